This is an optimization exercise on Yosys and OpenROAD, whose aim is small area, not a production implementation.
The RTL was checked by simulation tests, not by an equivalence proof against the original design.
The runs stand in the order in which they began. Some may have run side by side, so a run need not build on the results above it, and the first need not be the original design.
The series may have gaps, and a smaller design here may also do less where the tests do not look.
Power figures rest on the tool's default switching activity, not on a simulated workload.

**run.sh**
```bash
#!/bin/bash
# synth_recipe.tcl (not shown) runs the flow's synth.tcl, then flattens the netlist and writes it again
# the make line also repeats each setting of config.mk as NAME=value (left out here)
make -C /OpenROAD-flow-scripts/flow DESIGN_CONFIG=/design/flow/config.mk WORK_HOME=/design/flow/orfs CLKGATE_MAP_FILE= SYNTH_SCRIPT=/design/flow/synth_recipe.tcl finish
```
**config.mk**
```make
export PLATFORM = sky130hd
export DESIGN_NAME = Snake404
export DESIGN_NICKNAME = Snake404
export VERILOG_FILES = /design/flow/design.v
export SDC_FILE = /design/flow/constraint.sdc
export NUM_CORES = 8
export LEC_CHECK = 0
export CAP_MARGIN = 40
export CORE_MARGIN = 2
export CORE_UTILIZATION = 25
export SLEW_MARGIN = 40
```
**constraint.sdc**
```tcl
create_clock -name core_clock -period 100.0 [get_ports {clockInp}]
set_input_delay 20.0000 -clock core_clock [delete_from_list [all_inputs] [get_ports {clockInp}]]
set_output_delay 20.0000 -clock core_clock [all_outputs]
set_load 0.01 [all_outputs]
```
**design.v**
```verilog
module Snake404
(
input [1:0] KEY ,  
input clockInp,  
input reset,  
output [47:0] HEX,  
output [9:0] LED  
);
function [2:0] jinc; input [2:0] j; jinc = {j[1], j[0], ~j[2]}; endfunction
function [2:0] jdec; input [2:0] j; jdec = {~j[0], j[2], j[1]}; endfunction
function [5:0] step_pos;
    input [5:0] p;
    input [2:0] c;
    reg [2:0] s;
    reg [1:0] dd;  
    begin
        s = 3'd0; dd = 2'd0;
        case ({p[2:0], c})
            6'o00: begin s = 0; dd = 1; end
            6'o01: begin s = 0; dd = 1; end
            6'o02: begin s = 0; dd = 2; end
            6'o03: begin s = 0; dd = 2; end
            6'o04: s = 4;
            6'o05: s = 5;
            6'o06: s = 1;
            6'o07: s = 2;
            6'o10: s = 3;
            6'o11: s = 0;
            6'o12: begin s = 3; dd = 2; end
            6'o13: begin s = 0; dd = 2; end
            6'o14, 6'o15, 6'o16, 6'o17: s = 2;
            6'o20: s = 6;
            6'o21: s = 3;
            6'o22: begin s = 6; dd = 2; end
            6'o23: begin s = 3; dd = 2; end
            6'o24, 6'o25, 6'o26, 6'o27: s = 1;
            6'o30: begin s = 3; dd = 1; end
            6'o31: begin s = 3; dd = 1; end
            6'o32: begin s = 3; dd = 2; end
            6'o33: begin s = 3; dd = 2; end
            6'o34: s = 5;
            6'o35: s = 4;
            6'o36: s = 2;
            6'o37: s = 1;
            6'o40: begin s = 3; dd = 1; end
            6'o41: begin s = 0; dd = 1; end
            6'o42: s = 3;
            6'o43: s = 0;
            6'o44, 6'o45, 6'o46, 6'o47: s = 5;
            6'o50: begin s = 6; dd = 1; end
            6'o51: begin s = 3; dd = 1; end
            6'o52: s = 6;
            6'o53: s = 3;
            6'o54, 6'o55, 6'o56, 6'o57: s = 4;
            6'o60: begin s = 6; dd = 1; end
            6'o61: begin s = 6; dd = 1; end
            6'o62: begin s = 6; dd = 2; end
            6'o63: begin s = 6; dd = 2; end
            6'o64: s = 4;
            6'o65: s = 5;
            6'o66: s = 1;
            6'o67: s = 2;
            default: ;
        endcase
        step_pos[2:0] = s;
        step_pos[5:3] = (dd == 2'd1) ? jinc(p[5:3]) : (dd == 2'd2) ? jdec(p[5:3]) : p[5:3];
    end
endfunction
function [2:0] cand_code;
    input [2:0] cp;
    input [2:0] k;
    begin
        if (cp == 3'd0 || cp == 3'd3 || cp == 3'd6)
            cand_code = k[2] ? {1'b0, k[0], 1'b0} : {1'b1, k[1:0]};
        else
            cand_code = (k == 3'd0) ? 3'b100 : {1'b0, 2'(k - 3'd1)};
    end
endfunction
localparam [47:0] MSG_COOL = 48'b111111111000111010001000100010001000111111111111;
localparam [47:0] MSG_LOSE = 48'b100010011111111110001111100010001010001010000110;
reg [47:0] hq;       
reg [4:0] cnt;       
reg mclk;            
reg [3:0] lvl;       
reg ledu;            
reg [4:0] c5;        
reg eg;              
reg pressed, applied;
reg [2:0] dhv;       
reg [5:0] apple;
reg [5:0] headpos;
reg [5:0] tail;
reg [4:0] H;         
reg [4:0] T;         
reg [4:0] ph;        
reg [2:0] pend;      
reg [2:0] ring [0:29];
reg adv;             
reg [1:0] wst;       
reg [5:0] wpos;
reg [5:0] tf;        
reg [3:0] sf;        
integer i;
genvar g;
generate for (g = 0; g < 48; g = g + 1) begin : gh
    if (g % 8 == 7) begin : dot
        assign HEX[g] = 1'b1;
    end
    else begin : seg
        assign HEX[g] = hq[g];
    end
end endgenerate
wire [3:0] nled = lvl + {3'b0, ledu};
generate for (g = 0; g < 10; g = g + 1) begin : gl
    assign LED[g] = (nled > g);
end endgenerate
wire ph_h = (ph == H);
wire ph_t = (ph == T);
wire [2:0] code = ph_h ? pend : ring[29];
wire idle = (wst == 2'd0);
wire w_start = (wst == 2'd1) && ph_t;
wire [5:0] sx = idle ? headpos : (w_start ? tail : wpos);
wire [2:0] sc = idle ? dhv : code;
wire [5:0] sy = step_pos(sx, sc);
wire [5:0] np = sy;
wire [5:0] cin = w_start ? 6'd0 : sy;
wire wrapT = (T > H) && (T <= 5'd28);
reg [5:0] match;
always @* begin
    for (i = 0; i < 6; i = i + 1)
        match[i] = (cin == step_pos(headpos, cand_code(headpos[2:0], i[2:0])));
end
wire wrap = cnt[4] & cnt[1] & cnt[0];    
wire stp = wrap && mclk;
wire mv = !eg && c5[2];                   
wire egend = c5[4] & c5[2];               
wire typeA = (headpos[2:0] == 3'd0) || (headpos[2:0] == 3'd3) || (headpos[2:0] == 3'd6);
reg [2:0] nslot;
reg [1:0] rslot, lslot;
always @* begin
    if (typeA) begin
        nslot = dhv[2] ? {1'b0, dhv[1:0]} : {2'b10, dhv[1]};
        if (!dhv[2]) begin
            rslot = {dhv[1], 1'b0};
            lslot = {dhv[1], 1'b1};
        end
        else begin
            rslot = {1'b0, dhv[0]};
            lslot = {1'b1, dhv[0]};
        end
    end
    else begin
        nslot = dhv[2] ? 3'd0 : {1'b0, dhv[1:0]} + 3'd1;
        rslot = 2'd0;
        lslot = 2'd0;
    end
end
wire crash = tf[nslot] || (sf[rslot] && sf[lslot]);
wire eat = (apple == np);
wire [4:0] T4 = (T >= 5'd26) ? T - 5'd26 : T + 5'd4;
wire win = eat && (H == T4) && !(lvl[3] && lvl[1]);
wire [4:0] Hn = (H == 5'd29) ? 5'd0 : H + 5'd1;
wire [4:0] Tn = (T == 5'd29) ? 5'd0 : T + 5'd1;
wire [5:0] apple_n = (apple[2:0] == 3'd0) ? {~apple[5:3], 3'd6}
                                         : {~jinc(apple[5:3]), apple[2:0] - 3'd1};
wire [3:0] lvl_n = (stp && mv) ? (crash ? 4'd0 : (win ? lvl + 4'd1 : lvl)) : lvl;
function [5:0] dig1h; input [2:0] j;
    dig1h = {j[2] & ~j[1], j[1] & ~j[0], j[2] & j[0], j[1] & ~j[2], ~j[1] & j[0], ~j[2] & ~j[0]};
endfunction
wire [5:0] dA = dig1h(apple[5:3]), dT = dig1h(tail[5:3]), dN = dig1h(np[5:3]);
wire [7:0] sA = 8'd1 << apple[2:0], sT = 8'd1 << tail[2:0], sN = 8'd1 << np[2:0];
reg [47:0] hx;
always @* begin
    for (i = 0; i < 48; i = i + 1) begin
        hx[i] = hq[i];
        if (mv) begin
            if (dT[i/8] && sT[i%8]) hx[i] = 1'b1;
            if (crash) hx[i] = MSG_LOSE[i];
            else begin
                if (dN[i/8] && sN[i%8]) hx[i] = 1'b0;
                if (win) hx[i] = MSG_COOL[i];
            end
        end
        if (dA[i/8] && sA[i%8]) hx[i] = ~hq[i];
    end
end
always @(posedge clockInp) begin
    for (i = 1; i < 30; i = i + 1) ring[i] <= ring[i-1];
    ring[0] <= code;
    ph <= (ph == 5'd29) ? 5'd0 : ph + 5'd1;
    if (reset) begin
        hq <= 48'hFFFFFFFFFFFF;
        cnt <= 0;
        mclk <= 0;
        lvl <= 0;
        ledu <= 0;
        c5 <= 0;
        eg <= 0;
        pressed <= 0;
        applied <= 0;
        dhv <= 0;
        apple <= 0;
        headpos <= 0;
        tail <= 0;
        H <= 0;
        T <= 0;
        adv <= 0;
        wst <= 2'd1;
    end
    else begin
        begin : btn
            reg a1, p1;
            a1 = wrap ? 1'b0 : applied;
            p1 = (KEY == 2'b11) ? 1'b0 : pressed;
            if (!KEY[0] && !p1 && !a1) begin
                p1 = 1; a1 = 1;
                if (!dhv[2]) dhv <= {1'b1, dhv[1], ~dhv[1]};
                else dhv <= {1'b0, dhv[0], dhv[0]};
            end
            else if (!KEY[1] && !p1 && !a1) begin
                p1 = 1; a1 = 1;
                if (!dhv[2]) dhv <= {1'b1, dhv[1], dhv[1]};
                else dhv <= {1'b0, ~dhv[0], dhv[0]};
            end
            pressed <= p1;
            applied <= a1;
        end
        case (wst)
            2'd1: if (ph_t) begin
                tf <= match & {6{wrapT}};
                sf <= 4'd0;
                if (adv) begin
                    tail <= sy;
                    wpos <= sy;
                end
                else wpos <= tail;
                adv <= 0;
                wst <= ph_h ? 2'd0 : 2'd2;
            end
            2'd2: begin
                wpos <= sy;
                tf <= tf | match;
                wst <= ph_h ? 2'd0 : 2'd3;
            end
            2'd3: begin
                wpos <= sy;
                tf <= tf | match;
                sf <= sf | match[3:0];
                wst <= ph_h ? 2'd0 : 2'd3;
            end
            default: ;
        endcase
        cnt <= wrap ? {1'b0, lvl_n} : cnt + 5'd1;
        if (wrap) mclk <= ~mclk;
        if (stp) begin
            c5 <= (mv || egend) ? 5'd0 : c5 + 5'd1;
            if (eg) begin
                if (egend) begin
                    hq <= 48'hFFFFFFFFFFFF;
                    eg <= 0;
                end
            end
            else begin
                ledu <= 1;
                hq <= hx;
                if (mv) begin
                    wst <= 2'd1;
                    if (crash) begin
                        eg <= 1;
                        apple <= 0;
                        lvl <= 0;
                        ledu <= 0;
                        headpos <= 0;
                        tail <= 0;
                        T <= H;
                        adv <= 0;
                    end
                    else begin
                        H <= Hn;
                        headpos <= np;
                        pend <= dhv;
                        if (eat) apple <= apple_n;
                        if (win) begin
                            lvl <= lvl + 4'd1;
                            ledu <= 0;
                            eg <= 1;
                            T <= Hn;
                            tail <= np;
                            adv <= 0;
                        end
                        else if (eat) adv <= 0;
                        else begin
                            T <= Tn;
                            adv <= 1;
                        end
                    end
                end
            end
        end
    end
end
endmodule
```
==> summary.txt, run 1 <==
The flow ran to the end and the layout has no timing, DRC or antenna violations. The initial utilization of the core area, before any placement, comes to 25.1%. For the sequential cell area fraction in the yosys report, the log shows 36.3%. The core region is 0.0486 sq mm. The first routing iteration left 1202 violations.

The tools report the category of the worst setup path capture point as a primary output. The top cell type by area accounts for 31.6% of the synthesized area. Across the VDD grid, the largest voltage drop is 0.00994 mV. Derived from the worst setup path, the maximum achievable clock frequency is 44.2 MHz. Total routing usage reported by global routing: 14.4%.

The first-pass GRT wire length is 58900 um. The die covers 0.0507 sq mm. The final sum of negative setup slack came out at 0 ns.

The slowest stage of the critical path belongs to the cell sky130_fd_sc_hd__clkdlybuf4s50_1. For this design the ratio of total power to cell area is 13.5 mW/mm^2. The tree is rooted in a sky130_fd_sc_hd__clkbuf_16. Number of diodes added for antenna fixing: 0. For the maximum number of pins on one net before global-route repair, the log shows 52.

Fill cells in the final layout number 5202. The tool flagged a number of max-cap violations equal to 0. For the sequential cell area, the log shows 0.00444 sq mm. Yosys attributes the largest share of cell area to sky130_fd_sc_hd__dfxtp_1, sky130_fd_sc_hd__a21oi_1, sky130_fd_sc_hd__mux2i_1, sky130_fd_sc_hd__edfxtp_1, sky130_fd_sc_hd__nor2_1. For this run, the detailed router's first-pass iteration total came to 8. Buffers added to address setup during post-CTS repair amount to 0. Cells fill 28.8% of the core in the end. The tools report the net switching power figure as 0.0503 mW. Setup repair after global routing left no endpoint under its margin. In this run, distinct cell masters in the synthesized netlist total 85.

The clock insertion delay at the later pin of the skew report came out at 0.54 ns. The run gives 0 as the sum of overflow across all layers after global routing. The clock network is responsible for 43.6% of the overall power. The headroom to the max-slew limit is 42.9%, and the final cycle utilization of the critical path is 22.6%. In this run the worst hold path is classified as flip-flop to flip-flop. The die extent in y is 225 um, and the number of endpoints with negative hold slack in the final report is 0. Peak fanout along the critical path: 5. Across the routed clock network, the largest skew measured is 0.0314 ns. After synthesis, the mean cell area works out to 8.27 sq um. The number of max-slew violations in the final report came out at 0. The post-synthesis cell area is 0.0122 sq mm. Counting flops with an async set or reset pin after synthesis yields a share of 0%. The actual transition at the worst max-transition pin came out at 0.850 ns. By count the netlist is led by sky130_fd_sc_hd__dfxtp_1, sky130_fd_sc_hd__nor2_1, sky130_fd_sc_hd__nand2_1.

Summing over every cut layer, the via total after detailed routing is 11.3k. The run gives 45.9% as the relative contribution of sequential cells to total power. In the post-synthesis netlist, the cell with the most instances is sky130_fd_sc_hd__dfxtp_1. The most used flip-flop cell after synthesis is sky130_fd_sc_hd__dfxtp_1. The critical path goes through ha_1 > nand3_1 > xor2_1 > inv_1 > or2_2 > a21o_1 > clkdlybuf4s50_1.

For the number of buffers inserted for hold repair after clock tree synthesis, the log shows 0. The number of global-route vias before repair is 10.6k. Buffers placed on the I/O ports in this run total 55. The multi-input combinational cells in the finished layout cover a total of 0.00725 sq mm. The synthesized design spends more area on one cell type than any other, namely sky130_fd_sc_hd__dfxtp_1. After detailed routing, the number of remaining DRC violations is 0. Combinational cells account for 10.6% of the total power. Data on the critical path arrives at its endpoint at 2.60 ns. Power after layout: 0.189 mW. In the final layout, the share of cells above drive strength 1 is 8.80%. The internal cell power is 0.139 mW, and the wire length reported by the detailed router is 37300 um. At the end of routability-driven placement, the weighted congestion stood at 0.931. Measured along the x axis, the die boundary spans 225 um. For this run, the post-layout net count is 1517. The number of placement rows is 81, and the total of cells resized after clock tree synthesis is 0.

For this run, the number of Yosys warnings is 2. In this run the static leakage power is 4.90 nW. TritonCTS built the clock tree. In this design, the stage delay of the slowest critical-path cell is 0.47 ns. Startpoint-to-endpoint class of the critical path: flip-flop to primary output. The total clock sinks is 212, and the number of top-level pins is 62. Subtracting the final worst setup slack from the clock period gives 22.60 ns. The count of antenna-violating nets left after detailed routing was 0; the worst slack after detailed placement was 77.95 ns.

The flip-flop and latch count after synthesis was 212; the number of CTS-inserted buffers was 23. Clock-pin slew on the worst setup and hold paths: 0.06 ns. The number of buffers between clock root and the deepest sink was 3; the detailed-route vias per instance was 5.34. The number of enable-type register cells in the synthesized netlist was 19; the relative area change from synthesis to final layout was 14.5%. For the initial antenna violation count, the log shows 0.

STA puts the critical path data required time at 80.00 ns. Once routing completed, OpenROAD measured the worst setup slack at 77.40 ns. The net switching fraction of the power works out to 26.6%. For the number of failing setup endpoints in the final timing report, the log shows 0. The H-tree depth is 1, and the routed wire length per instance is 17.7 um. The detailed placement HPWL was 25900 um.

The worst setup path is launched from a flip-flop. Synthesis produced a netlist whose cell count is 1478.
per-stage QoR:
step | instance area (sq um) | instances | hold slack [ns]
after global routing | 14000 | 2111 | 0.330
after global placement | 13200 | 2070 | 0.313
after CTS | 14000 | 2111 | 0.322
after detailed placement | 13300 | 2070 | 0.312
after floorplan | 12200 | 1483 | 0.310
final | 14000 | 2111 | 0.320
power groups by stage:
stage	registers, mW	clock network, mW	logic, mW
after floorplan	0.0886	0	0.0144
after global placement	0.0887	0	0.0190
after detailed placement	0.0887	0	0.0195
after CTS	0.0868	0.0845	0.0196
after global routing	0.0869	0.0877	0.0215
final	0.0868	0.0824	0.0200
worst paths after layout:
path	start	end	slack (ns)	depth (start not counted)
min reg2reg	ring[10][0]$_DFF_P_	ring[11][0]$_DFF_P_	0.32	0
max reg2reg	headpos[0]$_SDFFE_PP0P_	flip-flop	95.00	15
max	lvl[0]$_SDFFE_PP0P_	LED[2]	77.40	7
min	ring[10][0]$_DFF_P_	ring[11][0]$_DFF_P_	0.32	0
per-layer routing:
layer  global-route usage, %  wire, um
met5                       0         0
met4                    5.92      1530
met3                    2.10      2380
met2                    23.4     16900
met1                    19.3     16500
critical path, delay by kind of cell, from the launching register on:
family | cells | cell delay (ns)
AND/OR/NAND/NOR | 2 | 0.44
flip-flops | 1 | 0.39
XOR/XNOR | 1 | 0.27
AO/OA/AOI/OAI | 1 | 0.16
adder cells (fa/ha/maj) | 1 | 0.20
buffers and inverters | 2 | 0.61
flip-flops by register name (all words and copies together) (netlist names), 6 cells and up, named ones only:
name	count
apple	6
tail	6
headpos	6
tf	6
wpos	6
hq	42
ring	90
cell families (layout without fill, tap and decap cells):
kind of cell	after synthesis	count (layout)	share of synthesized area [%]
and+or+nand+nor	514	514	20.2
AOI/OAI and AO/OA	439	439	24.4
DFF	212	212	36.3
buffers and inverters	145	151	5.18
muxes	66	66	5.51
xor gates and xnor gates	61	61	4.37
adders and majority gates	40	40	4.09
other	1	6	0.0307
cells in the final DEF (no fill, tap or decap), types with 7 or more instances in the layout:
cell type,n
sky130_fd_sc_hd__a211oi_1,16
sky130_fd_sc_hd__a21boi_0,9
sky130_fd_sc_hd__a21o_1,10
sky130_fd_sc_hd__a21oi_1,121
sky130_fd_sc_hd__a221oi_1,14
sky130_fd_sc_hd__a221oi_2,24
sky130_fd_sc_hd__a22oi_1,11
sky130_fd_sc_hd__a31oi_1,41
sky130_fd_sc_hd__and2_1,12
sky130_fd_sc_hd__and3_1,18
sky130_fd_sc_hd__buf_4,17
sky130_fd_sc_hd__clkbuf_16,24
sky130_fd_sc_hd__clkdlybuf4s50_1,54
sky130_fd_sc_hd__dfxtp_1,192
sky130_fd_sc_hd__edfxtp_1,19
sky130_fd_sc_hd__ha_1,40
sky130_fd_sc_hd__inv_1,39
sky130_fd_sc_hd__mux2i_1,59
sky130_fd_sc_hd__nand2_1,139
sky130_fd_sc_hd__nand3_1,65
sky130_fd_sc_hd__nand4_1,15
sky130_fd_sc_hd__nor2_1,146
sky130_fd_sc_hd__nor2b_1,17
sky130_fd_sc_hd__nor3_1,26
sky130_fd_sc_hd__nor4_1,7
sky130_fd_sc_hd__o211ai_1,10
sky130_fd_sc_hd__o21a_1,10
sky130_fd_sc_hd__o21ai_0,101
sky130_fd_sc_hd__or2_2,13
sky130_fd_sc_hd__or3_1,8
sky130_fd_sc_hd__xnor2_1,43
sky130_fd_sc_hd__xor2_1,18
cell type report:
type                       instances  area share (%)
clock buffer                      33            4.75
clock inverter                     8           0.429
inverter                          39            1.05
multi-input combinational       1126            51.8
sequential                       212            31.7
tap                              622            5.56
timing repair buffer              71            4.77
==> run 2: changes to the inputs <==
--- a/design.v
+++ b/design.v
@@ -12,57 +12,30 @@
     input [5:0] p;
     input [2:0] c;
-    reg [2:0] s;
-    reg [1:0] dd;  
+    reg [2:0] cp, s;
+    reg up, dn;  
     begin
-        s = 3'd0; dd = 2'd0;
-        case ({p[2:0], c})
-            6'o00: begin s = 0; dd = 1; end
-            6'o01: begin s = 0; dd = 1; end
-            6'o02: begin s = 0; dd = 2; end
-            6'o03: begin s = 0; dd = 2; end
-            6'o04: s = 4;
-            6'o05: s = 5;
-            6'o06: s = 1;
-            6'o07: s = 2;
-            6'o10: s = 3;
-            6'o11: s = 0;
-            6'o12: begin s = 3; dd = 2; end
-            6'o13: begin s = 0; dd = 2; end
-            6'o14, 6'o15, 6'o16, 6'o17: s = 2;
-            6'o20: s = 6;
-            6'o21: s = 3;
-            6'o22: begin s = 6; dd = 2; end
-            6'o23: begin s = 3; dd = 2; end
-            6'o24, 6'o25, 6'o26, 6'o27: s = 1;
-            6'o30: begin s = 3; dd = 1; end
-            6'o31: begin s = 3; dd = 1; end
-            6'o32: begin s = 3; dd = 2; end
-            6'o33: begin s = 3; dd = 2; end
-            6'o34: s = 5;
-            6'o35: s = 4;
-            6'o36: s = 2;
-            6'o37: s = 1;
-            6'o40: begin s = 3; dd = 1; end
-            6'o41: begin s = 0; dd = 1; end
-            6'o42: s = 3;
-            6'o43: s = 0;
-            6'o44, 6'o45, 6'o46, 6'o47: s = 5;
-            6'o50: begin s = 6; dd = 1; end
-            6'o51: begin s = 3; dd = 1; end
-            6'o52: s = 6;
-            6'o53: s = 3;
-            6'o54, 6'o55, 6'o56, 6'o57: s = 4;
-            6'o60: begin s = 6; dd = 1; end
-            6'o61: begin s = 6; dd = 1; end
-            6'o62: begin s = 6; dd = 2; end
-            6'o63: begin s = 6; dd = 2; end
-            6'o64: s = 4;
-            6'o65: s = 5;
-            6'o66: s = 1;
-            6'o67: s = 2;
-            default: ;
-        endcase
+        cp = p[2:0];
+        s = cp; up = 1'b0; dn = 1'b0;
+        if (c[2]) begin  
+            if (cp == 3'd1) s = 3'd2;
+            else if (cp == 3'd2) s = 3'd1;
+            else if (cp == 3'd4) s = 3'd5;
+            else if (cp == 3'd5) s = 3'd4;
+            else if (cp == 3'd3) s = c[1] ? (c[0] ? 3'd1 : 3'd2) : (c[0] ? 3'd4 : 3'd5);
+            else s = c[1] ? (c[0] ? 3'd2 : 3'd1) : (c[0] ? 3'd5 : 3'd4);  
+        end
+        else if (cp == 3'd0 || cp == 3'd3 || cp == 3'd6) begin
+            up = !c[1]; dn = c[1];
+        end
+        else if (cp == 3'd1 || cp == 3'd2) begin
+            s = c[0] ? (cp == 3'd1 ? 3'd0 : 3'd3) : (cp == 3'd1 ? 3'd3 : 3'd6);
+            dn = c[1];
+        end
+        else begin  
+            s = c[0] ? (cp == 3'd4 ? 3'd0 : 3'd3) : (cp == 3'd4 ? 3'd3 : 3'd6);
+            up = !c[1];
+        end
         step_pos[2:0] = s;
-        step_pos[5:3] = (dd == 2'd1) ? jinc(p[5:3]) : (dd == 2'd2) ? jdec(p[5:3]) : p[5:3];
+        step_pos[5:3] = up ? jinc(p[5:3]) : dn ? jdec(p[5:3]) : p[5:3];
     end
 endfunction
@@ -83,5 +56,4 @@
 reg mclk;            
 reg [3:0] lvl;       
-reg ledu;            
 reg [4:0] c5;        
 reg eg;              
@@ -111,5 +83,5 @@
     end
 end endgenerate
-wire [3:0] nled = lvl + {3'b0, ledu};
+wire [3:0] nled = lvl + {3'b0, c5[3] & !eg};
 generate for (g = 0; g < 10; g = g + 1) begin : gl
     assign LED[g] = (nled > g);
@@ -126,9 +98,11 @@
 wire [5:0] cin = w_start ? 6'd0 : sy;
 wire wrapT = (T > H) && (T <= 5'd28);
-reg [5:0] match;
-always @* begin
-    for (i = 0; i < 6; i = i + 1)
-        match[i] = (cin == step_pos(headpos, cand_code(headpos[2:0], i[2:0])));
-end
+wire [2:0] hj = headpos[5:3], cj = cin[5:3], hs = headpos[2:0], cs = cin[2:0];
+wire e0 = (cj == hj), ep = (cj == jinc(hj)), em = (cj == jdec(hj));
+wire [5:0] match;
+generate for (g = 0; g < 6; g = g + 1) begin : mt
+    wire [5:0] t = step_pos({3'b000, hs}, cand_code(hs, g));    
+    assign match[g] = (cs == t[2:0]) && ((t[5:3] == 3'b000) ? e0 : (t[5:3] == 3'b001) ? ep : em);
+end endgenerate
 wire wrap = cnt[4] & cnt[1] & cnt[0];    
 wire stp = wrap && mclk;
@@ -170,29 +144,35 @@
 wire [5:0] dA = dig1h(apple[5:3]), dT = dig1h(tail[5:3]), dN = dig1h(np[5:3]);
 wire [7:0] sA = 8'd1 << apple[2:0], sT = 8'd1 << tail[2:0], sN = 8'd1 << np[2:0];
-reg [47:0] hx;
-always @* begin
-    for (i = 0; i < 48; i = i + 1) begin
-        hx[i] = hq[i];
-        if (mv) begin
-            if (dT[i/8] && sT[i%8]) hx[i] = 1'b1;
-            if (crash) hx[i] = MSG_LOSE[i];
-            else begin
-                if (dN[i/8] && sN[i%8]) hx[i] = 1'b0;
-                if (win) hx[i] = MSG_COOL[i];
-            end
-        end
-        if (dA[i/8] && sA[i%8]) hx[i] = ~hq[i];
-    end
-end
+localparam [47:0] APPLES = (48'd1 << 0) | (48'd1 << 3) | (48'd1 << 6) | (48'd1 << 10) | (48'd1 << 13) |
+                           (48'd1 << 17) | (48'd1 << 20) | (48'd1 << 24) | (48'd1 << 27) | (48'd1 << 30) |
+                           (48'd1 << 34) | (48'd1 << 37) | (48'd1 << 41) | (48'd1 << 44);
+wire rst1 = reset || (stp && eg && egend);           
+wire tk = stp && !eg && !reset;                       
+wire mvt = tk && mv;                                   
+wire lsx = mvt && crash;                               
+wire wnx = mvt && !crash && win;                       
+wire nmx = mvt && !crash && !win;                      
+wire [3:0] f1 = {rst1 | lsx | wnx, rst1 | lsx, rst1 | wnx, rst1};    
+wire [3:0] f0 = {1'b0, wnx, lsx, lsx | wnx};
+wire [5:0] dAt = dA & {6{tk}}, dTn = dT & {6{nmx}}, dNn = dN & {6{nmx}};
+wire [47:0] hn;
+generate for (g = 0; g < 48; g = g + 1) begin : hb
+    wire a = APPLES[g] & dAt[g/8] & sA[g%8];
+    wire t = dTn[g/8] & sT[g%8];
+    wire h = dNn[g/8] & sN[g%8];
+    wire s1 = f1[{MSG_LOSE[g], MSG_COOL[g]}] | (t & ~h);
+    wire s0 = f0[{MSG_LOSE[g], MSG_COOL[g]}] | h;
+    wire u = s1 | (hq[g] & ~s0);
+    assign hn[g] = (a & ~hq[g]) | (~a & u);
+end endgenerate
 always @(posedge clockInp) begin
+    hq <= hn;
     for (i = 1; i < 30; i = i + 1) ring[i] <= ring[i-1];
     ring[0] <= code;
     ph <= (ph == 5'd29) ? 5'd0 : ph + 5'd1;
     if (reset) begin
-        hq <= 48'hFFFFFFFFFFFF;
         cnt <= 0;
         mclk <= 0;
         lvl <= 0;
-        ledu <= 0;
         c5 <= 0;
         eg <= 0;
@@ -254,14 +234,10 @@
         if (wrap) mclk <= ~mclk;
         if (stp) begin
-            c5 <= (mv || egend) ? 5'd0 : c5 + 5'd1;
             if (eg) begin
-                if (egend) begin
-                    hq <= 48'hFFFFFFFFFFFF;
-                    eg <= 0;
-                end
+                c5 <= egend ? 5'd0 : c5 + 5'd1;
+                if (egend) eg <= 0;
             end
             else begin
-                ledu <= 1;
-                hq <= hx;
+                c5 <= {2'b01, mv ? 3'd0 : c5[2:0] + 3'd1};
                 if (mv) begin
                     wst <= 2'd1;
@@ -270,5 +246,5 @@
                         apple <= 0;
                         lvl <= 0;
-                        ledu <= 0;
+                        c5 <= 0;
                         headpos <= 0;
                         tail <= 0;
@@ -283,5 +259,5 @@
                         if (win) begin
                             lvl <= lvl + 4'd1;
-                            ledu <= 0;
+                            c5 <= 0;
                             eg <= 1;
                             T <= Hn;
==> flow/run.sh (new file) <==
#!/bin/bash
# Own layout flow: the standard flow (standard.sh) with two changes.
#  1. Synthesis is the standard flow's own synthesis script, except that ABC maps the logic with the
#     area-oriented script flow/area.abc and Yosys does not extract half/full adders first.
#     (&deepsyn, a time-limited search, then area-oriented mapping.)
#     Registers are inferred and mapped exactly as in the standard synthesis (ABC only sees
#     the logic between them), so they keep their names and cell types.
#  2. Ports are buffered with the smallest buffer cell.
#  3. Clock tree synthesis uses clkbuf_8 buffers, clusters of at most 20 flip-flops and no dummy
#     loads (the standard settings build the tree from clkbuf_16 cells).
# Each tool's output goes to a log file in this folder (synth.log, layout.log) and ORFS's own
# logs under orfs/logs.
set -euo pipefail
W=$(pwd)
RES="$W/orfs/results/$FLOW_PLATFORM/Snake404/base"
ABC="$W/flow/area.abc"

# synth_recipe.tcl, with Yosys's abc command redirected to our script
{
  cat <<EOF
proc abc {args} {
  set out {}
  set skip 0
  foreach a \$args {
    if {\$skip} { set skip 0; continue }
    if {\$a eq "-script"} { set skip 1; continue }
    lappend out \$a
  }
  yosys abc -script $ABC {*}\$out
}
EOF
  cat "$W/synth_recipe.tcl"
} > "$W/own_synth.tcl"

make -C "$FLOW_HOME" DESIGN_CONFIG="$W/config.mk" WORK_HOME="$W/orfs" CLKGATE_MAP_FILE= \
  SYNTH_SCRIPT="$W/own_synth.tcl" ADDER_MAP_FILE= "$RES/1_2_yosys.v" > "$W/synth.log" 2>&1

CTS="-sink_clustering_enable -sink_clustering_size 20 -sink_clustering_max_diameter 60"
CTS="$CTS -buf_list sky130_fd_sc_hd__clkbuf_8 -root_buf sky130_fd_sc_hd__clkbuf_8 -dont_use_dummy_load -repair_clock_nets"
bash "$W/standard.sh" "BUFFER_PORTS_ARGS=-buffer_cell sky130_fd_sc_hd__buf_1" "CTS_ARGS=$CTS" finish \
  > "$W/layout.log" 2>&1
==> flow/area.abc (new file) <==
strash; &get -n; &deepsyn -T 300; &put; &get -n; &dch -f; &nf -a -R 1000; &put; topo; dnsize -c
==> standard.sh (new file) <==
#!/bin/bash
# synth_recipe.tcl (not shown) runs the flow's synth.tcl, then flattens the netlist and writes it again
# the make line also repeats each setting of config.mk as NAME=value (left out here)
make -C /OpenROAD-flow-scripts/flow DESIGN_CONFIG=/design/flow/config.mk WORK_HOME=/design/flow/orfs CLKGATE_MAP_FILE= SYNTH_SCRIPT=/design/flow/synth_recipe.tcl "${@:-finish}"
--- a/config.mk
+++ b/config.mk
@@ -8,4 +8,4 @@
 export CAP_MARGIN = 40
 export CORE_MARGIN = 2
-export CORE_UTILIZATION = 25
+export CORE_UTILIZATION = 60
 export SLEW_MARGIN = 40
removed: run.sh
==> run 2 against run 1 <==
Against the previous run:
- non-clock buffer count fell by 8
- first-iteration DRC count fell by 54%
- combinational power is 14% lower
- largest cell class is now flip-flops and latches
- critical path depth up 2
- cell count decreased by 48%
- worst setup slack worse by 0.055 ns
- design area down 39%
- fmax fell by 0.24%
- synthesized cell count down 43%
- global-route usage up 13 points
==> summary.txt, run 2 <==
For this design the ratio of total power to cell area is 16.7 mW/mm^2. The number of buffers between clock root and the deepest sink is 3, and the total of cells resized after clock tree synthesis is 0. Across all layers, the routed design uses 6735 vias. Yosys printed 2 warnings. By count the netlist is led by sky130_fd_sc_hd__dfxtp_1, sky130_fd_sc_hd__a21oi_1, sky130_fd_sc_hd__nor2_1.

At the worst endpoint, the required time is 100.36 ns. The number of standard cells in the final layout excluding fillers was 1090. After layout, the design draws a total of 0.143 mW. Ranked by flip-flop count, first place goes to ring. The tools report the H-tree depth as 1. Summing all placed instances gives a cell area of 0.00838 sq mm.

Max-cap violations in this run came to 0. For the number of CTS-inserted buffers, the log shows 15. The count of nets after finishing is 924, and the number of enable-type register cells in the synthesized netlist is 19.

The peak fanout along the critical path is 22, and the die boundary width is 119 um. The post-layout instance area is 0.00859 sq mm, and the die footprint is 0.0141 sq mm. Summing all multi-input logic gate instances after layout gives 0.00347 sq mm.

The detailed placement HPWL is 14000 um. Yosys instantiated no cell more often than sky130_fd_sc_hd__dfxtp_1. Measured along the y axis, the die boundary spans 119 um. After detailed routing, the number of vias per cell comes to 6.18. The final critical-path setup slack came out at 77.35 ns. The largest registers in the layout are ring: 90 flops, hq: 42 flops.

Average footprint of a synthesized cell: 9.39 sq um. The critical path data arrival time was 23.01 ns. The worst-case hold slack was 0.313 ns; the number of global-route vias before repair was 6351. For the number of diodes added for antenna fixing, the log shows 0.

The number of max-slew violations in the final report came out at 0. The flip-flop cell with the highest count after synthesis was sky130_fd_sc_hd__dfxtp_1. The first-pass iteration count of the detailed router was 5. The biggest area contributor in the post-synthesis netlist is sky130_fd_sc_hd__dfxtp_1. Entering global routing, the biggest net connects 23 pins. The number of hold buffers added after CTS was 0. After detailed routing, the average wire length per cell comes to 18.1 um. The worst setup path is captured at a flip-flop. In the global route stage, overall resource usage came out at 27.6%. The run finished with no timing, DRC or antenna violations. In the layout the commonest cells are sky130_fd_sc_hd__dfxtp_1, sky130_fd_sc_hd__a21oi_1, sky130_fd_sc_hd__nor2_1, sky130_fd_sc_hd__nand2_1, sky130_fd_sc_hd__buf_1. Setup total negative slack on the finished layout was measured at 0 ns. The number of placed instances with taps included came out at 1075. For the worst-skew pair, the clock arrives at the later sink with an insertion delay of 0.49 ns. The core region is 0.0127 sq mm.

Setup violations remaining at the end of the flow were counted as 0. Counting every instance in the synthesized netlist gives 841. For the final database, setup skew stands at 0.0505 ns. Clock-pin slew was measured on the worst setup and hold paths at 0.11 ns. The min-delay analysis places its worst path in the category flip-flop to flip-flop. For this block, the initial DRC count from the detailed router was 557.

At the end of routability-driven placement, the weighted congestion stood at 0.936. Startpoint kind of the worst setup timing path: an input port. The run gives 3.18 nW as the total leakage power. After detailed routing, the total wire length is 19800 um. The sum of overflow across all layers after global routing is 0, and the effective utilization at floorplan is 62.0%. Count of port buffers added during placement: 55.

After detailed routing, the number of remaining DRC violations is 0. Compared with the post-synthesis result, the final layout area differs by 8.88%. The final cycle utilization of the critical path came out at 22.7%.

Synthesis inferred 208 register bits. The maximum frequency from static timing analysis was 44.1 MHz. The buffers inserted during post-CTS setup optimization was 0; the post-synthesis cell area was 0.00789 sq mm. The post-route netlist has 3.38% of its cells at a drive strength greater than 1.

For the finished layout, the period the worst path requires is 22.65 ns. Most common cell after layout, fill and taps aside: sky130_fd_sc_hd__dfxtp_1. Clock tree synthesis found a total of 208 sinks. The critical path is of the input port to flip-flop type. CTS placed an instance of sky130_fd_sc_hd__clkbuf_8 at the clock tree root. IR analysis of the VDD net gives a maximum drop of 0.0123 mV. Measured against its own limit, the worst slew margin works out to 40.7%. Setup repair after global routing left no endpoint under its margin. TritonCTS built the clock tree.

The initial antenna violation count was 0; the fraction of synthesized cell area taken by the top area cell type was 47.9%. The register with the most flip-flops in the layout has 90 of them. In this run the core area contains 41 standard-cell rows. For the number of distinct library cell variants in the gate-level netlist after synthesis, the log shows 53.

Fill cells in the final layout number 1046. 62 I/O pins were placed. Timing analysis after detailed placement gives a worst setup slack of 76.92 ns. In the final layout, flip-flops and latches occupy 0.00435 sq mm. For this run, asynchronously set or reset flops after synthesis account for 0%.

Ranked by total cell area, the synthesized netlist is headed by sky130_fd_sc_hd__dfxtp_1, sky130_fd_sc_hd__edfxtp_1, sky130_fd_sc_hd__a21oi_1, sky130_fd_sc_hd__nor2_1, sky130_fd_sc_hd__nand2_1. In this run the remaining antenna-violating nets after routing total 0. The number of endpoints with negative hold slack in the final report is 0, and the actual transition at the worst max-transition pin is 0.888 ns. The first global-routing pass estimated 31800 um of wire. The sequential cell area fraction in the yosys report was 55.2%.

For this run, the share of the core covered by cells in the final layout is 67.6%.
run 2: critical path: stages:
cell and delay, ns:
sky130_fd_sc_hd__buf_1 0.08, sky130_fd_sc_hd__buf_4 0.21, sky130_fd_sc_hd__nor2_1 0.47, sky130_fd_sc_hd__nor2_1 0.26, sky130_fd_sc_hd__a21oi_1 0.45, sky130_fd_sc_hd__or2_0 0.45
sky130_fd_sc_hd__a21boi_0 0.67, sky130_fd_sc_hd__or2_0 0.31, sky130_fd_sc_hd__o21ai_0 0.11
run 2: metal layers:
layer  global-route usage (%)  vias up  share of wire (%)  wire (um)
met5                        0        -                  0          0
met4                     11.1        0                4.0        798
met3                     4.05       58                6.7       1320
met2                     44.9      273                 46       9080
met1                     37.1     3207                 43       8570
li1                         -     3197                  -          -
run 2: kinds of logic after synthesis:
logic type | after synthesis | share of synthesized area [%]
buffers and inverters | 28 | 1.62
xor gates and xnor gates | 36 | 3.99
AOI/OAI and AO/OA | 236 | 18.9
muxes | 7 | 0.903
and+or+nand+nor | 325 | 19.3
DFF | 208 | 55.2
other | 1 | 0.0475
run 2: layout make-up:
type                    count  area share, %
flip-flops and latches    208           50.7
well taps                 172           2.50
clock buffers              15           2.40
multi-input cells         610           40.4
inverters                  22          0.961
repair buffers             63           3.10
run 2: worst paths after layout:
path / slack, ns / depth (start not counted) / to / start
setup / recovery: 77.35 / 9 / tail[2]$_SDFF_PP0_ / reset
hold / removal: 0.31 / 0 / ring[10][2]$_DFF_P_ / ring[9][2]$_DFF_P_
setup reg to reg: 93.48 / 22 / tail[2]$_SDFF_PP0_ / ph[0]$_SDFF_PN0_
hold reg to reg: 0.31 / 0 / ring[10][2]$_DFF_P_ / ring[9][2]$_DFF_P_
run 2: where the power goes:
group	internal, mW	total [mW]	switching [mW]
logic	0.00572	0.0172	0.0115
registers	0.0858	0.0886	0.00278
clock network	0.0136	0.0376	0.0240
total	0.105	0.143	0.0383
==> run 3: changes to the inputs <==
--- a/design.v
+++ b/design.v
@@ -61,4 +61,5 @@
 reg [2:0] dhv;       
 reg [5:0] apple;
+reg [2:0] lc;        
 reg [5:0] headpos;
 reg [5:0] tail;
@@ -96,5 +97,5 @@
 wire [5:0] sy = step_pos(sx, sc);
 wire [5:0] np = sy;
-wire [5:0] cin = w_start ? 6'd0 : sy;
+wire [5:0] cin = sy;
 wire wrapT = (T > H) && (T <= 5'd28);
 wire [2:0] hj = headpos[5:3], cj = cin[5:3], hs = headpos[2:0], cs = cin[2:0];
@@ -130,8 +131,7 @@
     end
 end
-wire crash = tf[nslot] || (sf[rslot] && sf[lslot]);
+wire crash = tf[nslot] || (wrapT && np == 6'd0) || (sf[rslot] && sf[lslot]);
 wire eat = (apple == np);
-wire [4:0] T4 = (T >= 5'd26) ? T - 5'd26 : T + 5'd4;
-wire win = eat && (H == T4) && !(lvl[3] && lvl[1]);
+wire win = eat && (lc == 3'd4) && !(lvl[3] && lvl[1]);   
 wire [4:0] Hn = (H == 5'd29) ? 5'd0 : H + 5'd1;
 wire [4:0] Tn = (T == 5'd29) ? 5'd0 : T + 5'd1;
@@ -167,4 +167,9 @@
 end endgenerate
 always @(posedge clockInp) begin
+    wpos <= (w_start && !adv) ? tail : sy;
+    tf <= w_start ? 6'd0 : (tf | (match & {6{wst[1]}}));
+    sf <= w_start ? 4'd0 : (sf | (match[3:0] & {4{wst == 2'd3}}));
+end
+always @(posedge clockInp) begin
     hq <= hn;
     for (i = 1; i < 30; i = i + 1) ring[i] <= ring[i-1];
@@ -181,4 +186,5 @@
         dhv <= 0;
         apple <= 0;
+        lc <= 0;
         headpos <= 0;
         tail <= 0;
@@ -208,25 +214,10 @@
         case (wst)
             2'd1: if (ph_t) begin
-                tf <= match & {6{wrapT}};
-                sf <= 4'd0;
-                if (adv) begin
-                    tail <= sy;
-                    wpos <= sy;
-                end
-                else wpos <= tail;
+                if (adv) tail <= sy;
                 adv <= 0;
                 wst <= ph_h ? 2'd0 : 2'd2;
             end
-            2'd2: begin
-                wpos <= sy;
-                tf <= tf | match;
-                wst <= ph_h ? 2'd0 : 2'd3;
-            end
-            2'd3: begin
-                wpos <= sy;
-                tf <= tf | match;
-                sf <= sf | match[3:0];
-                wst <= ph_h ? 2'd0 : 2'd3;
-            end
+            2'd2: wst <= ph_h ? 2'd0 : 2'd3;
+            2'd3: wst <= ph_h ? 2'd0 : 2'd3;
             default: ;
         endcase
@@ -245,4 +236,5 @@
                         eg <= 1;
                         apple <= 0;
+                        lc <= 0;
                         lvl <= 0;
                         c5 <= 0;
@@ -256,7 +248,11 @@
                         headpos <= np;
                         pend <= dhv;
-                        if (eat) apple <= apple_n;
+                        if (eat) begin
+                            apple <= apple_n;
+                            lc <= lc + 3'd1;
+                        end
                         if (win) begin
                             lvl <= lvl + 4'd1;
+                            lc <= 0;
                             c5 <= 0;
                             eg <= 1;
--- a/flow/run.sh
+++ b/flow/run.sh
@@ -1,4 +1,4 @@
 #!/bin/bash
-# Own layout flow: the standard flow (standard.sh) with two changes.
+# Own layout flow: the standard flow (standard.sh) with three changes.
 #  1. Synthesis is the standard flow's own synthesis script, except that ABC maps the logic with the
 #     area-oriented script flow/area.abc and Yosys does not extract half/full adders first.
==> run 3 against run 2 <==
Against the previous run:
- still clean on timing, DRC and antenna
- core utilization is 0.54 points lower
- non-clock buffer count is 1 higher
- clock power is 4% higher
- register-to-register slack worse by 0.85 ns
- highest routed layer unchanged
==> summary.txt, run 3 <==
Post-synthesis cell area: 0.00767 sq mm. Subtracting the final worst setup slack from the clock period gives 22.37 ns. In this run the most critical hold path is launched from ring[1][0]$_DFF_P_. The tools report the iteration-0 DRC count of the detailed router as 442. Dividing the detail-routed via count by the number of cells gives 6.13. Registers are responsible for 54.6% of the overall power. The clock passes through at most 3 buffers. Buffer type at the clock tree root: sky130_fd_sc_hd__clkbuf_8. The number of instances on the worst hold path was 0. In this run the critical register-to-register path is launched from ph[0]$_SDFF_PN0_. In this run the tool buffered the top-level ports with 55 buffer cells. Global routing used 27.9% of the available tracks. Setup slack on the worst reg-to-reg path comes out at 92.63 ns. The die footprint was 0.0137 sq mm; the effective utilization at floorplan was 61.1%. The number of buffers inserted for hold repair after clock tree synthesis is 0, and the first-pass iteration count of the detailed router is 5.

The final clock skew was 0.0489 ns; the number of CTS-inserted buffers was 16. After synthesis, the netlist uses 49 different library cells. Of the cells placed in the final design, the portion with a size suffix greater than 1 is 3.98%.

The number of endpoints with negative hold slack in the final report is 0. In this run, synthesis inferred 3 flip-flops with an integrated enable. The total of warnings raised by yosys was 2; the relative area change from synthesis to final layout was 9.75%.

The buffers inserted during post-CTS setup optimization is 0, and the total leakage power is 3.03 nW. The flip-flop and latch count after synthesis came out at 211. By count the netlist is led by sky130_fd_sc_hd__dfxtp_1, sky130_fd_sc_hd__a21oi_1, sky130_fd_sc_hd__nor2_1. Clock-pin slew was measured on the worst setup and hold paths at 0.10 ns.

The number of diodes added for antenna fixing is 0. In this run the mean area of a mapped cell was 9.59 sq um. The wire length reported by the detailed router was 18800 um. Setup repair after global routing left no endpoint under its margin. Cell accounting for the most synthesized area: sky130_fd_sc_hd__dfxtp_1.

The tools report the weighted congestion reported at the end of routability-driven placement as 0.920. The library cell used most frequently in the layout, excluding fill and tap cells, is sky130_fd_sc_hd__dfxtp_1. The tools report the initial antenna violation count as 0. The logs give 62 for the number of top-level pins and 100.34 ns for the required time of the critical path. For the worst flop-to-flop path, the logic depth is 22. Dividing total power by cell area gives a power density of 19.6 mW/mm^2. The flip-flop cell with the highest count after synthesis is sky130_fd_sc_hd__dfxtp_1. Counting flops with an async set or reset pin after synthesis yields a share of 0%. Counting flops per register, the top entry is ring. The floorplan step set the die width to 117 um. The floorplan step defined a core boundary enclosing 0.0126 sq mm. In the post-synthesis netlist, the biggest area contributors are sky130_fd_sc_hd__dfxtp_1, sky130_fd_sc_hd__a21oi_1, sky130_fd_sc_hd__nor2_1, sky130_fd_sc_hd__a221oi_1, sky130_fd_sc_hd__nor3_1. Summed over all nets, the half-perimeter wirelength after detailed placement is 13100 um. The internal cell power is 0.114 mW, and the total clock sinks is 211.

Leaving out fill and tap cells, the most frequent cells in the layout are sky130_fd_sc_hd__dfxtp_1, sky130_fd_sc_hd__a21oi_1, sky130_fd_sc_hd__nor2_1, sky130_fd_sc_hd__nand2_1, sky130_fd_sc_hd__buf_1. Static timing analysis puts the maximum clock frequency at 44.7 MHz. The worst setup path is launched from an input port.

The largest registers in the layout are ring: 90 flops, hq: 42 flops. In this run the remaining antenna-violating nets after routing total 0. Final sum of negative setup slack: 0 ns. In this run the tightest slew margin relative to its limit is 45.2%. The worst register-to-register path ends at tail[2]$_SDFF_PP0_. The startpoint-to-endpoint class of the critical path was input port to flip-flop. The number of global-route vias before repair is 6102, and the critical path data arrival time is 22.71 ns. Die extent in y: 117 um. For hold timing, the worst endpoint is ring[2][0]$_DFF_P_. The fraction of synthesized cell area taken by the top area cell type works out to 54.3%. IR analysis of the VDD net gives a maximum drop of 0.0101 mV. Across the run, the number of max-cap violations was 0. Summing over every cut layer, the via total after detailed routing is 6438. The first global-routing pass estimated 30300 um of wire. Of the synthesized area, sequential elements account for 55.4%. The tools report the sum of overflow across all layers after global routing as 0. In the routed design, unresolved DRC markers number 0. Actual transition at the worst max-transition pin: 0.810 ns. The flow ran to the end and the layout has no timing, DRC or antenna violations. The H-tree depth came out at 1. TritonCTS built the clock tree. Clock latency on the worst-skew pair, taken at its later pin, is 0.50 ns.

The number of failing setup endpoints in the final timing report was 0; the final cycle utilization of the critical path was 22.4%. The peak fanout along the critical path was 18; the net switching fraction of the power was 31.1%. The clock power share was 23.7%. The worst setup path is captured at a flip-flop. For this run, the post-layout net count is 885. The count of filler cells inserted in the layout came out at 1041. The number of max-slew violations in the final report came out at 0. Among all cell types in the netlist, the one instantiated most often is sky130_fd_sc_hd__dfxtp_1.

In the synthesized netlist, the number of instances is 800. The min-delay analysis places its worst path in the category flip-flop to flip-flop. In this run, post-CTS repair resized a total of 0 instances. The number of placement rows came out at 41.

The tightest hold path in the finished design has a slack of 0.320 ns. The launch point of the worst path was reset. The register with the most flip-flops in the layout has 90 of them. Entering global routing, the biggest net connects 21 pins.

For this design the total switching power over the nets is 0.0514 mW. In this run, the combinational gates consume 21.7% of the power. Dividing the detail-routed wire length by the instance count gives 17.9 um.
## run 3: metrics by stage
| step | setup slack [ns] | cells | area, sq um | total power, mW | util (%) |
|---|---|---|---|---|---|
| after global placement | 77.39 | 1035 | 8150 | 0.124 | 64.8 |
| after CTS | 77.72 | 1051 | 8410 | 0.165 | 66.9 |
| final | 77.63 | 1051 | 8420 | 0.165 | 67.0 |
| after floorplan | 78.02 | 805 | 7690 | 0.115 | - |
| after global routing | 77.42 | 1051 | 8420 | 0.173 | 67.0 |
| after detailed placement | 77.21 | 1035 | 8190 | 0.127 | 65.1 |
## run 3: cell families (layout without fill, tap and decap cells)
group	count (synthesis)	in the layout	share of synthesized area (%)
xor+xnor	23	23	2.62
simple gates	278	278	17.7
mux	13	13	1.76
buf+inv	36	110	2.05
compound gates	238	238	20.4
other cells	1	6	0.0489
flops	211	211	55.4
## run 3: how the worst max path moves through the flow
stage / slack (ns) / endpoint / cells after the start
after floorplan: 78.02 / hq[20]$_DFF_P_ / 9
after global placement: 77.39 / hq[17]$_DFF_P_ / 11
after detailed placement: 77.21 / hq[20]$_DFF_P_ / 11
after CTS: 77.72 / hq[3]$_DFF_P_ / 11
after global routing: 77.42 / hq[3]$_DFF_P_ / 11
final: 77.63 / hq[3]$_DFF_P_ / 11
## run 3: metal layers
metal	share of wire, %	vias to the layer above	global-route usage, %
met5	0	-	0
met4	2.2	0	8.94
met3	7.3	41	5.20
met2	47	285	46.4
met1	44	3030	37.0
li1	-	3082	-
## run 3: critical path, cell delays in order
cell and delay, ns:
sky130_fd_sc_hd__buf_1 0.07, sky130_fd_sc_hd__buf_4 0.23, sky130_fd_sc_hd__or3_1 0.35, sky130_fd_sc_hd__clkinv_1 0.32, sky130_fd_sc_hd__nand2_1 0.13, sky130_fd_sc_hd__or2_0 0.48, sky130_fd_sc_hd__nand2_1 0.49, sky130_fd_sc_hd__a221oi_1 0.35
sky130_fd_sc_hd__a21oi_1 0.08, sky130_fd_sc_hd__a21oi_1 0.15, sky130_fd_sc_hd__a31oi_1 0.05
## run 3: cell type report
| class | instances | area [sq um] | share of cell area, % |
|---|---|---|---|
| Tap cell | 172 | 215 | 2.55 |
| Multi-Input combinational cell | 558 | 3350 | 39.7 |
| Timing Repair Buffer | 64 | 274 | 3.25 |
| Sequential cell | 211 | 4250 | 50.5 |
| Clock buffer | 16 | 220 | 2.61 |
| Inverter | 30 | 113 | 1.34 |
## run 3: power groups by stage
stage | combinational (mW) | clock [mW] | sequential, mW
global placement | 0.0330 | 0 | 0.0914
detailed placement | 0.0348 | 0 | 0.0919
floorplan | 0.0242 | 0 | 0.0907
finish | 0.0358 | 0.0391 | 0.0901
global route | 0.0392 | 0.0432 | 0.0905
CTS | 0.0349 | 0.0402 | 0.0900
==> run 4: changes to the inputs <==
--- a/design.v
+++ b/design.v
@@ -64,7 +64,8 @@
 reg [5:0] headpos;
 reg [5:0] tail;
-reg [4:0] H;         
-reg [4:0] T;         
 reg [4:0] ph;        
+reg [4:0] kH;        
+reg [4:0] kT;        
+reg pT;              
 reg [2:0] pend;      
 reg [2:0] ring [0:29];
@@ -88,6 +89,6 @@
     assign LED[g] = (nled > g);
 end endgenerate
-wire ph_h = (ph == H);
-wire ph_t = (ph == T);
+wire ph_h = (kH == 5'd0);
+wire ph_t = (kT == 5'd0);
 wire [2:0] code = ph_h ? pend : ring[29];
 wire idle = (wst == 2'd0);
@@ -98,5 +99,4 @@
 wire [5:0] np = sy;
 wire [5:0] cin = sy;
-wire wrapT = (T > H) && (T <= 5'd28);
 wire [2:0] hj = headpos[5:3], cj = cin[5:3], hs = headpos[2:0], cs = cin[2:0];
 wire e0 = (cj == hj), ep = (cj == jinc(hj)), em = (cj == jdec(hj));
@@ -131,9 +131,9 @@
     end
 end
-wire crash = tf[nslot] || (wrapT && np == 6'd0) || (sf[rslot] && sf[lslot]);
+wire crash = tf[nslot] || (pT && np == 6'd0) || (sf[rslot] && sf[lslot]);
 wire eat = (apple == np);
 wire win = eat && (lc == 3'd4) && !(lvl[3] && lvl[1]);   
-wire [4:0] Hn = (H == 5'd29) ? 5'd0 : H + 5'd1;
-wire [4:0] Tn = (T == 5'd29) ? 5'd0 : T + 5'd1;
+function [4:0] inc30; input [4:0] x; inc30 = (x == 5'd29) ? 5'd0 : x + 5'd1; endfunction
+wire moved = stp && mv && !crash;             
 wire [5:0] apple_n = (apple[2:0] == 3'd0) ? {~apple[5:3], 3'd6}
                                          : {~jinc(apple[5:3]), apple[2:0] - 3'd1};
@@ -169,4 +169,5 @@
     wpos <= (w_start && !adv) ? tail : sy;
     tf <= w_start ? 6'd0 : (tf | (match & {6{wst[1]}}));
+    pT <= w_start ? 1'b0 : (pT | (wst == 2'd3 && ph == 5'd0));
     sf <= w_start ? 4'd0 : (sf | (match[3:0] & {4{wst == 2'd3}}));
 end
@@ -175,6 +176,8 @@
     for (i = 1; i < 30; i = i + 1) ring[i] <= ring[i-1];
     ring[0] <= code;
-    ph <= (ph == 5'd29) ? 5'd0 : ph + 5'd1;
     if (reset) begin
+        ph <= 0;
+        kH <= 0;
+        kT <= 0;
         cnt <= 0;
         mclk <= 0;
@@ -189,10 +192,12 @@
         headpos <= 0;
         tail <= 0;
-        H <= 0;
-        T <= 0;
         adv <= 0;
         wst <= 2'd1;
     end
     else begin
+        ph <= inc30(ph);
+        kH <= moved ? kH : inc30(kH);
+        if (stp && mv && (crash || win)) kT <= moved ? kH : inc30(kH);    
+        else if (!(moved && !eat)) kT <= inc30(kT);                       
         begin : btn
             reg a1, p1;
@@ -241,9 +246,7 @@
                         headpos <= 0;
                         tail <= 0;
-                        T <= H;
                         adv <= 0;
                     end
                     else begin
-                        H <= Hn;
                         headpos <= np;
                         pend <= dhv;
@@ -257,5 +260,4 @@
                             c5 <= 0;
                             eg <= 1;
-                            T <= Hn;
                             tail <= np;
                             adv <= 0;
@@ -263,5 +265,4 @@
                         else if (eat) adv <= 0;
                         else begin
-                            T <= Tn;
                             adv <= 1;
                         end
--- a/flow/run.sh
+++ b/flow/run.sh
@@ -7,5 +7,5 @@
 #     the logic between them), so they keep their names and cell types.
 #  2. Ports are buffered with the smallest buffer cell.
-#  3. Clock tree synthesis uses clkbuf_8 buffers, clusters of at most 20 flip-flops and no dummy
+#  3. Clock tree synthesis uses clkbuf_8 buffers, clusters of at most 16 flip-flops and no dummy
 #     loads (the standard settings build the tree from clkbuf_16 cells).
 # Each tool's output goes to a log file in this folder (synth.log, layout.log) and ORFS's own
@@ -36,5 +36,5 @@
   SYNTH_SCRIPT="$W/own_synth.tcl" ADDER_MAP_FILE= "$RES/1_2_yosys.v" > "$W/synth.log" 2>&1
 
-CTS="-sink_clustering_enable -sink_clustering_size 20 -sink_clustering_max_diameter 60"
+CTS="-sink_clustering_enable -sink_clustering_size 16 -sink_clustering_max_diameter 60"
 CTS="$CTS -buf_list sky130_fd_sc_hd__clkbuf_8 -root_buf sky130_fd_sc_hd__clkbuf_8 -dont_use_dummy_load -repair_clock_nets"
 bash "$W/standard.sh" "BUFFER_PORTS_ARGS=-buffer_cell sky130_fd_sc_hd__buf_1" "CTS_ARGS=$CTS" finish \
--- a/config.mk
+++ b/config.mk
@@ -6,6 +6,6 @@
 export NUM_CORES = 8
 export LEC_CHECK = 0
-export CAP_MARGIN = 40
+export CAP_MARGIN = 20
 export CORE_MARGIN = 2
-export CORE_UTILIZATION = 60
-export SLEW_MARGIN = 40
+export CORE_UTILIZATION = 70
+export SLEW_MARGIN = 20
==> run 4 against run 3 <==
Against the previous run:
- sequential share of layout area rose by 1.7 points
- still clean
- first-iteration DRC count rose by 63%
- via count rose by 2.1%
- wire length rose by 5.1%
==> summary.txt, run 4 <==
The run finished with no timing, DRC or antenna violations. The tools report the die footprint as 0.0116 sq mm. The final critical path takes up 22.3% of the cycle. The logs give 0 for the number of violations of the max-capacitance limit and 0.917 for the weighted congestion reported at the end of routability-driven placement.

The run gives 24.1% as the headroom to the max-slew limit. The cell class contributing the biggest share of worst-path delay is simple AND/OR/NAND/NOR gates. Most common cell after layout, fill and taps aside: sky130_fd_sc_hd__dfxtp_1.

The worst-case hold slack is 0.322 ns, and the stage delay of the slowest cell on the critical path is 0.59 ns. From synthesis to final layout, the design area changed by 8.56%. For the number of endpoints with negative hold slack in the final report, the log shows 0.

After synthesis, the cell types taking the most area are sky130_fd_sc_hd__dfxtp_1, sky130_fd_sc_hd__a21oi_1, sky130_fd_sc_hd__nor2_1, sky130_fd_sc_hd__nand2_1, sky130_fd_sc_hd__a221oi_1. The number of distinct library cell variants in the gate-level netlist after synthesis was 50; the clock insertion delay at the later pin of the skew report was 0.51 ns. More flip-flops sit in one register than any other, and that register is ring. Counting flops with an async set or reset pin after synthesis yields a share of 0%.

TritonCTS built the clock tree. The number of enable-type register cells in the synthesized netlist came out at 3. The actual transition at the worst max-transition pin is 1.14 ns, and the number of placed instances with taps included is 975. Summed over all layers, the global routing overflow is 0. Clock tree synthesis inserted a total of 17 buffers.

Summing internal, switching and leakage power gives 0.189 mW. The floorplan step set the die height to 108 um. In this run, post-CTS hold repair placed 0 buffers. Once detailed placement completed, the half-perimeter wirelength came to 13700 um.

The tools report the number of top-level pins as 62. For this design, the slowest cell found on the critical path is sky130_fd_sc_hd__nor3_2. The logs give 0 for the total DRC errors in the routed layout and 0 for the number of max-slew violations in the final report. The worst setup path is captured at a flip-flop.

The worst setup path is launched from an input port. The core region is 0.0104 sq mm. The total routing usage reported by global routing is 33.7%, and the maximum frequency from static timing analysis is 44.8 MHz. The flip-flop and latch count after synthesis works out to 212.

The H-tree depth is 1, and the count of port buffers added during placement is 55. The total leakage power was 3.06 nW; the sequential cell area fraction in the yosys report was 56.7%. Count of nets after finishing: 863.

The largest registers in the layout are ring: 90 flops, hq: 42 flops. Counting the fill cells in the layout gives 699. After synthesis, the mean cell area works out to 9.68 sq um. The number of placement rows came out at 37. The tree is rooted in a sky130_fd_sc_hd__clkbuf_8.

The largest total area in the synthesized netlist belongs to sky130_fd_sc_hd__dfxtp_1. The min-delay analysis places its worst path in the category flip-flop to flip-flop. The number of instances in the synthesized netlist was 779; the first-pass GRT wire length was 31100 um. The first-pass iteration count of the detailed router was 8.

Among all flip-flop cells after synthesis, the most frequent one is sky130_fd_sc_hd__dfxtp_1. Dividing the detail-routed via count by the number of cells gives 6.62. Counting instances in the post-synthesis netlist gives the leading cell types as sky130_fd_sc_hd__dfxtp_1, sky130_fd_sc_hd__nor2_1, sky130_fd_sc_hd__a21oi_1.

The minimum clock period came out at 22.31 ns. The iteration-0 DRC count of the detailed router was 719. The die boundary width works out to 108 um. Summing all flip-flop and latch instances after layout gives 0.00427 sq mm. For the post-layout instance area, the log shows 0.00819 sq mm. The startpoint-to-endpoint class of the critical path is input port to flip-flop. The power density of the placed cells is 23.0 mW/mm^2. The run gives 6575 as the vias after detailed routing. The buffering stage count on the worst path with inverters included was 3; the required time of the critical path was 100.41 ns.

The routed wire length per instance is 19.9 um, and the area of the multi-input gates is 0.00319 sq mm. Counting along the longest clock path gives a buffer depth of 3. For the placed instance area, the log shows 0.00795 sq mm. Setup repair after global routing left no endpoint under its margin.

The wire length reported by the detailed router is 19700 um, and the fraction of final layout cells sized beyond drive strength 1 is 3.03%. After clock tree synthesis, the clock-pin slew on the worst setup and hold paths is 0.10 ns. The number of flip-flops in the largest register came out at 90. The logs give 0 for the buffers inserted during post-CTS setup optimization and 0.0195 mV for the largest vdd supply drop. Among all cell types in the netlist, the one instantiated most often is sky130_fd_sc_hd__dfxtp_1. The total of warnings raised by yosys was 2. Once detail routing completed, the nets flagged for antenna violations numbered 0. The tools report the final clock skew as 0.0668 ns.

The total of cells resized after clock tree synthesis is 0, and the peak fanout along the critical path is 27. Final sum of negative setup slack: 0 ns. The tools report the number of global-route vias before repair as 6287. Walking the worst path, the cells encountered are buf_1 > buf_4 > nor3_2 > clkinv_1 > nor2_1 > nand2_1 > nor2_1 > a22oi_1 > a21oi_1 > nor3_1 > a21oi_1.

The number of standard cells in the final layout excluding fillers was 993. The effective utilization at floorplan is 72.4%, and the maximum number of pins on one net before global-route repair is 28. The synthesized design devotes to its leading area cell type 55.5% of total area.

Data on the critical path arrives at its endpoint at 22.72 ns. For the initial antenna violation count, the log shows 0. The number of antenna diodes in the final layout is 0. Post-synthesis cell area: 0.00754 sq mm. The library cells used most frequently in the layout, excluding fill and tap cells, are sky130_fd_sc_hd__dfxtp_1, sky130_fd_sc_hd__nor2_1, sky130_fd_sc_hd__a21oi_1, sky130_fd_sc_hd__nand2_1, sky130_fd_sc_hd__buf_1. Counting every sink on the clock net gives 212. The number of failing setup endpoints in the final timing report was 0.
==> run 4: worst paths after layout <==
| path | from | depth (start not counted) | endpoint | slack [ns] |
|---|---|---|---|---|
| worst max-delay path | reset | 11 | hq[37]$_DFF_P_ | 77.69 |
| worst min-delay path | ring[1][2]$_DFF_P_ | 0 | ring[2][2]$_DFF_P_ | 0.32 |
| worst max register to register | wst[1]$_SDFF_PP0_ | 19 | hq[3]$_DFF_P_ | 93.26 |
| worst min register to register | ring[1][2]$_DFF_P_ | 0 | ring[2][2]$_DFF_P_ | 0.32 |
==> run 4: report_power, final <==
part | total (mW) | leakage, nW | switching [mW] | internal, mW
clock network | 0.0408 | 0.122 | 0.0255 | 0.0154
logic | 0.0506 | 1.19 | 0.0354 | 0.0152
registers | 0.0972 | 1.75 | 0.00532 | 0.0918
total | 0.189 | 3.06 | 0.0662 | 0.122
==> run 4: through the flow <==
step | worst slack, ns | util (%)
finish | 77.69 | 78.6
global route | 77.41 | 78.6
CTS | 77.30 | 78.5
detailed placement | 76.84 | 76.3
global placement | 76.83 | 76.2
floorplan | 77.74 | -
==> run 4: layout make-up <==
type / count / area share, %
flip-flops and latches: 212 / 52.2
multi-input cells: 549 / 39.0
repair buffers: 62 / 3.13
clock buffers: 17 / 2.86
well taps: 136 / 2.08
inverters: 17 / 0.779
==> run 4: logic make-up (layout without fill, tap and decap cells) <==
| logic type | after synthesis | count (layout) | share of synthesized area [%] |
|---|---|---|---|
| AOI/OAI and AO/OA | 231 | 231 | 20.3 |
| xor gates and xnor gates | 24 | 24 | 2.79 |
| buffers and inverters | 23 | 96 | 1.44 |
| DFF | 212 | 212 | 56.7 |
| muxes | 12 | 12 | 1.69 |
| other | 1 | 6 | 0.0497 |
| and+or+nand+nor | 276 | 276 | 17.1 |
==> run 4: metal layers <==
metal	track usage (%)	vias up	part of all wire (%)
met5	0	-	0
li1	-	3012	-
met2	55.4	405	46
met3	5.45	106	9.5
met1	44.2	3052	40
met4	14.5	0	4.6
==> run 4: worst reg2reg max path, stage by stage (launching register included) <==
cell and delay, ns:
sky130_fd_sc_hd__dfxtp_1 0.57, sky130_fd_sc_hd__nor4b_1 0.11, sky130_fd_sc_hd__nand2_1 0.54, sky130_fd_sc_hd__nand2_1 0.27
sky130_fd_sc_hd__o21bai_1 0.44, sky130_fd_sc_hd__xor2_1 0.16, sky130_fd_sc_hd__o32a_1 0.38, sky130_fd_sc_hd__nor2b_1 0.16
sky130_fd_sc_hd__o221ai_1 0.35, sky130_fd_sc_hd__o21ai_0 0.31, sky130_fd_sc_hd__o21ai_0 0.59, sky130_fd_sc_hd__xnor2_1 0.20
sky130_fd_sc_hd__nand4_1 0.24, sky130_fd_sc_hd__nor4_1 0.91, sky130_fd_sc_hd__nand2_1 0.50, sky130_fd_sc_hd__nand2_1 0.51
sky130_fd_sc_hd__a221oi_1 0.10, sky130_fd_sc_hd__a21oi_1 0.17, sky130_fd_sc_hd__nor2_1 0.05, sky130_fd_sc_hd__a21oi_1 0.11
==> run 5: changes to the inputs <==
--- a/design.v
+++ b/design.v
@@ -55,5 +55,5 @@
 reg [4:0] cnt;       
 reg mclk;            
-reg [3:0] lvl;       
+reg [3:0] nl;        
 reg [4:0] c5;        
 reg eg;              
@@ -85,7 +85,7 @@
     end
 end endgenerate
-wire [3:0] nled = lvl + {3'b0, c5[3] & !eg};
+wire ledu = c5[3] & !eg;                  
 generate for (g = 0; g < 10; g = g + 1) begin : gl
-    assign LED[g] = (nled > g);
+    assign LED[g] = (nl > g);
 end endgenerate
 wire ph_h = (kH == 5'd0);
@@ -106,5 +106,5 @@
     assign match[g] = (cs == t[2:0]) && ((t[5:3] == 3'b000) ? e0 : (t[5:3] == 3'b001) ? ep : em);
 end endgenerate
-wire wrap = cnt[4] & cnt[1] & cnt[0];    
+wire wrap = ledu ? (cnt[4] & cnt[2]) : (cnt[4] & cnt[1] & cnt[0]);    
 wire stp = wrap && mclk;
 wire mv = !eg && c5[2];                   
@@ -133,10 +133,10 @@
 wire crash = tf[nslot] || (pT && np == 6'd0) || (sf[rslot] && sf[lslot]);
 wire eat = (apple == np);
-wire win = eat && (lc == 3'd4) && !(lvl[3] && lvl[1]);   
+wire win = eat && (lc == 3'd4) && !(nl[3] && nl[1] && nl[0]);   
 function [4:0] inc30; input [4:0] x; inc30 = (x == 5'd29) ? 5'd0 : x + 5'd1; endfunction
 wire moved = stp && mv && !crash;             
 wire [5:0] apple_n = (apple[2:0] == 3'd0) ? {~apple[5:3], 3'd6}
                                          : {~jinc(apple[5:3]), apple[2:0] - 3'd1};
-wire [3:0] lvl_n = (stp && mv) ? (crash ? 4'd0 : (win ? lvl + 4'd1 : lvl)) : lvl;
+wire [3:0] nl_n = (stp && !eg) ? ((mv && crash) ? 4'd0 : (ledu ? nl : nl + 4'd1)) : nl;
 function [5:0] dig1h; input [2:0] j;
     dig1h = {j[2] & ~j[1], j[1] & ~j[0], j[2] & j[0], j[1] & ~j[2], ~j[1] & j[0], ~j[2] & ~j[0]};
@@ -182,5 +182,5 @@
         cnt <= 0;
         mclk <= 0;
-        lvl <= 0;
+        nl <= 0;
         c5 <= 0;
         eg <= 0;
@@ -227,5 +227,6 @@
             default: ;
         endcase
-        cnt <= wrap ? {1'b0, lvl_n} : cnt + 5'd1;
+        cnt <= wrap ? {1'b0, nl_n} : cnt + 5'd1;
+        nl <= nl_n;
         if (wrap) mclk <= ~mclk;
         if (stp) begin
@@ -242,5 +243,4 @@
                         apple <= 0;
                         lc <= 0;
-                        lvl <= 0;
                         c5 <= 0;
                         headpos <= 0;
@@ -256,5 +256,4 @@
                         end
                         if (win) begin
-                            lvl <= lvl + 4'd1;
                             lc <= 0;
                             c5 <= 0;
==> run 5 against run 4 <==
Against the previous run:
- still clean on timing, DRC and antenna
- non-clock buffer count down 3
- global-route usage down 0.36 points
- fmax down 0.67%
- synthesized area up 0.46%
- hold slack worse by 0.0047 ns
- core utilization up 0.060 points
- combinational power down 16%
- clock power about the same
- largest power group unchanged
==> summary.txt, run 5 <==
The largest registers in the layout are ring: 90 flops, hq: 42 flops. sky130_fd_sc_hd__dfxtp_1 takes more of the synthesized area than any other cell. The most common cell after layout, fill and taps aside is sky130_fd_sc_hd__dfxtp_1. The HPWL after detailed placement is 13800 um.

Setup repair after global routing left no endpoint under its margin. The tools report the startpoint of the lowest-slack hold path as ring[7][1]$_DFF_P_. The tools report the wire length reported by the detailed router as 19400 um.

The most common cell in the synthesized netlist is sky130_fd_sc_hd__dfxtp_1. After floorplanning, the core was sized to cover 0.0104 sq mm. The tool flagged a number of max-cap violations equal to 0.

The worst register-to-register path has a setup slack of 93.30 ns. Subtracting the final worst setup slack from the clock period gives 22.46 ns. The floorplan step set the die height to 108 um. The run gives 6290 as the number of global-route vias before repair. For the critical path data arrival time, the log shows 22.90 ns. For this run, the leading register cell type out of synthesis is sky130_fd_sc_hd__dfxtp_1.

The logs give 0 for the initial antenna violation count and 8 for the first-pass iteration count of the detailed router. For this design, the sink count on the clock tree is 212. Setup slack on the critical path of the routed design comes to 77.54 ns.

Counting instances in the post-synthesis netlist gives the leading cell types as sky130_fd_sc_hd__dfxtp_1, sky130_fd_sc_hd__a21oi_1, sky130_fd_sc_hd__nor2_1. The number of instances in the synthesized netlist was 782. The largest vdd supply drop came out at 0.0167 mV.

The total of cells resized after clock tree synthesis is 0, and the relative area change from synthesis to final layout is 8.14%. Total DRC errors in the routed layout: 0. Number of distinct library cell variants in the gate-level netlist after synthesis: 50. Clock-pin slew was measured on the worst setup and hold paths at 0.10 ns. The worst setup path is launched from an input port.

Counting stages on the worst path, the most repeated cell is sky130_fd_sc_hd__a21oi_1. The register with the most flip-flops in the layout has 90 of them. The run gives 0 ns as the final sum of negative setup slack.

The total routing usage reported by global routing was 33.4%; the buffers inserted during post-CTS setup optimization was 0. By area the synthesized netlist is led by sky130_fd_sc_hd__dfxtp_1, sky130_fd_sc_hd__a21oi_1, sky130_fd_sc_hd__nor2_1, sky130_fd_sc_hd__nand2_1, sky130_fd_sc_hd__a221oi_1. In the layout the commonest cells are sky130_fd_sc_hd__dfxtp_1, sky130_fd_sc_hd__a21oi_1, sky130_fd_sc_hd__nor2_1, sky130_fd_sc_hd__nand2_1, sky130_fd_sc_hd__buf_1. Average footprint of a synthesized cell: 9.69 sq um. For this run, the slowest stage of the critical path takes 0.83 ns. The cell area that synthesis handed to floorplanning was 0.00758 sq mm. At the placement stage, the worst setup path has a slack of 77.13 ns. Counting flops and latches in the post-synthesis netlist gives 212.

The critical path in this run is classified as input port to flip-flop. The tools report the final clock skew as 0.0400 ns. The number of failing setup endpoints in the final timing report was 0. In the final layout, the share of cells above drive strength 1 is 2.57%. Measured along the x axis, the die boundary spans 108 um.

The tools report the number of endpoints with negative hold slack in the final report as 0. The run gives 44.5 MHz as the maximum frequency from static timing analysis. The repair_antennas step left the layout with diodes totalling 0. The iteration-0 DRC count of the detailed router was 685; the number of CTS-inserted buffers was 17.

In this run the worst path has a maximum fanout of 21. Power density of the placed cells: 22.0 mW/mm^2. The count of nets left with antenna violations once routing finished came out at 0. In this run, placement finished with an instance count of 975. The worst hold path passes through 0 cells. STA puts the critical path data required time at 100.44 ns. The critical path goes through buf_1 > nor2_1 > nand3_1 > or3_1 > nor3b_1 > a22oi_1 > a21oi_1 > nor3_1 > a21oi_1.

The die covers 0.0117 sq mm. Grouping stages by cell kind, the critical path spends the most delay in simple AND/OR/NAND/NOR gates. The number of max-slew violations in the final report came out at 0.

The final critical path takes up 22.5% of the cycle. The worst hold path terminates at ring[8][1]$_DFF_P_. Once the floorplan was initialized, standard cells occupied 72.8% of the core. The tools report the buffer type at the clock tree root as sky130_fd_sc_hd__clkbuf_8.

Routability-driven placement finished with a final weighted congestion of 0.919. The run gives 31200 um as the first-pass GRT wire length. The count of cells along the worst register-to-register path is 22, and the sum of overflow across all layers after global routing is 0.

Using the TritonRoute via totals, the vias-per-cell ratio works out to 6.56. Dividing the detail-routed wire length by the instance count gives 19.6 um. The number of buffers inserted for hold repair after clock tree synthesis is 0, and the count of nets after finishing is 862. Row generation in the floorplan step produced 37 rows. Number of enable-type register cells in the synthesized netlist: 3. TritonCTS built the clock tree. After the flow finishes, the layout carries non-filler instances totaling 992. The maximum number of pins on one net before global-route repair was 22; the buffering stage count on the worst path with inverters included was 1.

The analysis attributes to cell leakage a power of 3.06 nW. Slowest cell on the critical path: sky130_fd_sc_hd__nor3b_1. In this run the tool buffered the top-level ports with 55 buffer cells. The run gives 1 as the H-tree depth.

The largest register by flop count was ring. The vias after detailed routing is 6509. The type of the tightest min-delay check is flip-flop to flip-flop. The tools report the capture point of the worst reg-to-reg path as tail[0]$_SDFF_PP0_. For this design the top-level I/O count stands at 62. The tools report the beginning of the worst register-to-register path as wst[1]$_SDFF_PP0_. The clock passes through at most 3 buffers. The worst pin sits at a relative slew slack of 26.1%. The share of the Yosys chip area taken by registers is 56.4%. The share of synthesized area in the top cell type comes to 55.2%.

Yosys printed 2 warnings. Clock insertion delay at the later pin of the skew report: 0.50 ns. The flow ran to the end and the layout has no timing, DRC or antenna violations. Category of the worst setup path capture point: a flip-flop. The actual transition at the worst max-transition pin was 1.10 ns. The post-synthesis async set-or-reset flop share was 0%.
[run 5: cell count changes in the layout (fill, tap and decap cells not counted), moves of 5 or more]
cell	before	now
sky130_fd_sc_hd__a211oi_1	12	7
sky130_fd_sc_hd__mux2_1	6	0
sky130_fd_sc_hd__nand2b_1	7	16
sky130_fd_sc_hd__nor3_1	40	26
sky130_fd_sc_hd__o211ai_1	0	5
sky130_fd_sc_hd__o21a_1	0	6
sky130_fd_sc_hd__o21ai_0	38	29
sky130_fd_sc_hd__o31ai_1	3	8
sky130_fd_sc_hd__or2_0	5	11
sky130_fd_sc_hd__or3_1	0	5
sky130_fd_sc_hd__xnor2_1	13	24
[run 5: final cells by class]
cell class                 count  area [sq um]
fill                         719          2220
tap                          136           170
sequential                   212          4270
multi-input combinational    552          3220
clock buffer                  17           234
timing repair buffer          59           236
inverter                      16          60.1
[run 5: kinds of logic after synthesis]
kind of cell | synth area share [%]
muxes | 0.925
and+or+nand+nor | 17.3
xor gates and xnor gates | 4.04
DFF | 56.4
buffers and inverters | 1.44
other | 0.0495
AOI/OAI and AO/OA | 19.8
[run 5: metrics by stage]
stage / hold WS, ns / instance area [sq um] / power (mW) / util (%)
CTS: 0.321 / 8190 / 0.178 / 78.6
finish: 0.318 / 8200 / 0.180 / 78.7
detailed placement: 0.312 / 7960 / 0.140 / 76.4
floorplan: 0.310 / 7600 / 0.127 / -
global route: 0.328 / 8200 / 0.187 / 78.7
global placement: 0.311 / 7960 / 0.137 / 76.4
[run 5: metal layers]
layer | share of wire (%) | GRT usage, % | wire length [um]
met4 | 3.0 | 11.1 | 592
met5 | 0 | 0 | 0
met1 | 39 | 43.0 | 7660
met2 | 47 | 57.3 | 9170
met3 | 10 | 5.73 | 2000
[run 5: worst register-to-register path: cells and delay by family, from the launching register on]
family / cells / cell delay (ns)
AND/OR/NAND/NOR: 12 / 3.07
AO/OA/AOI/OAI: 6 / 2.30
flip-flops: 1 / 0.64
buffers and inverters: 3 / 0.45
XOR/XNOR: 1 / 0.18
[run 5: power breakdown]
part / internal (mW) / switching (mW)
Clock: 0.0153 / 0.0252
Combinational: 0.0131 / 0.0291
Sequential: 0.0920 / 0.00546
[run 5: how the worst max path moves through the flow]
| stage | to | slack (ns) | start | cells past startpoint |
|---|---|---|---|---|
| after floorplan | hq[20]$_DFF_P_ | 78.21 | reset | 8 |
| after global placement | hq[20]$_DFF_P_ | 77.25 | reset | 9 |
| after detailed placement | hq[20]$_DFF_P_ | 77.13 | reset | 9 |
| after CTS | hq[20]$_DFF_P_ | 77.64 | reset | 9 |
| after global routing | hq[20]$_DFF_P_ | 77.34 | reset | 9 |
| final | hq[44]$_DFF_P_ | 77.54 | reset | 9 |
==> run 6: changes to the inputs <==
--- a/design.v
+++ b/design.v
@@ -94,5 +94,5 @@
 wire idle = (wst == 2'd0);
 wire w_start = (wst == 2'd1) && ph_t;
-wire [5:0] sx = idle ? headpos : (w_start ? tail : wpos);
+wire [5:0] sx = idle ? headpos : wpos;    
 wire [2:0] sc = idle ? dhv : code;
 wire [5:0] sy = step_pos(sx, sc);
@@ -166,6 +166,10 @@
     assign hn[g] = (a & ~hq[g]) | (~a & u);
 end endgenerate
+wire [5:0] tail_n = (reset || (stp && mv && crash)) ? 6'd0 :
+                    (stp && mv && win) ? np :
+                    (w_start && adv) ? sy : tail;
 always @(posedge clockInp) begin
-    wpos <= (w_start && !adv) ? tail : sy;
+    wpos <= (!wst[1] && !(w_start && adv)) ? tail_n : sy;
+    tail <= tail_n;
     tf <= w_start ? 6'd0 : (tf | (match & {6{wst[1]}}));
     pT <= w_start ? 1'b0 : (pT | (wst == 2'd3 && ph == 5'd0));
@@ -191,5 +195,4 @@
         lc <= 0;
         headpos <= 0;
-        tail <= 0;
         adv <= 0;
         wst <= 2'd1;
@@ -219,5 +222,4 @@
         case (wst)
             2'd1: if (ph_t) begin
-                if (adv) tail <= sy;
                 adv <= 0;
                 wst <= ph_h ? 2'd0 : 2'd2;
@@ -245,5 +247,4 @@
                         c5 <= 0;
                         headpos <= 0;
-                        tail <= 0;
                         adv <= 0;
                     end
@@ -259,5 +260,4 @@
                             c5 <= 0;
                             eg <= 1;
-                            tail <= np;
                             adv <= 0;
                         end
==> run 6 against run 5 <==
Against the previous run:
- still clean
- sequential share of layout area fell by 0.51 points
- power decreased by 4.4%
- worst setup slack gained 0.00060 ns
- synthesized cell count grew 2.7%
- design area rose by 0.99%
- sequential power down 2.9%
- synthesized area is 0.41% higher
- register-to-register slack worse by 0.14 ns
- hold slack better by 0.010 ns
- die area is 0.40% higher
==> summary.txt, run 6 <==
The run finished with no timing, DRC or antenna violations. Dividing the detail-routed wire length by the instance count gives 19.3 um. The maximum frequency from static timing analysis was 44.5 MHz; the final cycle utilization of the critical path was 22.5%.

The required time of the critical path was 100.43 ns. The startpoint identified for the worst register-to-register timing path is wst[1]$_SDFF_PP0_. The clock power share is 23.8%, and the buffers inserted during post-CTS setup optimization is 0.

The tools report the number of top-level pins as 62. The worst setup path is launched from an input port. The analysis attributes to cell leakage a power of 3.13 nW.

Registers are responsible for 54.9% of the overall power. The worst-case hold slack was 0.328 ns. The run gives 77.12 ns as the worst slack after detailed placement. In the post-synthesis netlist, the cell with the most instances is sky130_fd_sc_hd__dfxtp_1.

The synthesized design spends more area on one cell type than any other, namely sky130_fd_sc_hd__dfxtp_1. Number of placement rows: 38. H-tree depth: 1. The top cell types in the final layout, fill and taps aside, are sky130_fd_sc_hd__dfxtp_1, sky130_fd_sc_hd__nor2_1, sky130_fd_sc_hd__nand2_1, sky130_fd_sc_hd__a21oi_1, sky130_fd_sc_hd__buf_1. The met2 wire length was 8870 um. For the final routed database, the setup TNS stands at 0 ns.

The initial utilization of the core area, before any placement, comes to 70.8%. The total core area is 0.0107 sq mm, and the fraction of final layout cells sized beyond drive strength 1 is 3.17%. The post-synthesis cell area is 0.00761 sq mm. The weighted congestion reported at the end of routability-driven placement is 0.953, and the count of nets after finishing is 889. For the net switching power figure, the log shows 0.0553 mW. The clock-pin slew on the worst setup and hold paths came out at 0.10 ns. Launch point of the worst path: reset. Critical path data arrival time: 22.89 ns. Number of global-route vias before repair: 6336. On the worst path, the slowest cell contributes a delay of 0.76 ns. TritonCTS built the clock tree. No sink is reached through more buffers than the 3 on the longest clock path.

The register with the most flip-flops in the final layout is ring. Net switching fraction of the power: 32.1%. The top routing layer in use was met4. The category of the worst setup path capture point is a flip-flop.

Dividing the detail-routed via count by the number of cells gives 6.57. For this design, the slowest cell found on the critical path is sky130_fd_sc_hd__nor2_1. The cell sitting at the root of the clock tree is a sky130_fd_sc_hd__clkbuf_8.

The logs give 0 for the number of max-slew violations in the final report and 0 for the sum of overflow across all layers after global routing. Clock latency on the worst-skew pair, taken at its later pin, is 0.51 ns. Setup violations remaining at the end of the flow were counted as 0. Before antenna repair, the detailed router went through 8 iterations. For the pin with the worst max-slew slack, the measured transition is 1.10 ns. Yosys mapped the design onto 48 distinct sky130hd cell types. The final critical-path setup slack is 77.54 ns, and the sequential cell area fraction in the yosys report is 56.2%. The most common cell after layout, fill and taps aside was sky130_fd_sc_hd__dfxtp_1. In the final layout, the registers with the most flip-flops are ring: 90 flops, hq: 42 flops.

The repair_antennas step left the layout with diodes totalling 0. The vias after detailed routing came out at 6720. The peak fanout along the critical path was 20. Dividing total power by cell area gives a power density of 20.8 mW/mm^2. The fraction of synthesized cell area taken by the top area cell type is 55.0%. The most used flip-flop cell after synthesis is sky130_fd_sc_hd__dfxtp_1. The post-synthesis async set-or-reset flop share was 0%.

The tightest min-delay check is of the flip-flop to flip-flop type. The signal on the critical path passes through buf_1 > buf_4 > nor2_1 > nand2_1 > or2_0 > and2_0 > nand2_1 > a211oi_1 > a21oi_1 > nor2_1 > a21oi_1. From bottom edge to top edge, the die measures 108 um.

Across the VDD grid, the largest voltage drop is 0.0163 mV. Sum of met3 wire segment lengths after detailed routing: 2050 um. The Yosys step of the flow raised 2 warnings.

The worst hold path begins at ring[23][1]$_DFF_P_. The die boundary width is 108 um. The startpoint-to-endpoint class of the critical path is input port to flip-flop. The total routing usage reported by global routing was 33.8%.

The detail route stage leaves a number of antenna-violating nets equal to 0. Counting the buffers created by CTS gives 17. The register with the most flip-flops in the layout has 90 of them.

The number of violations of the max-capacitance limit was 0; the relative area change from synthesis to final layout was 8.76%. The total clock sinks was 212; the number of enable-type register cells in the synthesized netlist was 3. Yosys attributes the largest share of cell area to sky130_fd_sc_hd__dfxtp_1, sky130_fd_sc_hd__a21oi_1, sky130_fd_sc_hd__nand2_1, sky130_fd_sc_hd__nor2_1, sky130_fd_sc_hd__o21ai_0.

In the synthesized netlist, the cells that appear most often are sky130_fd_sc_hd__dfxtp_1, sky130_fd_sc_hd__nand2_1, sky130_fd_sc_hd__nor2_1. The tools report the initial antenna violation count as 0. The average footprint of a synthesized cell works out to 9.48 sq um. The tools report the number of endpoints with negative hold slack in the final report as 0.

Setup repair after global routing left no endpoint under its margin. After synthesis the netlist holds a flip-flop and latch count of 212. The run gives 19700 um as the wire length reported by the detailed router. The run gives 7800 um as the routed length on met1. Internal power comes to 0.117 mW. The headroom to the max-slew limit was 26.2%.

Number of buffers inserted for hold repair after clock tree synthesis: 0. The total of cells resized after clock tree synthesis came out at 0. The logs give 0 for the total DRC errors in the routed layout and 590 for the iteration-0 DRC count of the detailed router.

The logs give 0.0448 ns for the final clock skew and 803 for the number of instances in the synthesized netlist. After legalization and detailed placement, the total HPWL measured 13800 um. The first-pass GRT wire length came out at 31200 um.

The die footprint is 0.0117 sq mm, and the minimum clock period is 22.46 ns. Of the total power, combinational logic draws 21.4%. Entering global routing, the biggest net connects 21 pins. Total power for the finished layout comes to 0.172 mW.

Input and output buffers added on the ports amount to 55. For the count of filler cells inserted in the layout, the log shows 753.
[run 6: worst paths after layout]
path                         end  slack [ns]  cells past startpoint
max               hq[27]$_DFF_P_       77.54                     11
min          ring[24][1]$_DFF_P_        0.33                      0
max reg2reg       hq[27]$_DFF_P_       93.16                     19
min reg2reg  ring[24][1]$_DFF_P_        0.33                      0
[run 6: power by group through the flow]
| stage | Clock [mW] | Combinational, mW | Sequential (mW) |
|---|---|---|---|
| final | 0.0410 | 0.0368 | 0.0946 |
| after global routing | 0.0440 | 0.0390 | 0.0952 |
| after CTS | 0.0410 | 0.0352 | 0.0945 |
| after detailed placement | 0 | 0.0350 | 0.0963 |
| after global placement | 0 | 0.0331 | 0.0959 |
| after floorplan | 0 | 0.0239 | 0.0948 |
[run 6: metrics by stage]
stage,cells,utilization [%],cell area [sq um]
4_1_cts,1023,77.0,8280
6_report,1023,77.0,8280
3_3_place_gp,1006,74.8,8040
2_1_floorplan,808,-,7630
5_1_grt,1023,77.0,8280
3_5_place_dp,1006,74.8,8040
[run 6: worst max-delay path, delay by kind of cell]
kind,cells,cell delay (ns)
buffers and inverters,2,0.27
AO/OA/AOI/OAI,3,0.32
AND/OR/NAND/NOR,6,2.30
[run 6: kinds of logic after synthesis]
group                     Yosys count  share of synthesized area (%)
muxes                              17                           2.35
buffers and inverters              26                           1.58
other                               1                         0.0493
DFF                               212                           56.2
xor gates and xnor gates           20                           2.30
AOI/OAI and AO/OA                 227                           19.3
and+or+nand+nor                   300                           18.3
[run 6: per-layer routing]
layer / vias up / GRT usage [%]
met2: 421 / 53.6
met1: 3154 / 44.1
met5: - / 0
met4: 0 / 16.8
li1: 3061 / -
met3: 84 / 6.87
[run 6: final cells by class]
cell class	instances	area, sq um	area share [%]
sequential	212	4270	51.6
tap	140	175	2.12
clock buffer	17	234	2.83
multi-input combinational	570	3240	39.2
inverter	19	71.3	0.862
timing repair buffer	65	282	3.40
==> run 7: changes to the inputs <==
--- a/design.v
+++ b/design.v
@@ -133,5 +133,5 @@
 wire crash = tf[nslot] || (pT && np == 6'd0) || (sf[rslot] && sf[lslot]);
 wire eat = (apple == np);
-wire win = eat && (lc == 3'd4) && !(nl[3] && nl[1] && nl[0]);   
+wire win = eat && (lc[1] && !lc[0]) && !(nl[3] && nl[1] && nl[0]);   
 function [4:0] inc30; input [4:0] x; inc30 = (x == 5'd29) ? 5'd0 : x + 5'd1; endfunction
 wire moved = stp && mv && !crash;             
@@ -161,7 +161,5 @@
     wire t = dTn[g/8] & sT[g%8];
     wire h = dNn[g/8] & sN[g%8];
-    wire s1 = f1[{MSG_LOSE[g], MSG_COOL[g]}] | (t & ~h);
-    wire s0 = f0[{MSG_LOSE[g], MSG_COOL[g]}] | h;
-    wire u = s1 | (hq[g] & ~s0);
+    wire u = f1[{MSG_LOSE[g], MSG_COOL[g]}] | (~h & (t | (hq[g] & ~f0[{MSG_LOSE[g], MSG_COOL[g]}])));
     assign hn[g] = (a & ~hq[g]) | (~a & u);
 end endgenerate
@@ -254,5 +252,5 @@
                         if (eat) begin
                             apple <= apple_n;
-                            lc <= lc + 3'd1;
+                            lc <= {lc[1], lc[0], ~lc[2]};    
                         end
                         if (win) begin
--- a/flow/run.sh
+++ b/flow/run.sh
@@ -3,5 +3,5 @@
 #  1. Synthesis is the standard flow's own synthesis script, except that ABC maps the logic with the
 #     area-oriented script flow/area.abc and Yosys does not extract half/full adders first.
-#     (&deepsyn, a time-limited search, then area-oriented mapping.)
+#     (&deepsyn, stopped after 200 steps without improvement, then area-oriented mapping.)
 #     Registers are inferred and mapped exactly as in the standard synthesis (ABC only sees
 #     the logic between them), so they keep their names and cell types.
==> flow/area.abc (replaced) <==
strash; &get -n; &deepsyn -J 200 -T 1500; &put; &get -n; &dch -f; &nf -a -R 1000; &put; topo; dnsize -c
==> run 7 against run 6 <==
Against the previous run:
- still clean
- clock power is essentially flat
- global-route usage down 1.8 points
- count of clock-buffer cells in the layout is the same
- sequential power is essentially flat
- fmax up 0.53%
- highest routed layer unchanged
- largest power group unchanged
==> summary.txt, run 7 <==
Summed over all cells, the static leakage comes to 3.06 nW. The number of buffers between clock root and the deepest sink was 3. The run gives 1 as the H-tree depth.

The post-route netlist has 2.79% of its cells at a drive strength greater than 1. In this run the power density over the cells is 20.4 mW/mm^2. Setup repair after global routing left no endpoint under its margin. The run gives 0 as the number of endpoints with negative hold slack in the final report. The average footprint of a synthesized cell was 9.62 sq um.

The synthesized design contains 212 register bits. TritonCTS built the clock tree. The later pin in the worst-skew pair is clocked with a latency of 0.51 ns.

The die is 108 um wide. The total DRC errors in the routed layout is 0. Once detail routing completed, the nets flagged for antenna violations numbered 0.

For the worst setup path, the data arrival time is 22.76 ns. The count of cells along the worst register-to-register path is 20. The run gives 2 as the total of warnings raised by yosys. For this block, the initial DRC count from the detailed router was 523. The number of instances in the synthesized netlist came out at 785.

The mapped netlist covers 0.00755 sq mm. The run gives 13100 um as the detailed placement HPWL. The largest individual stage delay along the critical path comes from the cell sky130_fd_sc_hd__nor3b_1. Measured against its own limit, the worst slew margin works out to 28.8%. In this run, post-CTS hold repair placed 0 buffers. Number of violations of the max-capacitance limit: 0. The worst setup path is of the input port to flip-flop kind. The most instantiated library cell after synthesis is sky130_fd_sc_hd__dfxtp_1. Actual transition at the worst max-transition pin: 1.07 ns. For the number of max-slew violations in the final report, the log shows 0.

The flip-flop cell with the highest count after synthesis is sky130_fd_sc_hd__dfxtp_1. The worst register-to-register path ends at wpos[1]$_DFF_P_. The cell seen most often among critical-path stages is sky130_fd_sc_hd__a21oi_1. For the final routed database, the setup TNS stands at 0 ns.

The worst hold path belongs to the class flip-flop to flip-flop. The commonest cells after synthesis are sky130_fd_sc_hd__dfxtp_1, sky130_fd_sc_hd__a21oi_1, sky130_fd_sc_hd__nor2_1. In this run the worst setup path begins at reset.

The floorplan step defined a die boundary enclosing 0.0116 sq mm. Row generation in the floorplan step produced 37 rows. The tools report the sequential cell area fraction in the yosys report as 56.6%. At the end of the flow, the number of nets in the layout was 867. The number of enable-type register cells in the synthesized netlist was 3. The maximum number of pins on one net before global-route repair is 21, and the maximum frequency from static timing analysis is 44.8 MHz. The tools report the end point of the critical path as hq[17]$_DFF_P_. In this run the worst path has a maximum fanout of 20. In this run the register-to-register setup slack is 93.89 ns.

The total of cells resized after clock tree synthesis came out at 0. The final route contains 6447 vias. In this run the tool buffered the top-level ports with 55 buffer cells. STA classifies the critical path startpoint as an input port.

The flow ran to the end and the layout has no timing, DRC or antenna violations. After clock tree synthesis, the clock-pin slew on the worst setup and hold paths is 0.11 ns. sky130_fd_sc_hd__dfxtp_1 takes more of the synthesized area than any other cell. The synthesized design devotes to its leading area cell type 55.4% of total area. Subtracting the final worst setup slack from the clock period gives 22.34 ns. Counting flops with an async set or reset pin after synthesis yields a share of 0%. The number of antenna diodes in the final layout is 0. The first global-routing pass estimated 29700 um of wire. The worst setup path is captured at a flip-flop.

The number of flip-flops in the largest register is 90, and the number of global-route vias before repair is 5983. Traced cell by cell, the critical path runs through buf_1 > buf_4 > nor2_1 > nand2_1 > nor3b_1 > a22oi_1 > a21oi_1 > nor3_1 > a21oi_1. Sorting the synthesized cells by area gives the leading types as sky130_fd_sc_hd__dfxtp_1, sky130_fd_sc_hd__a21oi_1, sky130_fd_sc_hd__nor2_1, sky130_fd_sc_hd__nand2_1, sky130_fd_sc_hd__o21ai_0. The largest register by flop count is ring.

The number of top-level pins was 62. The most common cell after layout, fill and taps aside is sky130_fd_sc_hd__dfxtp_1. The pre-antenna-repair detailed-routing pass consisted of 5 iterations. The die extent in y was 108 um; the wire length reported by the detailed router was 18700 um. After floorplanning, the core was sized to cover 0.0104 sq mm. In the routed layout, each cell is associated on average with a via count of 6.47. The initial utilization of the core area, before any placement, comes to 72.5%.

In the final layout, the registers with the most flip-flops are ring: 90 flops, hq: 42 flops. The sum of overflow across all layers after global routing was 0; the buffers inserted during post-CTS setup optimization was 0. The run gives 32.0% as the total routing usage reported by global routing. Yosys mapped the design onto 48 distinct sky130hd cell types. Relative to the synthesized area, the layout overhead comes to 8.35%. The library cells used most frequently in the layout, excluding fill and tap cells, are sky130_fd_sc_hd__dfxtp_1, sky130_fd_sc_hd__a21oi_1, sky130_fd_sc_hd__nor2_1, sky130_fd_sc_hd__nand2_1, sky130_fd_sc_hd__buf_1. The tools report the number of failing setup endpoints in the final timing report as 0. Number of CTS-inserted buffers: 17. The run gives 0 as the initial antenna violation count. The worst path uses 22.3% of the clock period. The largest single stage delay on the critical path is 0.87 ns.

Cells fill 78.6% of the core in the end. The tools report the weighted congestion reported at the end of routability-driven placement as 0.914. The tools report the total clock sinks as 212. The largest vdd supply drop came out at 0.0150 mV.

In this run the critical register-to-register path is launched from wst[1]$_SDFF_PP0_. Across the routed clock network, the largest skew measured is 0.0620 ns. The number of placed instances with taps included came out at 980. The routed wire length per instance is 18.7 um. Number of standard cells in the final layout excluding fillers: 997.

In this run the clock root is driven by a sky130_fd_sc_hd__clkbuf_8. At the worst endpoint, the required time is 100.42 ns.
run 7: cell types whose count changed after synthesis, moves of 7 or more:
| cell | before | now |
|---|---|---|
| sky130_fd_sc_hd__nand2_1 | 86 | 72 |
| sky130_fd_sc_hd__a21oi_1 | 79 | 90 |
| sky130_fd_sc_hd__a22o_1 | 18 | 8 |
| sky130_fd_sc_hd__nor2_1 | 86 | 76 |
| sky130_fd_sc_hd__nand2b_1 | 6 | 13 |
run 7: final cells by class:
type / count / area (sq um)
inverter: 13 / 48.8
sequential: 212 / 4270
tap: 136 / 170
fill: 726 / 2230
multi-input combinational: 558 / 3200
clock buffer: 17 / 234
timing repair buffer: 61 / 251
run 7: power by group:
group / internal (mW) / leakage [nW] / switching, mW
clock: 0.0153 / 0.122 / 0.0253
sequential: 0.0905 / 1.75 / 0.00375
combinational: 0.00970 / 1.19 / 0.0221
run 7: cells by family (layout without fill, tap and decap cells):
logic type                Yosys count  count (layout)  synth area share, %
AOI/OAI and AO/OA                 235             235                 19.8
buffers and inverters              20              91                 1.29
other                               1               6               0.0497
DFF                               212             212                 56.6
muxes                              14              14                 1.95
xor gates and xnor gates           23              23                 2.67
and+or+nand+nor                   280             280                 17.6
run 7: worst max-delay path: cells and delay by family:
family | cells | cell delay, ns
buffers and inverters | 2 | 0.26
AND/OR/NAND/NOR | 4 | 1.97
AO/OA/AOI/OAI | 3 | 0.53
run 7: through the flow:
step                      hold WS [ns]  power (mW)  instance area [sq um]  worst slack, ns
after global placement           0.311       0.125                   7950            77.35
after detailed placement         0.312       0.127                   7950            77.18
after CTS                        0.329       0.166                   8180            77.71
after floorplan                  0.310       0.116                   7570            78.11
after global routing             0.338       0.173                   8180            77.37
final                            0.332       0.167                   8180            77.66
run 7: metal layers:
| layer | vias to the layer above | share of wire (%) | track usage, % |
|---|---|---|---|
| met1 | 3024 | 40 | 41.4 |
| met4 | 0 | 3.3 | 12.2 |
| met2 | 369 | 48 | 54.0 |
| met5 | - | 0 | 0 |
| met3 | 68 | 9.4 | 4.90 |
| li1 | 2986 | - | - |
run 7: worst min-delay path by stage:
stage,start,end,slack (ns),cells after the start
finish,ring[2][1]$_DFF_P_,ring[3][1]$_DFF_P_,0.33,0
global route,ring[19][1]$_DFF_P_,ring[20][1]$_DFF_P_,0.34,0
CTS,ring[27][1]$_DFF_P_,ring[28][1]$_DFF_P_,0.33,0
detailed placement,ring[0][1]$_DFF_P_,ring[1][1]$_DFF_P_,0.31,0
global placement,ring[15][2]$_DFF_P_,ring[16][2]$_DFF_P_,0.31,0
floorplan,ring[9][0]$_DFF_P_,ring[10][0]$_DFF_P_,0.31,0
==> run 8: changes to the inputs <==
--- a/design.v
+++ b/design.v
@@ -107,4 +107,7 @@
 end endgenerate
 wire wrap = ledu ? (cnt[4] & cnt[2]) : (cnt[4] & cnt[1] & cnt[0]);    
+wire keys_up = KEY[0] & KEY[1];
+wire a1 = !wrap && applied;
+wire take = !keys_up && !pressed && !a1;    
 wire stp = wrap && mclk;
 wire mv = !eg && c5[2];                   
@@ -201,21 +204,7 @@
         if (stp && mv && (crash || win)) kT <= moved ? kH : inc30(kH);    
         else if (!(moved && !eat)) kT <= inc30(kT);                       
-        begin : btn
-            reg a1, p1;
-            a1 = wrap ? 1'b0 : applied;
-            p1 = (KEY == 2'b11) ? 1'b0 : pressed;
-            if (!KEY[0] && !p1 && !a1) begin
-                p1 = 1; a1 = 1;
-                if (!dhv[2]) dhv <= {1'b1, dhv[1], ~dhv[1]};
-                else dhv <= {1'b0, dhv[0], dhv[0]};
-            end
-            else if (!KEY[1] && !p1 && !a1) begin
-                p1 = 1; a1 = 1;
-                if (!dhv[2]) dhv <= {1'b1, dhv[1], dhv[1]};
-                else dhv <= {1'b0, ~dhv[0], dhv[0]};
-            end
-            pressed <= p1;
-            applied <= a1;
-        end
+        pressed <= !keys_up && (pressed || !a1);
+        applied <= a1 || take;
+        if (take) dhv <= dhv[2] ? {1'b0, dhv[0] ^ KEY[0], dhv[0]} : {1'b1, dhv[1], dhv[1] ^ !KEY[0]};
         case (wst)
             2'd1: if (ph_t) begin
==> run 8 against run 7 <==
Against the previous run:
- clock skew rose by 0.019 ns
- hold slack got worse by 0.031 ns
- sequential share of layout area increased by 0.31 points
- global-route usage grew 0.83 points
- wire length grew 1.1%
- sequential power rose by 2%
- synthesized cell count down 0.89%
- register-to-register slack got worse by 0.28 ns
- synthesized area is 0.61% lower
- critical endpoint is now hq[6]$_DFF_P_
- combinational power is 32% higher
- largest power group unchanged
- core utilization fell by 0.11 points
==> summary.txt, run 8 <==
Top routing layer in use: met4. The cell family contributing the most delay on the critical path is simple AND/OR/NAND/NOR gates. Counting flops with an async set or reset pin after synthesis yields a share of 0%. The largest register by flop count was ring. For this block, the initial DRC count from the detailed router was 528.

The tools report the total DRC errors in the routed layout as 0. The run gives 0.00751 sq mm as the post-synthesis cell area. Timing analysis after detailed placement gives a worst setup slack of 76.43 ns.

Combinational logic burns 23.4% of the power. By area the synthesized netlist is led by sky130_fd_sc_hd__dfxtp_1, sky130_fd_sc_hd__a21oi_1, sky130_fd_sc_hd__nand2_1, sky130_fd_sc_hd__nor2_1, sky130_fd_sc_hd__o21ai_0. The logs give 0.120 mW for the internal cell power and 53.8% for the relative contribution of sequential cells to total power.

The tools report the number of distinct library cell variants in the gate-level netlist after synthesis as 47. Leaving out fill and tap cells, the most frequent cells in the layout are sky130_fd_sc_hd__dfxtp_1, sky130_fd_sc_hd__a21oi_1, sky130_fd_sc_hd__nand2_1, sky130_fd_sc_hd__nor2_1, sky130_fd_sc_hd__buf_1. On the final layout, the worst clock skew is 0.0812 ns. In this run the power density over the cells is 22.0 mW/mm^2. For the initial antenna violation count, the log shows 0. The critical path in this run is classified as input port to flip-flop. The reg-to-reg setup timing slack was 93.61 ns; the number of violations of the max-capacitance limit was 0. The average footprint of a synthesized cell was 9.65 sq um; the total routing usage reported by global routing was 32.8%.

Once layout is done, the placed cells without fillers occupy 0.00814 sq mm. The maximum frequency from static timing analysis was 44.1 MHz; the number of placement rows was 37. By count the netlist is led by sky130_fd_sc_hd__dfxtp_1, sky130_fd_sc_hd__a21oi_1, sky130_fd_sc_hd__nand2_1. Buffers inserted during post-CTS setup optimization: 0.

The number of endpoints with negative hold slack in the final report is 0. The run gives 0 as the number of max-slew violations in the final report. The buffer type at the clock tree root is sky130_fd_sc_hd__clkbuf_8. TritonCTS built the clock tree. The final sum of negative setup slack is 0 ns. Synthesis produced 778 cells. The largest registers in the layout are ring: 90 flops, hq: 42 flops.

The final cell utilization of the core is 78.5%, and the net switching fraction of the power is 33.1%. The flow ran to the end and the layout has no timing, DRC or antenna violations. Yosys printed 2 warnings.

In this run, post-CTS hold repair placed 0 buffers. Counting both buffers and inverters, the worst setup path holds a total of 2. The net count of the finished layout is 859.

The minimum clock period was 22.69 ns; the fraction of final layout cells sized beyond drive strength 1 was 2.81%. At the pin with the least slew margin, the transition time is 1.23 ns. The first-pass iteration count of the detailed router was 5. The tools report the number of diodes added for antenna fixing as 0. The floorplan step defined a die boundary enclosing 0.0116 sq mm. Number of top-level pins: 62. Setup repair after global routing left no endpoint under its margin.

The worst pin sits at a relative slew slack of 18.1%. Entering global routing, the biggest net connects 19 pins. For the worst-skew pair, the clock arrives at the later sink with an insertion delay of 0.51 ns. The clock network burns 22.8% of the power. The relative area change from synthesis to final layout works out to 8.38%. Counting stages on the worst path, the most repeated cell is sky130_fd_sc_hd__a21oi_1. STA classifies the critical path endpoint as a flip-flop. The clock drives 212 sinks. In this run, CTS created clock tree buffers numbering 17. The run gives 100.43 ns as the required time of the critical path. The critical path goes through buf_1 > clkinv_1 > nand4_1 > nor4_2 > nand3_1 > nand2_1 > a221oi_1 > a21oi_1 > nor2_1 > a21oi_1. The tools report the largest vdd supply drop as 0.0150 mV.

The die is 108 um wide. The routed design has 18900 um of wire. At the end of routability-driven placement, the weighted congestion stood at 0.912. The die is 108 um tall. The number of failing setup endpoints in the final timing report was 0; the total of cells resized after clock tree synthesis was 0.

STA puts the critical path data arrival time at 23.12 ns. In the detailed route, the total length drawn on met2 is 8710 um. Peak fanout along the critical path: 15. For this run, the leading register cell type out of synthesis is sky130_fd_sc_hd__dfxtp_1. The fraction of synthesized cell area taken by the top area cell type is 55.7%, and the first-pass GRT wire length is 30200 um. In this run the worst hold path is classified as flip-flop to flip-flop. H-tree depth: 1.

In this run, synthesis produced a sequential element count of 212. The placed instance area is 0.00789 sq mm. Detailed placement HPWL: 13300 um. Sum of met3 wire segment lengths after detailed routing: 1640 um. In this run the deepest clock path goes through 3 buffers. The most instantiated library cell after synthesis was sky130_fd_sc_hd__dfxtp_1. Clock-pin slew was measured on the worst setup and hold paths at 0.11 ns. The total leakage power was 3.00 nW; the power after layout was 0.179 mW. Summing the sequential cell areas from Yosys gives 56.9% of the chip area. After floorplanning, the core was sized to cover 0.0104 sq mm. The analysis attributes to net switching a power of 0.0592 mW. The routed wire length per instance works out to 19.1 um. The final cycle utilization of the critical path was 22.7%. The cell accounting for the most synthesized area is sky130_fd_sc_hd__dfxtp_1. For this run, the slowest stage of the critical path takes 0.70 ns. The number of flip-flops in the largest register came out at 90.

The number of enable-type register cells in the synthesized netlist works out to 3. Startpoint kind of the worst setup timing path: an input port. The detail route stage leaves a number of antenna-violating nets equal to 0. The count of port buffers added during placement came out at 55. The run gives 6058 as the number of global-route vias before repair. After layout, the worst setup slack is 77.31 ns. The initial utilization of the core area, before any placement, comes to 72.4%.

Summed over all layers, the global routing overflow is 0. The slowest cell on the critical path is sky130_fd_sc_hd__nor4_2. The vias after detailed routing was 6360; the routed length on met1 was 7730 um. The library cell used most frequently in the layout, excluding fill and tap cells, is sky130_fd_sc_hd__dfxtp_1.

The detailed-route vias per instance was 6.43.
run 8: through the flow:
step	hold WS (ns)	std cells
2_1_floorplan	0.310	783
3_3_place_gp	0.313	972
3_5_place_dp	0.312	972
4_1_cts	0.296	989
5_1_grt	0.302	989
6_report	0.301	989
run 8: power by group through the flow:
stage | Sequential, mW | Combinational [mW] | Clock [mW]
2_1_floorplan | 0.0964 | 0.0276 | 0
5_1_grt | 0.0971 | 0.0451 | 0.0440
3_3_place_gp | 0.0975 | 0.0379 | 0
4_1_cts | 0.0962 | 0.0400 | 0.0409
6_report | 0.0963 | 0.0419 | 0.0408
3_5_place_dp | 0.0980 | 0.0398 | 0
run 8: cell families (layout without fill, tap and decap cells):
logic type      count (synthesis)  after routing  synth area share [%]
simple gates                  270            270                  17.1
compound gates                238            238                  20.1
flops                         212            212                  56.9
xor+xnor                       22             22                  2.57
buf+inv                        21             91                  1.35
mux                            14             14                  1.90
other cells                     1              6                0.0500
run 8: area by class of cell:
type | count | area [sq um]
Clock buffer | 17 | 234
Inverter | 14 | 52.6
Sequential cell | 212 | 4270
Timing Repair Buffer | 60 | 244
Multi-Input combinational cell | 550 | 3160
Fill cell | 690 | 2230
Tap cell | 136 | 170
run 8: routing by layer:
metal | track usage [%] | up-vias
li1 | - | 2974
met1 | 42.5 | 2959
met2 | 53.6 | 356
met3 | 6.05 | 71
met4 | 14.7 | 0
met5 | 0 | -
run 8: worst paths after layout:
path                           start                  to  cells after the start
setup reg to reg   wst[1]$_SDFF_PP0_     wpos[0]$_DFF_P_                     21
hold reg to reg   ring[7][2]$_DFF_P_  ring[8][2]$_DFF_P_                      0
hold / removal    ring[7][2]$_DFF_P_  ring[8][2]$_DFF_P_                      0
setup / recovery               reset       hq[6]$_DFF_P_                     10
==> run 9: changes to the inputs <==
--- a/design.v
+++ b/design.v
@@ -43,9 +43,11 @@
     input [2:0] cp;
     input [2:0] k;
+    reg [2:0] km1;
     begin
+        km1 = k - 3'd1;
         if (cp == 3'd0 || cp == 3'd3 || cp == 3'd6)
             cand_code = k[2] ? {1'b0, k[0], 1'b0} : {1'b1, k[1:0]};
         else
-            cand_code = (k == 3'd0) ? 3'b100 : {1'b0, 2'(k - 3'd1)};
+            cand_code = (k == 3'd0) ? 3'b100 : {1'b0, km1[1:0]};
     end
 endfunction
==> run 9 against run 8 <==
Against the previous run:
- power unchanged
- global-route usage is the same
- first-iteration DRC count did not move
- clock skew did not move
- combinational power is essentially flat
- design area unchanged
==> summary.txt, run 9 <==
The number of enable-type register cells in the synthesized netlist came out at 3. For this design, the CTS-stage hold fixing added 0 buffers. The library cell used most frequently in the layout, excluding fill and tap cells, is sky130_fd_sc_hd__dfxtp_1. The logs give 22.8% for the clock power share and 0 for the count of antenna-violating nets left after detailed routing. The final layout contains 859 nets. Setup repair after global routing left no endpoint under its margin. Yosys mapped the design onto 47 distinct sky130hd cell types.

STA classifies the critical path endpoint as a flip-flop. The logs give 3.00 nW for the total leakage power and 212 for the total clock sinks. The net switching power figure is 0.0592 mW, and the post-synthesis cell area is 0.00751 sq mm.

The number of CTS-inserted buffers came out at 17. In the layout the commonest cells are sky130_fd_sc_hd__dfxtp_1, sky130_fd_sc_hd__a21oi_1, sky130_fd_sc_hd__nand2_1, sky130_fd_sc_hd__nor2_1, sky130_fd_sc_hd__buf_1. The floorplan step set the die width to 108 um. Final clock skew: 0.0812 ns. The critical path in this run is classified as input port to flip-flop.

The headroom to the max-slew limit came out at 18.1%. The total DRC errors in the routed layout is 0, and the die extent in y is 108 um. Summed over all instances, the cell type with the most area after synthesis is sky130_fd_sc_hd__dfxtp_1. In the final layout, the registers with the most flip-flops are ring: 90 flops, hq: 42 flops. The number of instances in the synthesized netlist was 778. The die footprint was 0.0116 sq mm; the first-pass GRT wire length was 30200 um.

TritonCTS built the clock tree. The tightest min-delay check is of the flip-flop to flip-flop type. The logs give 53.8% for the relative contribution of sequential cells to total power and 72.4% for the effective utilization at floorplan. The clock passes through at most 3 buffers.

The worst setup path is launched from an input port. The worst hold path begins at ring[7][2]$_DFF_P_. The initial antenna violation count was 0. The count of port buffers added during placement is 55, and the number of flip-flops in the largest register is 90. The filler cells instantiated in the layout total 690. The detailed placement HPWL came out at 13300 um. Of the total synthesized cell area, the portion taken by full adders, half adders and majority gates is 0%. In this run the clock root is driven by a sky130_fd_sc_hd__clkbuf_8. The compound-gate portion of the synthesized area is 20.1%. After synthesis, the cell types taking the most area are sky130_fd_sc_hd__dfxtp_1, sky130_fd_sc_hd__a21oi_1, sky130_fd_sc_hd__nand2_1, sky130_fd_sc_hd__nor2_1, sky130_fd_sc_hd__o21ai_0. The relative area change from synthesis to final layout came out at 8.38%.

For this run, the share of the core covered by cells in the final layout is 78.5%. The flow ran to the end and the layout has no timing, DRC or antenna violations. The sequential cell area came out at 0.00427 sq mm. Setup violations remaining at the end of the flow were counted as 0. The net switching fraction of the power came out at 33.1%.

For the pin with the worst max-slew slack, the measured transition is 1.23 ns. The Yosys step of the flow raised 2 warnings. Counting flops with an async set or reset pin after synthesis yields a share of 0%. The floorplan step defined a core boundary enclosing 0.0104 sq mm. The tool flagged a number of max-cap violations equal to 0. The routed layout has 6360 vias.

For the clock insertion delay at the later pin of the skew report, the log shows 0.51 ns. Global routing finished with a remaining overflow of 0. The register with the most flip-flops in the final layout is ring. Of the total synthesized cell area, the portion taken by AND, OR, NAND and NOR gates is 17.1%. The most instantiated library cell after synthesis is sky130_fd_sc_hd__dfxtp_1. The first-pass iteration count of the detailed router is 5.

For the weighted congestion reported at the end of routability-driven placement, the log shows 0.912. The beginning of the worst register-to-register path was wst[1]$_SDFF_PP0_. In this run the worst path has a maximum fanout of 15. Fraction of final layout cells sized beyond drive strength 1: 2.81%.

The total routing usage reported by global routing is 32.8%, and the final cycle utilization of the critical path is 22.7%. The maximum number of pins on one net before global-route repair is 19. In this run the power density over the cells is 22.0 mW/mm^2. Dividing the detail-routed wire length by the instance count gives 19.1 um. The area of the multi-input gates is 0.00316 sq mm, and the number of diodes added for antenna fixing is 0.

The logs give 0.0150 mV for the largest vdd supply drop and 0 for the number of max-slew violations in the final report. Based on the critical path, the design can be clocked at up to 44.1 MHz. The number of endpoints with negative hold slack in the final report is 0. The largest family of logic cells by synthesized area was compound AO/OA/AOI/OAI gates. For the final routed database, the setup TNS stands at 0 ns. The floorplan has 37 rows. In this run, synthesis produced a sequential element count of 212.

After synthesis, the mean cell area works out to 9.65 sq um. The worst-case hold slack came out at 0.301 ns. The multiplexer share of the synthesized area is 1.90%. The run gives 56.9% as the sequential cell area fraction in the yosys report. Ranked by instance count, the synthesized netlist is headed by sky130_fd_sc_hd__dfxtp_1, sky130_fd_sc_hd__a21oi_1, sky130_fd_sc_hd__nand2_1. The tools report the critical path data arrival time as 23.12 ns. For the H-tree depth, the log shows 1.

The most used flip-flop cell after synthesis is sky130_fd_sc_hd__dfxtp_1. The post-synthesis xor/xnor area fraction is 2.57%, and the minimum clock period is 22.69 ns. The wire length reported by the detailed router was 18900 um; the detailed-route vias per instance was 6.43. The run gives 23.4% as the share of power burned in combinational logic. The iteration-0 DRC count of the detailed router is 528. The number of global-route vias before repair is 6058, and the fraction of synthesized cell area taken by the top area cell type is 55.7%. Buffers added to address setup during post-CTS repair amount to 0.

Clock-pin slew on the worst setup and hold paths: 0.11 ns. Launch point of the worst path: reset. The internal cell power is 0.120 mW. In this run the count of I/O pins placed on the die edge is 62. The total of cells resized after clock tree synthesis was 0; the required time of the critical path was 100.43 ns.
run 9: cell counts after synthesis:
No cell type changed its count.
run 9: area by class of cell:
| cell class | count | area share (%) |
|---|---|---|
| Clock buffer | 17 | 2.88 |
| Timing Repair Buffer | 60 | 3.00 |
| Multi-Input combinational cell | 550 | 38.8 |
| Tap cell | 136 | 2.09 |
| Sequential cell | 212 | 52.5 |
| Inverter | 14 | 0.646 |
run 9: cell families after synthesis:
group | count (synthesis)
buf+inv | 21
compound gates | 238
mux | 14
xor+xnor | 22
simple gates | 270
other cells | 1
flops | 212
run 9: final timing paths:
check | end | cells after the start | slack [ns]
max | hq[6]$_DFF_P_ | 10 | 77.31
min | ring[8][2]$_DFF_P_ | 0 | 0.30
max reg2reg | wpos[0]$_DFF_P_ | 21 | 93.61
min reg2reg | ring[8][2]$_DFF_P_ | 0 | 0.30
run 9: power by group through the flow:
stage	combinational (mW)	clock (mW)	sequential [mW]
2_1_floorplan	0.0276	0	0.0964
3_5_place_dp	0.0398	0	0.0980
3_3_place_gp	0.0379	0	0.0975
5_1_grt	0.0451	0.0440	0.0971
6_report	0.0419	0.0408	0.0963
4_1_cts	0.0400	0.0409	0.0962
run 9: stage by stage:
stage          area [sq um]  power (mW)  setup WS (ns)  std cells
2_1_floorplan          7520       0.124          77.79        783
3_3_place_gp           7890       0.135          76.68        972
3_5_place_dp           7890       0.138          76.43        972
4_1_cts                8120       0.177          76.95        989
5_1_grt                8140       0.186          77.07        989
6_report               8140       0.179          77.31        989
run 9: per-layer routing:
| metal | GRT usage (%) | wire length (um) |
|---|---|---|
| met1 | 42.5 | 7730 |
| met2 | 53.6 | 8710 |
| met3 | 6.05 | 1640 |
| met5 | 0 | 0 |
| met4 | 14.7 | 806 |
run 9: critical path, cell delays in order:
cell                       delay [ns]
sky130_fd_sc_hd__buf_1           0.28
sky130_fd_sc_hd__clkinv_1        0.30
sky130_fd_sc_hd__nand4_1         0.36
sky130_fd_sc_hd__nor4_2          0.70
sky130_fd_sc_hd__nand3_1         0.48
sky130_fd_sc_hd__nand2_1         0.51
sky130_fd_sc_hd__a221oi_1        0.09
sky130_fd_sc_hd__a21oi_1         0.18
sky130_fd_sc_hd__nor2_1          0.05
sky130_fd_sc_hd__a21oi_1         0.14

## static timing again, ports no longer ideal
In the flow no input, the clock included, has a driving cell. The finished layouts below were timed again as built, in two steps.
Step 1, drivers: a clkbuf_16 drives clockInp and a buf_2 each remaining input, both assumed.
Step 2 adds t to the input delays and takes it off the output delays; t is the mean of the earliest and latest rising clock arrival at the registers after step 1. Input paths then give back, and output paths get back, about the clock's delay inside the block.
a / b / c = no drivers / after step 1 / after step 2; a / b = the first two.
| run | t, ns | slack for setup (ns) | clock arrival spread, ns | worst register clock-pin slew, ns | pins driven straight from the clock port |
|---|---|---|---|---|---|
| run 1 | 0.578 | 77.401 / 77.349 / 77.927 | 0.033 / 0.032 | 0.07 / 0.07 | 1 |
| run 2 | 0.508 | 77.345 / 77.358 / 76.851 | 0.051 / 0.051 | 0.11 / 0.11 | 1 |
| run 3 | 0.519 | 77.632 / 77.652 / 77.133 | 0.048 / 0.048 | 0.12 / 0.12 | 1 |
| run 4 | 0.509 | 77.688 / 77.703 / 77.194 | 0.067 / 0.066 | 0.10 / 0.10 | 1 |
| run 5 | 0.510 | 77.538 / 77.546 / 77.036 | 0.040 / 0.040 | 0.11 / 0.11 | 1 |
| run 6 | 0.530 | 77.539 / 77.560 / 77.029 | 0.045 / 0.045 | 0.10 / 0.10 | 1 |
| run 7 | 0.512 | 77.658 / 77.674 / 77.162 | 0.063 / 0.062 | 0.11 / 0.11 | 1 |
| run 8 | 0.509 | 77.310 / 77.323 / 76.814 | 0.081 / 0.082 | 0.11 / 0.11 | 1 |
| run 9 | 0.509 | 77.310 / 77.323 / 76.814 | 0.081 / 0.082 | 0.11 / 0.11 | 1 |
After both steps every run listed still meets setup and hold. For run 6, which loses most, drivers alone change the setup slack by +0.021 ns; drivers and shift together by -0.510 ns.
